This design comes from an exercise in tuning for small area on the open sky130 flow, not from production work.
At most, simulation tests tie the RTL to the original design; equivalence was not proved.
Runs are listed by start time; runs that overlapped did not see each other's results, and the first one shown may already differ from the original design.
Some runs may be left out. An edit can pass the tests and still lose a function that they never use.
Only the layout flow was run in run 1; the RTL was not checked for function there.
The clock cells of runs 8 and 9 come from the design's own scripts or RTL, not from TritonCTS.
The flow treats the clock pin as an ideal source. Dropping or thinning the clock tree relies on that and would not hold on a real chip.
Power and IR drop assume default switching activity.

`flow/run.sh`:
```
#!/bin/bash
# synth_recipe.tcl (not shown) runs the flow's synth.tcl, then flattens the netlist and writes it again
# the make line also repeats each setting of config.mk as NAME=value (left out here)
make -C /OpenROAD-flow-scripts/flow DESIGN_CONFIG=/design/flow/config.mk WORK_HOME=/design/flow/orfs CLKGATE_MAP_FILE= SYNTH_SCRIPT=/design/flow/synth_recipe.tcl finish
```
`flow/config.mk`:
```
export PLATFORM = sky130hd
export DESIGN_NAME = irig_ctrl
export DESIGN_NICKNAME = irig_ctrl
export VERILOG_FILES = /design/flow/design.v
export SDC_FILE = /design/flow/constraint.sdc
export NUM_CORES = 4
export LEC_CHECK = 0
export CAP_MARGIN = 20
export CORE_MARGIN = 2
export CORE_UTILIZATION = 40
export SLEW_MARGIN = 20
```
`flow/constraint.sdc`:
```
create_clock -name core_clock -period 5.0 [get_ports {clk}]
set_input_delay 1.0000 -clock core_clock [delete_from_list [all_inputs] [get_ports {clk}]]
set_output_delay 1.0000 -clock core_clock [all_outputs]
set_load 0.01 [all_outputs]
```
`flow/design.v`:
```
`timescale 1 ns / 1 ps
module irig_read_2 ( clk ,ce ,state ,en ,irig_data ,cal ,hrd_rst ,ind ,write ,dir ,start ,rst_reg ,cont ,in_frame ,terminate ,issue, aux_out );
output [3:0] aux_out;
wire [3:0] aux_out;
output [4:0] state ;
wire [4:0] state ;
output write ;
wire write ;
output [3:0] dir ;
wire [3:0] dir ;
output start ;
wire start ;
output rst_reg ;
wire rst_reg ;
output cont ;
wire cont ;
output in_frame ;
wire in_frame ;
output terminate ;
wire terminate ;
output issue ;
wire issue ;
input clk ;
wire clk ;
input ce ;
wire ce ;
input en ;
wire en ;
input [2:0] irig_data ;
wire [2:0] irig_data ;
input cal ;
wire cal ;
input hrd_rst ;
wire hrd_rst ;
input [7:0] ind ;
wire [7:0] ind ;
reg[1:0] count;
reg[7:0] count_fin;
reg[3:0] aux;
reg[4:0] next_state;
parameter start_state = 5'b01111;
parameter a = 5'b01110;
parameter b = 5'b01100;
parameter c = 5'b01101;
parameter d = 5'b11101;
parameter e = 5'b11001;
parameter f = 5'b01001;
parameter g = 5'b10111;
parameter h = 5'b10101;
parameter i = 5'b10011;
parameter j = 5'b10010;
parameter k = 5'b00110;
parameter l = 5'b00010;
parameter m = 5'b10100;
parameter n = 5'b10110;
parameter o = 5'b11110;
parameter p = 5'b10000;
parameter q = 5'b00000;
parameter r = 5'b00100;
parameter s = 5'b00101;
parameter t = 5'b10001;
parameter u = 5'b00001;
parameter v = 5'b01000;
parameter x = 5'b11100;
parameter y = 5'b01011;
parameter z = 5'b11111;
parameter aa = 5'b11000;
parameter [7:0]val = 8'b00000011;
reg[3:0] dir_dic;
always@(*)begin
	case(ind)
		8'd1, 8'd2, 8'd3, 8'd4:			dir_dic = 4'b0000;
		8'd6, 8'd7, 8'd8:			dir_dic = 4'b0001;
		8'd9, 8'd19, 8'd29, 8'd39, 8'd49:	dir_dic = 4'b1100;
		8'd10, 8'd11, 8'd12, 8'd13:		dir_dic = 4'b0010;
		8'd15, 8'd16, 8'd17:			dir_dic = 4'b0011;
		8'd20, 8'd21, 8'd22, 8'd23:		dir_dic = 4'b0100;
		8'd24:					dir_dic = 4'b0111;
		8'd25, 8'd26:				dir_dic = 4'b0101;
		8'd30, 8'd31, 8'd32, 8'd33:		dir_dic = 4'b0110;
		8'd35, 8'd36, 8'd37, 8'd38:		dir_dic = 4'b0111;
		8'd40, 8'd41:				dir_dic = 4'b1000;
		default:				dir_dic = 4'b1111;
	endcase
end
reg terminate_, cont_, in_frame_, issue_, rst_reg_, start_, write_;
reg[3:0] dir_;
reg[4:0] actual_state;
always@(posedge clk, posedge hrd_rst)begin
	if(hrd_rst)
		actual_state <= start_state;
	else
		actual_state <= next_state;
end
always@(*)begin
	case(actual_state)
	   	start_state:
	   		next_state = a;
	   	a:
	   		next_state = b;
	   	b:
	   		if(~cal)		next_state = b;
		   	else			next_state = c;
	   	c:
	   		next_state = d;
	   	d:
	   		next_state = e;
	   	e:
	   		if(~en)			next_state = e;
	   		else			next_state = f;
	   	f:
	   		next_state = y;
	   	g:
			next_state = h;
		h:
			if(irig_data == 3'b111)	next_state = i;
			else 			next_state = z;
		i:
			next_state = j;
		j:
			if(count == 2)		next_state = k;
			else				next_state = x;
		k:
			next_state = l;
		l:
			if(~en)			next_state = l;
			else			next_state = m;
		m:
			if(ind==100)			next_state = n;
			else 				next_state = aa;
		n:
			if(count_fin==val)	next_state = o;
			else 				next_state = n;
		o:
			next_state = b;
		p:
			if(aux==4'b1100)	next_state = r;
			else if(aux==4'b1111)	next_state = q;
			else if(aux<9)		next_state = t;
			else			next_state = p;
		q:
			next_state = l;
		r:
			if(irig_data == 3'b111)		next_state = q;
			else						next_state = s;
		s:
			next_state = c;
		t:
			if(irig_data == 3'b011)			next_state = u;
			else if(irig_data == 3'b001)	next_state = v;
			else 							next_state = s;
		u:
			next_state = q;
		v:
			next_state = q;
		x:
			next_state = e;
		y:
			next_state = g;
                z:
                        next_state = d;
                aa:
                        next_state = p;
		default:
			next_state = c;
	endcase
end
always@(posedge clk, posedge hrd_rst) begin
	if(hrd_rst) begin
		rst_reg_ <= 0;
		cont_ <= 0;
		dir_ <= 4'b1111;
		start_ <= 0;
		write_ <= 0;
		in_frame_ <= 0;
		terminate_ <= 0;
		issue_ <= 0;
		aux <= 4'b1111;
	end
	else case(actual_state)
		start_state:
			begin
			 	start_ <= 0;
				terminate_ <= 0;
			 	cont_ <= 0;
				in_frame_ <= 0;
				issue_ <= 0;
				rst_reg_ <= 1;
				dir_ <= 4'b1111;
				write_ <= 0;
			end
		a:
		  	begin
				dir_ <= 4'b1111;
				rst_reg_ <= 0;
			end
		b:
			begin
				terminate_ <= 0;
				rst_reg_ <= 0;
			end
		c:
			begin
				start_ <= 0;
				rst_reg_ <= 1;
				issue_ <= 0;
			end
		d:
			begin
				rst_reg_ <= 0;
                                issue_ <= 0;
			end
		e:
                        begin
                            rst_reg_ <= 0;
			    cont_ <= 0;
                        end
                f:
                        begin
                            rst_reg_ <= 0;
                        end
		k:
			begin
				in_frame_ <= 1;
				start_ <= 1;
			end
		l:
			begin
				in_frame_ <= 0;
				terminate_ <= 0;
				issue_ <= 0;
				cont_ <= 0;
			end
		n:
			dir_ <= 4'b1111;
		o:
			terminate_ <= 1;
		aa:
			aux <= dir_dic;
		q:
			begin
				dir_ <= 4'b1111;
				in_frame_ <= 1;
			end
		s:
			begin
				dir_ <= 4'b1111;
				issue_ <= 1;
			end
		u:
			begin
				dir_ <= aux;
				write_ <= 1;
			end
		v:
			begin
				dir_ <= aux;
				write_ <= 0;
			end
		x:
			cont_ <= 1;
                z:
                        issue_ <= 1;
		default: ;
	endcase
end
always@(posedge clk) begin
	case(actual_state)
		d:
			count <= 0;
		i:
			count <= count + 1;
		l:
			count_fin <= 0;
		n:
			count_fin <= count_fin + 1;
		default: ;
	endcase
end
assign start = start_;
assign terminate = terminate_;
assign dir = dir_;
assign write = write_;
assign rst_reg = rst_reg_;
assign cont = cont_;
assign in_frame = in_frame_;
assign state = actual_state;
assign issue = issue_;
assign aux_out = aux;
endmodule
`timescale 1 ns / 1 ps
module parse_inputs ( clk ,ce ,hard_rst ,rst ,gpio ,cal ,in_frame ,terminate ,cont ,en_ind ,rst_ind ,data_ready ,en_cbh ,rst_cbh, state_out, reg_wait);
output en_ind ;
wire en_ind ;
output rst_ind ;
wire rst_ind ;
output data_ready ;
wire data_ready ;
output en_cbh ;
wire en_cbh ;
output rst_cbh ;
wire rst_cbh ;
output [3:0] state_out;
wire  [3:0] state_out;
input clk ;
wire clk ;
input ce ;
wire ce ;
input hard_rst ;
wire hard_rst ;
input rst ;
wire rst ;
input gpio ;
wire gpio ;
input cal ;
wire cal ;
input in_frame ;
wire in_frame ;
input terminate ;
wire terminate ;
input cont ;
wire cont ;
input[15:0] reg_wait;
wire[15:0] reg_wait;
reg[15:0] aux;
reg[15:0] counter;
reg[3:0] next_state;
parameter start = 4'b1011;
parameter a = 4'b1010;
parameter b = 4'b0010;
parameter c = 4'b0000;
parameter d = 4'b1101;
parameter e = 4'b1111;
parameter f = 4'b1110;
parameter g = 4'b1000;
parameter h = 4'b0101;
parameter i = 4'b1100;
parameter j = 4'b0001;
parameter k = 4'b1001;
parameter l = 4'b0100;
parameter m = 4'b0110;
reg[3:0] actual_state;
reg en_ind_r, rst_ind_r, en_cbh_r, rst_cbh_r, data_ready_r;
always@(posedge clk, posedge hard_rst)begin
	if(hard_rst)
		actual_state <= start;
	else
		actual_state <= next_state;
end
always@(*)begin
	case(actual_state)
		start:
			next_state = a;
		a:
			next_state = b;
		b:
			if(~cal)		next_state = b;
			else			next_state = c;
		c:
			next_state = h;
		d:
			if(~gpio)		next_state = d;
			else			next_state = e;
		e:
			if(gpio)		next_state = e;
			else			next_state = m;
		f:
			next_state = g;
		g:
			if(terminate)	next_state = a;
			else if(rst& ~terminate)	next_state = k;
			else if(in_frame & ~rst & ~terminate )	next_state = i;
			else if(cont & ~in_frame & ~rst & ~terminate)	next_state = c;
			else	next_state = g;
		h:
			next_state = d;
		i:
			next_state = j;
		j:
			next_state = c;
		k:
			next_state = l;
		l:
			next_state = c;
		m:
			begin
				if(aux < counter)	next_state = f;
				else              next_state = c;
			end
		default:
			next_state = start;
	endcase
end
always@(posedge clk, posedge hard_rst) begin
	if(hard_rst) begin
		en_ind_r <= 0;
		rst_ind_r <= 0;
		en_cbh_r <= 0;
		rst_cbh_r <= 0;
		data_ready_r <= 0;
	end
	else case(actual_state)
		start:
		begin
			data_ready_r <= 0;
			en_ind_r <= 0;
			rst_ind_r <= 1;
			en_cbh_r <= 0;
			rst_cbh_r <= 1;
		end
		a:
			rst_ind_r <= 1;
		b:
			rst_ind_r <= 0;
		c:
			rst_cbh_r <= 1;
		e:
			en_cbh_r <= 1;
		f:
		begin
			en_cbh_r <= 0;
			data_ready_r <= 1;
		end
		g:
			data_ready_r <= 0;
		h:
			rst_cbh_r <= 0;
		i:
			en_ind_r <= 1;
		j:
			en_ind_r <= 0;
		k:
			begin
			en_ind_r <= 0;
			rst_ind_r <= 1;
			end
		l:
			rst_ind_r <= 0;
		m:
			en_cbh_r <= 0;
		default: ;
	endcase
end
always@(posedge clk) begin
	case(actual_state)
		start:
			aux <= reg_wait;
		c:
			counter <= 0;
		e:
			counter <= counter +1;
		default: ;
	endcase
end
assign data_ready = data_ready_r;
assign en_ind = en_ind_r;
assign rst_ind = rst_ind_r;
assign en_cbh = en_cbh_r;
assign rst_cbh = rst_cbh_r;
assign state_out = actual_state;
endmodule
`timescale 1 ns / 1 ps
module fsm_frac_sec (clk ,ce ,hard_rst, gpio,new_count, waiting, threshold, state );
output new_count;
wire new_count;
output[2:0] state;
wire [2:0]	state;
input clk;
wire clk;
input ce;
wire ce;
input hard_rst;
wire hard_rst;
input gpio;
wire gpio;
input [15:0] threshold;
wire [15:0] threshold;
input [15:0] waiting;
wire [15:0]  waiting;
reg[15:0] aux;
reg[15:0] aux_wait;
reg[15:0] counter;
reg[2:0] actual_state;
reg[2:0] next_state;
reg new_count_r;
parameter start = 3'b000;
parameter a = 3'b100;
parameter b = 3'b101;
parameter c = 3'b001;
parameter d = 3'b011;
parameter e = 3'b111;
parameter f = 3'b110;
always@(posedge clk, posedge hard_rst)begin
	if(hard_rst)
		actual_state <= start;
	else
		actual_state <= next_state;
end
always@(*)begin
	case(actual_state)
		start:
			next_state = a;
		a:
			if(gpio)        next_state = b;
			else            next_state = a;
		b:
         		begin
				if(counter >aux)                 next_state = c;
				else if (~gpio)			 next_state = start;
				else                         	 next_state = b;
         		end
      		c:
			next_state = d;
		d:
			if(counter>aux_wait)			next_state = e;
			else					next_state = d;
		e:
			if(~gpio)				next_state = f;
			else					next_state = e;
		f:
			next_state = a;
		default:
			next_state = start;
	endcase
end
always@(posedge clk, posedge hard_rst) begin
	if(hard_rst) begin
		new_count_r <= 0;
		counter <= 0;
	end
	else case(actual_state)
		start:
				new_count_r <= 0;
		b:
			counter <= counter+1;
		c:
			begin
				new_count_r <= 1;
				counter <= 0;
			end
     		d:
			begin
				counter <= counter+1;
				new_count_r <= 0;
			end
		f:
			counter <= 0;
		default: ;
	endcase
end
always@(posedge clk) begin
	if(actual_state == start) begin
		aux <= threshold;
		aux_wait <= waiting;
	end
end
assign new_count = new_count_r;
assign state = actual_state;
endmodule
`timescale 1 ns / 1 ps
module irig_ctrl (
    input         clk,
    input         rst,
    input         ir_en,
    input         ir_cal,
    input  [2:0]  ir_irig_data,
    input  [7:0]  ir_ind,
    output        ir_write,
    output [3:0]  ir_dir,
    output        ir_start,
    output        ir_rst_reg,
    output        ir_cont,
    output        ir_in_frame,
    output        ir_terminate,
    output        ir_issue,
    output [3:0]  ir_aux_out,
    input         pi_rst,
    input         pi_gpio,
    input         pi_cal,
    input         pi_in_frame,
    input         pi_terminate,
    input         pi_cont,
    input  [15:0] pi_reg_wait,
    output        pi_en_ind,
    output        pi_rst_ind,
    output        pi_data_ready,
    output        pi_en_cbh,
    output        pi_rst_cbh,
    input         fs_gpio,
    input  [15:0] fs_threshold,
    input  [15:0] fs_waiting,
    output        fs_new_count
);
    wire [4:0] ir_state;
    wire [3:0] pi_state;
    wire [2:0] fs_state;
    irig_read_2 u_irig (
        .clk(clk), .ce(1'b1), .state(ir_state), .en(ir_en),
        .irig_data(ir_irig_data), .cal(ir_cal), .hrd_rst(rst), .ind(ir_ind),
        .write(ir_write), .dir(ir_dir), .start(ir_start), .rst_reg(ir_rst_reg),
        .cont(ir_cont), .in_frame(ir_in_frame), .terminate(ir_terminate),
        .issue(ir_issue), .aux_out(ir_aux_out)
    );
    parse_inputs u_parse (
        .clk(clk), .ce(1'b1), .hard_rst(rst), .rst(pi_rst), .gpio(pi_gpio),
        .cal(pi_cal), .in_frame(pi_in_frame), .terminate(pi_terminate),
        .cont(pi_cont), .en_ind(pi_en_ind), .rst_ind(pi_rst_ind),
        .data_ready(pi_data_ready), .en_cbh(pi_en_cbh), .rst_cbh(pi_rst_cbh),
        .state_out(pi_state), .reg_wait(pi_reg_wait)
    );
    fsm_frac_sec u_frac (
        .clk(clk), .ce(1'b1), .hard_rst(rst), .gpio(fs_gpio),
        .new_count(fs_new_count), .waiting(fs_waiting),
        .threshold(fs_threshold), .state(fs_state)
    );
endmodule
```
==> flow_metrics.py, run 1 <==
metrics = {
    "synth": {
        "synth-seq-area-share_pct": 48.5,
        "synth_area_leaders": "edfxtp_1 (31%), dfrtp_1 (12%), ha_1 (10%), dfstp_2 (5.5%), a21oi_1 (4.3%)",
        "yosysTopAreaCell": "edfxtp_1",
        "async_flop_share_pct": 39.8,
        "synth.top_cell.area_share_pct": 31.1,
        "synth_ff_type": "edfxtp_1",
        "synth_cells": 728,
        "postSynthAreaPerCell_um2": 9.82,
        "yosysMostFrequentCell": "nor2_1",
        "synth.distinct_cells": 64,
        "ys_ff_latch": 123,
        "synth_enable_flop_cells": 74,
        "synthTopCellsByCount": "nor2_1 (76), edfxtp_1 (74), inv_1 (65), a21oi_1 (61), nand2_1 (61)",
        "syn_area_um2": 7150,
        "synth_fp_nets": 855,
        "ys.warnings.count": 3,
    },
    "final_layout": {
        "area_growth_pct": 23.0,
        "layout.nets": 937,
        "drive_gt1_share_pct": 6.81,
        "diodes": 0,
        "instances_no_fill": 1047,
    },
    "placed_design": {
        "place_ws_ns": 1.59,
        "numPortBuffers": 90,
        "dp_cells": 1016,
        "dpl.hpwl_um": 11400,
        "place.gp.congestion": 0.915,
    },
    "clock_network": {
        "clockBufferDepth": 2,
        "cts_setup_buffers": 0,
        "root_buffer": "clkbuf_16",
        "holdBufCountCts": 0,
        "numCtsBuffers": 17,
        "clk_pin_slew_worst_paths_ns": 0.06,
        "htreeDepth": 4,
        "cts_tree": "yes",
        "clk_latency_ns": 0.42,
        "cts.sinks": 123,
        "cts_resized": 0,
    },
    "drt": {
        "ant_nets": 0,
        "routed_wl_um": 15600,
        "drt-initial-drc-count": 511,
        "viasPerCell": 5.35,
        "vias": 5605,
        "drc_errors": 0,
        "wire_per_inst_um": 14.9,
        "firstDrtPassIters": 5,
    },
    "die": {
        "die_y_um": 138,
        "start_util_pct": 41.2,
        "io_pins": 91,
        "die-area_um2": 18900,
        "fp-row-count": 48,
        "dieWidth_um": 138,
        "core-area_um2": 17400,
    },
    "timing": {
        "worst_slack_ns": 1.99,
        "period_needed_ns": 3.01,
        "hold_slack_ns": 0.496,
        "finalSetupTns_ns": 0,
        "tightest_slew_ns": 1.04,
        "hold_viol_final": 0,
        "setup_viol": 0,
        "timing.fmax_mhz": 332,
        "rsz0062_at_grt": "no",
        "finClkSkew_ns": 0.00682,
        "relSlewSlack_pct": 30.5,
        "finalCritPeriodShare_pct": 60.2,
        "slew_viol_final": 0,
    },
    "pwr": {
        "clkPwrFrac_pct": 27.1,
        "seq_power_share_pct": 41.2,
        "powerDensity_nw_per_um2": 500,
        "power.internal_mw": 2.82,
        "p_sw_mw": 1.58,
        "power_mw": 4.40,
        "ir_drop_mv": 0.232,
        "leakage_nw": 3.55,
        "p_comb_share_pct": 31.7,
        "netSwitchingFraction_pct": 35.8,
    },
    "setup_path": {
        "cp.arrival_ns": 3.33,
        "cp-end-kind": "flop",
        "slowest_delay_ns": 0.64,
        "crit_slowest_cell": "clkdlybuf4s50_1",
        "cp_cell_sequence": "clkdlybuf4s50_1, inv_1, ha_1, and4b_1, a21oi_4, o22ai_1, and3_1, or4_1",
        "path_class": "in -> reg",
        "cp.required_ns": 5.32,
        "cp_max_fo": 8,
        "startpoint_type": "input pin",
    },
    "run_status": {
        "status": "timing/DRC/antenna clean",
    },
    "global_routing": {
        "antenna_found_initial": 0,
        "grt_use_total_pct": 17.4,
        "grt_pass1_wl_um": 25900,
        "grt_pass1_vias": 5503,
        "grt_max_degree": 50,
        "grt_overflow": 0,
    },
    "worst_hold_path": {
        "hp-class": "reg -> reg",
    },
    "job": {
        "drv_cap": 0,
    },
}
==> layout make-up <==
class	count	area (µm²)
multi-input cells	511	3320
well taps	225	282
clock inverters	11	128
inverters	66	249
repair buffers	91	908
fillers	1587	8570
flip-flops and latches	123	3470
clock buffers	20	437
==> cell usage in the layout (no fill, tap or decap), types with 9 or more instances in the layout <==
cell type	Yosys	layout
a31oi_1	10	10
nand4_1	16	16
ha_1	57	57
o211ai_1	9	9
clkbuf_16	0	17
clkdlybuf4s50_1	0	90
dfstp_2	15	15
nor3_1	14	13
edfxtp_1	74	74
o21ai_0	41	41
xor2_1	12	12
inv_1	65	64
xnor2_1	19	19
a21oi_1	61	61
dfrtp_1	34	34
nand3_1	23	23
nand2_1	61	61
nor2_1	76	76
==> critical path: cells and delay by family <==
family | cells | cell delay, ns
AOI/OAI and AO/OA | 2 | 0.29
and+or+nand+nor | 3 | 0.98
adders and majority gates | 1 | 0.27
buffers and inverters | 2 | 0.79
==> state kept, by name (all words and copies together) (netlist names), 2 cells and up <==
register / cells
u_parse.aux: 16
u_parse.actual_state: 4
u_irig.count: 2
u_frac.aux_wait: 16
u_frac.counter: 16
u_frac.actual_state: 3
u_irig.aux: 4
u_frac.aux: 16
u_irig.actual_state: 5
u_parse.counter: 16
u_irig.count_fin: 8
u_irig.dir_: 4
==> power groups by stage <==
stage          combinational [mW]  sequential [mW]  clock, mW
6_report                     1.39             1.81       1.19
5_1_grt                      1.57             1.87       1.27
4_1_cts                      1.40             1.81       1.22
3_5_place_dp                 1.40             1.83          0
3_3_place_gp                 1.35             1.82          0
2_1_floorplan                1.12             1.61          0
==> kinds of logic (layout without fill, tap and decap cells) <==
logic type	Yosys count	count (layout)	share of synthesized area [%]
AOI/OAI and AO/OA	172	172	14.9
xor gates and xnor gates	32	32	4.18
adders and majority gates	58	58	10.1
buffers and inverters	94	188	5.22
DFF	123	123	48.5
muxes	5	5	0.718
and+or+nand+nor	244	244	16.3
==> layer usage <==
metal | share of wire [%] | track usage [%] | up-vias
met3 | 4.4 | 4.49 | 21
met1 | 46 | 22.6 | 2668
li1 | - | - | 2777
met4 | 1.3 | 5.78 | 0
met5 | 0 | 0 | -
met2 | 48 | 28.2 | 139
==> path summary, 6_finish.rpt <==
path | from | end | slack (ns) | cells past startpoint
max in group asynchronous | rst | u_frac.counter[7] | 3.39 | 2
worst min-delay path | u_frac.new_count_r | u_frac.new_count_r | 0.50 | 1
worst max-delay path | ir_ind[1] | u_irig.actual_state[2] | 1.99 | 8
worst min register to register | u_frac.new_count_r | u_frac.new_count_r | 0.50 | 1
worst max register to register | u_irig.actual_state[1] | u_irig.count_fin[7] | 2.53 | 2
min in group asynchronous | rst | u_irig.actual_state[4] | 1.08 | 2
==> through the flow <==
step                utilization (%)  area [µm²]
floorplan                         -        7150
global placement               47.4        8220
detailed placement             47.4        8220
CTS                            50.6        8790
global route                   50.6        8790
finish                         50.6        8790
==> inputs of run 2 (changes only) <==
==> flow/design.v (replaced) <==
`timescale 1 ns / 1 ps
module irig_read_2 (clk, ce, state, en, irig_data, cal, hrd_rst, ind, write, dir, start, rst_reg, cont, in_frame, terminate, issue, aux_out);
output [3:0] aux_out;
output [4:0] state;
output write;
output [3:0] dir;
output start;
output rst_reg;
output cont;
output in_frame;
output terminate;
output issue;
input clk;
input ce;
input en;
input [2:0] irig_data;
input cal;
input hrd_rst;
input [7:0] ind;
localparam S  = 5'd0,  A  = 5'd1,  B  = 5'd2,  AA = 5'd3,  C  = 5'd4,  CS = 5'd5,  DC = 5'd6,  DZ = 5'd7,
           E  = 5'd8,  EX = 5'd9,  F  = 5'd10, Y  = 5'd11, G  = 5'd12, H  = 5'd13, I  = 5'd14, J  = 5'd15,
           K  = 5'd16, L1 = 5'd17, L  = 5'd18, M  = 5'd19, N  = 5'd20, O  = 5'd21, P  = 5'd22, Q  = 5'd23,
           QU = 5'd24, R  = 5'd25, SS = 5'd26, T  = 5'd27, U  = 5'd28, V  = 5'd29, X  = 5'd30, Z  = 5'd31;
reg [3:0] dir_dic;
always @(*) begin
	case (ind)
		8'd1, 8'd2, 8'd3, 8'd4:			dir_dic = 4'b0000;
		8'd6, 8'd7, 8'd8:			dir_dic = 4'b0001;
		8'd9, 8'd19, 8'd29, 8'd39, 8'd49:	dir_dic = 4'b1100;
		8'd10, 8'd11, 8'd12, 8'd13:		dir_dic = 4'b0010;
		8'd15, 8'd16, 8'd17:			dir_dic = 4'b0011;
		8'd20, 8'd21, 8'd22, 8'd23:		dir_dic = 4'b0100;
		8'd24:					dir_dic = 4'b0111;
		8'd25, 8'd26:				dir_dic = 4'b0101;
		8'd30, 8'd31, 8'd32, 8'd33:		dir_dic = 4'b0110;
		8'd35, 8'd36, 8'd37, 8'd38:		dir_dic = 4'b0111;
		8'd40, 8'd41:				dir_dic = 4'b1000;
		default:				dir_dic = 4'b1111;
	endcase
end
reg [4:0] st, nx;
reg [1:0] cnt;       
reg [3:0] aux;
reg start_r, write_r, term_r;
always @(posedge clk, posedge hrd_rst)
	if (hrd_rst) st <= S;
	else st <= nx;
always @(*) begin
	case (st)
		S:      nx = A;
		A:      nx = B;
		B:      nx = cal ? C : B;
		C, CS:  nx = DC;
		DC, DZ: nx = E;
		E, EX:  nx = en ? F : E;
		F:      nx = Y;
		Y:      nx = G;
		G:      nx = H;
		H:      nx = (irig_data == 3'b111) ? I : Z;
		I:      nx = J;
		J:      nx = cnt[1] ? K : X;
		K:      nx = L1;
		L1, L:  nx = en ? M : L;
		M:      nx = (ind == 8'd100) ? N : AA;
		N:      nx = (cnt == 2'd3) ? O : N;
		O:      nx = B;
		AA:     nx = P;
		P:      nx = (aux == 4'b1100) ? R : (aux == 4'b1111) ? Q : T;
		Q, QU:  nx = L1;
		R:      nx = (irig_data == 3'b111) ? Q : SS;
		SS:     nx = CS;
		T:      nx = (irig_data == 3'b011) ? U : (irig_data == 3'b001) ? V : SS;
		U, V:   nx = QU;
		X:      nx = EX;
		default: nx = DZ;  
	endcase
end
always @(posedge clk, posedge hrd_rst)
	if (hrd_rst) begin
		start_r <= 1'b0;
		write_r <= 1'b0;
		term_r <= 1'b0;
		aux <= 4'b1111;
	end else begin
		case (st)
			K: start_r <= 1'b1;
			S, C, CS: start_r <= 1'b0;
			default: ;
		endcase
		case (st)
			U: write_r <= 1'b1;
			S, V: write_r <= 1'b0;
			default: ;
		endcase
		term_r <= (st == O);
		if (st == AA) aux <= dir_dic;
	end
always @(posedge clk)
	case (st)
		DC, DZ, L1, L: cnt <= 2'd0;
		I, N: cnt <= cnt + 2'd1;
		default: ;
	endcase
assign start = start_r;
assign write = write_r;
assign terminate = term_r;
assign rst_reg = (st == A) | (st == DC);
assign issue = (st == CS) | (st == DZ);
assign cont = (st == EX);
assign in_frame = (st == L1);
assign dir = (st == QU) ? aux : 4'b1111;
assign aux_out = aux;
assign state = st;
endmodule
`timescale 1 ns / 1 ps
module parse_inputs (clk, ce, hard_rst, rst, gpio, cal, in_frame, terminate, cont, en_ind, rst_ind, data_ready, en_cbh, rst_cbh, state_out, reg_wait);
output en_ind;
output rst_ind;
output data_ready;
output en_cbh;
output rst_cbh;
output [3:0] state_out;
input clk;
input ce;
input hard_rst;
input rst;
input gpio;
input cal;
input in_frame;
input terminate;
input cont;
input [15:0] reg_wait;
localparam START = 4'd0, A = 4'd1, B = 4'd2, C = 4'd3, D = 4'd4, E1 = 4'd5, E2 = 4'd6, F = 4'd7,
           G1 = 4'd8, G = 4'd9, H = 4'd10, I = 4'd11, J = 4'd12, K = 4'd13, L = 4'd14, M = 4'd15;
reg [3:0] st, nx;
reg [15:0] aux, counter;
reg rst_ind_r, rst_cbh_r;
reg gt;     
always @(posedge clk, posedge hard_rst)
	if (hard_rst) st <= START;
	else st <= nx;
always @(*) begin
	case (st)
		START: nx = A;
		A: nx = B;
		B: nx = cal ? C : B;
		C: nx = H;
		H: nx = D;
		D: nx = gpio ? E1 : D;
		E1, E2: nx = gpio ? E2 : M;
		M: nx = gt ? F : C;
		F: nx = G1;
		G1, G: nx = terminate ? A : rst ? K : in_frame ? I : cont ? C : G;
		I: nx = J;
		J: nx = C;
		K: nx = L;
		default: nx = C;  
	endcase
end
always @(posedge clk, posedge hard_rst)
	if (hard_rst) begin
		rst_ind_r <= 1'b0;
		rst_cbh_r <= 1'b0;
	end else begin
		case (st)
			START, A, K: rst_ind_r <= 1'b1;
			B, L: rst_ind_r <= 1'b0;
			default: ;
		endcase
		case (st)
			START, C: rst_cbh_r <= 1'b1;
			H: rst_cbh_r <= 1'b0;
			default: ;
		endcase
	end
always @(posedge clk) begin
	if (st == START) aux <= reg_wait;
	if (st == E1 || st == E2) begin
		counter <= counter + 16'd1;
		gt <= (counter != 16'hffff) && (gt || counter == aux);
	end else begin
		counter <= 16'd0;
		gt <= 1'b0;
	end
end
assign data_ready = (st == G1);
assign en_ind = (st == J);
assign en_cbh = (st == E2) | (st == M);
assign rst_ind = rst_ind_r;
assign rst_cbh = rst_cbh_r;
assign state_out = st;
endmodule
`timescale 1 ns / 1 ps
module fsm_frac_sec (clk, ce, hard_rst, gpio, new_count, waiting, threshold, state);
output new_count;
output [2:0] state;
input clk;
input ce;
input hard_rst;
input gpio;
input [15:0] threshold;
input [15:0] waiting;
localparam S0 = 3'd0, ST = 3'd1, A = 3'd2, B = 3'd3, C = 3'd4, D = 3'd5, E = 3'd6, F = 3'd7;
reg [2:0] st, nx;
reg [15:0] aux, aux_wait, counter;
reg nc;
reg d_exit;    
always @(posedge clk, posedge hard_rst)
	if (hard_rst) st <= S0;
	else st <= nx;
always @(*) begin
	case (st)
		S0, ST: nx = A;
		A: nx = gpio ? B : A;
		B: nx = (counter > aux) ? C : (~gpio ? ST : B);
		C: nx = D;
		D: nx = d_exit ? E : D;
		E: nx = ~gpio ? F : E;
		default: nx = A;  
	endcase
end
always @(posedge clk, posedge hard_rst)
	if (hard_rst) nc <= 1'b0;
	else nc <= (st == C);
always @(posedge clk) begin
	if (st == S0 || st == C || st == F) counter <= 16'd0;
	else counter <= counter + {15'd0, (st == B || st == D)};
	d_exit <= (st == D) && (counter == aux_wait) && (counter != 16'hffff);
end
always @(posedge clk)
	if (st == S0 || st == ST) begin
		aux <= threshold;
		aux_wait <= waiting;
	end
assign new_count = nc;
assign state = st;
endmodule
`timescale 1 ns / 1 ps
module irig_ctrl (
    input         clk,
    input         rst,
    input         ir_en,
    input         ir_cal,
    input  [2:0]  ir_irig_data,
    input  [7:0]  ir_ind,
    output        ir_write,
    output [3:0]  ir_dir,
    output        ir_start,
    output        ir_rst_reg,
    output        ir_cont,
    output        ir_in_frame,
    output        ir_terminate,
    output        ir_issue,
    output [3:0]  ir_aux_out,
    input         pi_rst,
    input         pi_gpio,
    input         pi_cal,
    input         pi_in_frame,
    input         pi_terminate,
    input         pi_cont,
    input  [15:0] pi_reg_wait,
    output        pi_en_ind,
    output        pi_rst_ind,
    output        pi_data_ready,
    output        pi_en_cbh,
    output        pi_rst_cbh,
    input         fs_gpio,
    input  [15:0] fs_threshold,
    input  [15:0] fs_waiting,
    output        fs_new_count
);
    wire [4:0] ir_state;
    wire [3:0] pi_state;
    wire [2:0] fs_state;
    irig_read_2 u_irig (
        .clk(clk), .ce(1'b1), .state(ir_state), .en(ir_en),
        .irig_data(ir_irig_data), .cal(ir_cal), .hrd_rst(rst), .ind(ir_ind),
        .write(ir_write), .dir(ir_dir), .start(ir_start), .rst_reg(ir_rst_reg),
        .cont(ir_cont), .in_frame(ir_in_frame), .terminate(ir_terminate),
        .issue(ir_issue), .aux_out(ir_aux_out)
    );
    parse_inputs u_parse (
        .clk(clk), .ce(1'b1), .hard_rst(rst), .rst(pi_rst), .gpio(pi_gpio),
        .cal(pi_cal), .in_frame(pi_in_frame), .terminate(pi_terminate),
        .cont(pi_cont), .en_ind(pi_en_ind), .rst_ind(pi_rst_ind),
        .data_ready(pi_data_ready), .en_cbh(pi_en_cbh), .rst_cbh(pi_rst_cbh),
        .state_out(pi_state), .reg_wait(pi_reg_wait)
    );
    fsm_frac_sec u_frac (
        .clk(clk), .ce(1'b1), .hard_rst(rst), .gpio(fs_gpio),
        .new_count(fs_new_count), .waiting(fs_waiting),
        .threshold(fs_threshold), .state(fs_state)
    );
endmodule
==> flow_metrics.py, run 2 <==
metrics = {
    "synth": {
        "synth_xor_area_share_pct": 8.81,
        "synthSimpleGateAreaFrac_pct": 20.6,
        "synth_top_family_by_area": "simple AND/OR/NAND/NOR gates",
        "syn_area_um2": 5770,
        "yosysMostFrequentCell": "nor2_1",
        "synth_compound_area_share_pct": 13.0,
        "postSynthAreaPerCell_um2": 9.71,
        "synth_ff_type": "edfxtp_1",
        "synth_fp_nets": 690,
        "synth-seq-area-share_pct": 47.5,
        "async_flop_share_pct": 20.8,
        "synth_cells": 594,
        "yosysTopAreaCell": "edfxtp_1",
        "synth_area_leaders": "edfxtp_1 (26%), dfxtp_1 (12%), dfrtp_1 (7.8%), xor2_1 (7.4%), ha_1 (5.6%)",
        "synth.distinct_cells": 66,
        "synth-adder-area-share_pct": 5.64,
        "synth.top_cell.area_share_pct": 26.0,
        "synth_enable_flop_cells": 50,
        "ys_ff_latch": 106,
        "ys.warnings.count": 3,
        "synth_mux_area_share_pct": 0.369,
        "synthTopCellsByCount": "nor2_1 (57), edfxtp_1 (50), xor2_1 (49), nand2_1 (37), dfxtp_1 (34)",
    },
    "final_layout": {
        "area_growth_pct": 23.0,
        "layout.nets": 764,
        "final_common_cell": "clkdlybuf4s50_1",
        "diodes": 0,
        "drive_gt1_share_pct": 4.61,
        "final_cell_mix": "clkdlybuf4s50_1 (90), nor2_1 (56), edfxtp_1 (50), xor2_1 (49), nand2_1 (37)",
        "instances_no_fill": 853,
        "finalCoreUtilization_pct": 50.7,
    },
    "die": {
        "core-area_um2": 14000,
        "io_pins": 91,
        "start_util_pct": 41.2,
        "fp-row-count": 43,
        "die-area_um2": 15400,
        "dieWidth_um": 124,
        "die_y_um": 124,
    },
    "timing": {
        "hold_viol_final": 0,
        "relSlewSlack_pct": 38.2,
        "hold_slack_ns": 0.509,
        "period_needed_ns": 3.41,
        "setup_viol": 0,
        "rsz0062_at_grt": "no",
        "worst_slack_ns": 1.59,
        "slew_viol_final": 0,
        "finalSetupTns_ns": 0,
        "finClkSkew_ns": 0.00679,
        "timing.fmax_mhz": 293,
        "finalCritPeriodShare_pct": 68.2,
        "tightest_slew_ns": 0.926,
    },
    "setup_path": {
        "startpoint_type": "flop",
        "cp_max_fo": 25,
        "cp-end-kind": "output pin",
        "path_class": "reg -> out",
        "cp.required_ns": 4.00,
        "cp.arrival_ns": 2.41,
    },
    "drt": {
        "wire_per_inst_um": 14.8,
        "routed_wl_um": 12600,
        "drc_errors": 0,
        "ant_nets": 0,
        "viasPerCell": 5.34,
        "firstDrtPassIters": 4,
        "drt-initial-drc-count": 323,
        "vias": 4558,
    },
    "run_status": {
        "status": "timing/DRC/antenna clean",
    },
    "global_routing": {
        "grt-busiest-layer": "met2",
        "antenna_found_initial": 0,
        "grt_overflow": 0,
        "met3_usage_pct": 4.81,
        "grt_use_met1_pct": 22.6,
        "grt_use_total_pct": 17.0,
        "grt_pass1_vias": 4380,
        "grt_max_degree": 30,
        "grt_pass1_wl_um": 20500,
        "met2_usage_pct": 27.5,
    },
    "placed_design": {
        "numPortBuffers": 90,
        "dpl.hpwl_um": 9320,
        "place.gp.congestion": 0.854,
        "place_ws_ns": 1.93,
        "dp_cells": 837,
    },
    "clock_network": {
        "cts_setup_buffers": 0,
        "cts_tree": "yes",
        "clk_latency_ns": 0.35,
        "numCtsBuffers": 9,
        "cts.sinks": 106,
        "holdBufCountCts": 0,
        "cts_resized": 0,
        "clk_pin_slew_worst_paths_ns": 0.07,
        "clockBufferDepth": 2,
        "htreeDepth": 3,
        "root_buffer": "clkbuf_16",
    },
    "pwr": {
        "leakage_nw": 2.81,
        "powerDensity_nw_per_um2": 420,
        "ir_drop_mv": 0.203,
    },
    "worst_hold_path": {
        "hp-class": "reg -> reg",
    },
    "job": {
        "drv_cap": 0,
    },
}
[run 2: cell count changes after synthesis, sizes merged, moves of 11 or more]
cell / delta
o21ai: -12
a21oi: -29
dfxtp: +34
nor2: -19
dfrtp: -16
edfxtp: -24
ha: -31
xor2: +36
inv: -38
dfstp: -11
nand2: -25
[run 2: where the power goes]
| part | total [mW] | leakage, nW | switching [mW] | internal, mW |
|---|---|---|---|---|
| Clock | 0.709 | 0.143 | 0.307 | 0.403 |
| Combinational | 0.895 | 1.66 | 0.459 | 0.435 |
| Sequential | 1.37 | 1.00 | 0.283 | 1.09 |
[run 2: stage by stage]
step / total power, mW / instance area [µm²]
global placement: 2.26 / 6790
global route: 3.18 / 7090
floorplan: 1.96 / 5770
finish: 2.98 / 7090
detailed placement: 2.28 / 6790
CTS: 3.01 / 7090
[run 2: logic make-up after synthesis]
family                     after synthesis
AOI/OAI and AO/OA                      116
adders and majority gates               26
buffers and inverters                   58
muxes                                    2
and+or+nand+nor                        228
xor gates and xnor gates                58
DFF                                    106
[run 2: worst paths after layout]
path	startpoint	to	slack [ns]	depth (start not counted)
setup / recovery	u_irig.st[4]	ir_dir[2]	1.59	4
hold / removal	u_parse.counter[0]	u_parse.counter[0]	0.51	1
setup reg to reg	u_irig.st[2]	u_irig.st[1]	2.57	5
hold reg to reg	u_parse.counter[0]	u_parse.counter[0]	0.51	1
max in group asynchronous	rst	u_frac.nc	3.27	2
min in group asynchronous	rst	u_irig.term_r	1.16	2
[run 2: per-layer routing]
layer | vias to the layer above | part of all wire, %
met2 | 107 | 48
met3 | 8 | 5.5
met5 | - | 0
li1 | 2279 | -
met4 | 0 | 0.85
met1 | 2164 | 46
[run 2: layout make-up]
type	instances	area, µm²
sequential	106	2740
timing repair buffer	93	923
tap	180	225
inverter	28	105
fill	1281	6900
multi-input combinational	430	2800
clock inverter	4	51.3
clock buffer	12	246
[run 2: worst max-delay path: stages (launching register included)]
cell and delay, ns:
dfrtp_1 0.84, nand2b_1 0.21, nor3_1 0.42, nand2b_1 0.10, clkdlybuf4s50_1 0.49
==> inputs of run 3 (changes only) <==
==> flow/flow/run.sh (new file) <==
#!/bin/bash
# Own layout flow: the standard ORFS flow with
#  - synthesis mapped by an area-oriented ABC script and without the
#    half/full-adder extraction (registers are mapped as in the standard
#    synthesis, so they keep their names and cells),
#  - the smallest buffer on each port,
#  - a clock tree of small clock buffers without dummy loads.
# Each step's full output goes to its own log file in the work folder.
set -euo pipefail
W=$(pwd)
F=$W/flow
export FLOW_ABC_SCRIPT=$F/area.abc
bash standard.sh SYNTH_SCRIPT=$F/synth.tcl ADDER_MAP_FILE= synth > $W/log_synth.txt 2>&1
bash standard.sh SYNTH_SCRIPT=$F/synth.tcl ADDER_MAP_FILE= \
  "BUFFER_PORTS_ARGS=-buffer_cell sky130_fd_sc_hd__buf_1" \
  "CTS_ARGS=-sink_clustering_enable -repair_clock_nets -dont_use_dummy_load -buf_list {sky130_fd_sc_hd__clkbuf_4 sky130_fd_sc_hd__clkbuf_8}" \
  finish > $W/log_layout.txt 2>&1
==> flow/flow/area.abc (new file) <==
strash
&get -n
&deepsyn -T 40
&put
dch -f
amap
topo
stime -c
buffer -c
==> flow/flow/synth.tcl (new file) <==
proc synth {args} { yosys synth -nofsm -noshare {*}$args }
proc abc {args} {
  set i [lsearch -exact $args -script]
  if { $i >= 0 } {
    set args [lreplace $args $i [expr { $i + 1 }] -script $::env(FLOW_ABC_SCRIPT)]
  }
  yosys abc {*}$args
}
source $::env(SCRIPTS_DIR)/synth.tcl
# left out here: clear keep_hierarchy, flatten, clean up, hide names made inside functions, write 1_2_yosys.v
==> flow/standard.sh (new file) <==
#!/bin/bash
# synth_recipe.tcl (not shown) runs the flow's synth.tcl, then flattens the netlist and writes it again
# the make line also repeats each setting of config.mk as NAME=value (left out here)
make -C /OpenROAD-flow-scripts/flow DESIGN_CONFIG=/design/flow/config.mk WORK_HOME=/design/flow/orfs CLKGATE_MAP_FILE= SYNTH_SCRIPT=/design/flow/synth_recipe.tcl "${@:-finish}"
removed: flow/run.sh
==> flow_metrics.py, run 3 <==
metrics = {
    "clock_network": {
        "htreeDepth": 3,
        "numCtsBuffers": 9,
        "clockBufferDepth": 2,
        "root_buffer": "clkbuf_8",
        "holdBufCountCts": 0,
        "clk_pin_slew_worst_paths_ns": 0.09,
        "clk_latency_ns": 0.36,
        "cts.sinks": 106,
        "cts_resized": 0,
        "cts_setup_buffers": 0,
        "cts_tree": "yes",
    },
    "setup_path": {
        "worstSetupEndpoint": "u_frac.d_exit",
        "r2r-end": "u_frac.d_exit",
        "cp.arrival_ns": 3.67,
        "cp_max_fo": 6,
        "startpoint": "u_frac.st[1]",
        "ff2ff_path_depth": 19,
        "startpoint_type": "flop",
        "path_class": "reg -> reg",
        "cp.required_ns": 5.26,
        "r2r_slack_ns": 1.60,
        "cp-end-kind": "flop",
        "worstReg2RegStart": "u_frac.st[1]",
    },
    "pwr": {
        "leakage_nw": 2.00,
        "ir_drop_mv": 0.193,
        "powerDensity_nw_per_um2": 468,
    },
    "synth": {
        "synth.top_cell.area_share_pct": 30.0,
        "yosysTopAreaCell": "edfxtp_1",
        "yosysMostFrequentCell": "nor2_1",
        "async_flop_share_pct": 20.8,
        "synth_area_leaders": "edfxtp_1 (30%), dfxtp_1 (14%), dfrtp_1 (9.0%), nor2_1 (8.7%), inv_1 (5.7%)",
        "synth_enable_flop_cells": 50,
        "synth_fp_nets": 615,
        "syn_area_um2": 5000,
        "synth_cells": 545,
        "synth_ff_type": "edfxtp_1",
        "synth.distinct_cells": 48,
        "synth-seq-area-share_pct": 54.7,
        "synthTopCellsByCount": "nor2_1 (116), inv_1 (76), edfxtp_1 (50), nand2_1 (45), o21ai_0 (35)",
        "postSynthAreaPerCell_um2": 9.18,
        "ys.warnings.count": 3,
        "ys_ff_latch": 106,
    },
    "placed_design": {
        "numPortBuffers": 90,
        "place_area_um2": 5470,
        "dpl.hpwl_um": 8380,
        "place.gp.congestion": 0.881,
        "dp_cells": 798,
        "place_ws_ns": 1.60,
    },
    "drt": {
        "ant_nets": 0,
        "routed_wl_um": 10900,
        "firstDrtPassIters": 5,
        "wire_per_inst_um": 13.5,
        "drt-initial-drc-count": 234,
        "drc_errors": 0,
        "viasPerCell": 5.10,
        "vias": 4119,
    },
    "global_routing": {
        "grt_max_degree": 33,
        "antenna_found_initial": 0,
        "grt_pass1_vias": 3907,
        "grt_pass1_wl_um": 18100,
        "grt_use_total_pct": 17.1,
        "grt_overflow": 0,
    },
    "timing": {
        "hold_viol_final": 0,
        "finalSetupTns_ns": 0,
        "finClkSkew_ns": 0.0218,
        "setup_viol": 0,
        "slew_viol_final": 0,
        "timing.fmax_mhz": 294,
        "tightest_slew_ns": 0.873,
        "finalCritPeriodShare_pct": 68.1,
        "rsz0062_at_grt": "no",
        "relSlewSlack_pct": 41.8,
        "worst_slack_ns": 1.60,
        "period_needed_ns": 3.40,
    },
    "final_layout": {
        "layout.nets": 711,
        "final_common_cell": "nor2_1",
        "stdcell_area_um2": 5600,
        "diodes": 0,
        "fillers": 1235,
        "area_growth_pct": 11.9,
        "finalCoreUtilization_pct": 46.2,
        "instances_no_fill": 807,
        "drive_gt1_share_pct": 6.57,
        "final_cell_mix": "nor2_1 (115), buf_1 (90), inv_1 (76), edfxtp_1 (50), nand2_1 (45)",
    },
    "run_status": {
        "status": "timing/DRC/antenna clean",
    },
    "die": {
        "start_util_pct": 41.3,
        "dieWidth_um": 116,
        "io_pins": 91,
        "core-area_um2": 12100,
        "die_y_um": 116,
        "fp-row-count": 40,
        "die-area_um2": 13400,
    },
    "worst_hold_path": {
        "hp-class": "reg -> reg",
    },
    "job": {
        "drv_cap": 0,
    },
}
## run 3: cell types whose count changed after synthesis, sizes merged, moves of 17 or more
| cell | before | now |
|---|---|---|
| nor2 | 57 | 116 |
| xor2 | 49 | 0 |
| buf | 17 | 0 |
| nand2b | 18 | 0 |
| ha | 26 | 0 |
| nand3 | 26 | 4 |
| inv | 28 | 76 |
## run 3: critical path, cell delays in order (launching register included)
cell and delay (ns):
dfrtp_1 0.45, nand2_1 0.13, o21ai_0 0.26, nand2_1 0.13, nor2_1 0.18, nand2_1 0.12
nor2_1 0.19, nand2_1 0.11, nor2_1 0.18, nand2_1 0.11, nor2_1 0.17, nand2_1 0.10
nor2_1 0.16, nand2_1 0.11, nor2_1 0.16, nand2_1 0.11, nor2_1 0.18, and2_2 0.20
nor2_1 0.05, o2111a_1 0.22
## run 3: area by class of cell
type | instances | area, µm² | share of cell area (%)
Timing Repair Buffer | 93 | 360 | 6.44
Clock buffer | 9 | 124 | 2.21
Multi-Input combinational cell | 354 | 1880 | 33.5
Inverter | 77 | 289 | 5.16
Tap cell | 168 | 210 | 3.76
Sequential cell | 106 | 2740 | 48.9
## run 3: report_power, final
group / internal (mW) / total, mW / switching [mW]
registers: 1.14 / 1.32 / 0.172
logic: 0.316 / 0.895 / 0.578
clock network: 0.162 / 0.409 / 0.247
total: 1.62 / 2.62 / 0.997
## run 3: how the worst min path moves through the flow
| stage | startpoint | endpoint | slack [ns] | cells after the start |
|---|---|---|---|---|
| after global placement | u_parse.counter[0] | u_parse.counter[0] | 0.40 | 1 |
| after CTS | u_parse.counter[0] | u_parse.counter[0] | 0.42 | 1 |
| final | u_parse.counter[0] | u_parse.counter[0] | 0.41 | 1 |
| after detailed placement | u_parse.counter[0] | u_parse.counter[0] | 0.41 | 1 |
| after global routing | u_parse.counter[0] | u_parse.counter[0] | 0.44 | 1 |
| after floorplan | u_parse.counter[0] | u_parse.counter[0] | 0.39 | 1 |
## run 3: routing by layer
metal  part of all wire, %  GRT usage, %  up-vias
li1                      -             -     2096
met1                    46          22.4     1888
met2                    48          28.3      129
met3                   5.3          4.13        6
met4                  0.45          4.76        0
met5                     0             0        -
## run 3: logic make-up (layout without fill, tap and decap cells)
| kind of cell | Yosys count | count (layout) | share of synthesized area, % |
|---|---|---|---|
| and+or+nand+nor | 209 | 209 | 18.1 |
| buffers and inverters | 85 | 179 | 7.93 |
| DFF | 106 | 106 | 54.7 |
| AOI/OAI and AO/OA | 145 | 145 | 19.3 |
## run 3: per-stage QoR
stage | power (mW) | hold slack [ns]
2_1_floorplan | 2.01 | 0.391
3_5_place_dp | 2.22 | 0.405
4_1_cts | 2.64 | 0.417
6_report | 2.62 | 0.413
3_3_place_gp | 2.21 | 0.402
5_1_grt | 2.83 | 0.441
==> inputs of run 4 (changes only) <==
--- a/flow/design.v
+++ b/flow/design.v
@@ -66,5 +66,5 @@
 		O:      nx = B;
 		AA:     nx = P;
-		P:      nx = (aux == 4'b1100) ? R : (aux == 4'b1111) ? Q : T;
+		P:      nx = (aux[3] & aux[2]) ? (aux[0] ? Q : R) : T;
 		Q, QU:  nx = L1;
 		R:      nx = (irig_data == 3'b111) ? Q : SS;
@@ -97,9 +97,6 @@
 	end
 always @(posedge clk)
-	case (st)
-		DC, DZ, L1, L: cnt <= 2'd0;
-		I, N: cnt <= cnt + 2'd1;
-		default: ;
-	endcase
+	if (st == DC || st == DZ || st == L1 || st == L) cnt <= 2'd0;
+	else cnt <= cnt + {1'b0, (st == I || st == N)};
 assign start = start_r;
 assign write = write_r;
--- a/flow/flow/run.sh
+++ b/flow/flow/run.sh
@@ -11,7 +11,8 @@
 F=$W/flow
 export FLOW_ABC_SCRIPT=$F/area.abc
+CTS='-sink_clustering_enable -repair_clock_nets -dont_use_dummy_load -buf_list {sky130_fd_sc_hd__clkbuf_4 sky130_fd_sc_hd__clkbuf_8}'
 bash standard.sh SYNTH_SCRIPT=$F/synth.tcl ADDER_MAP_FILE= synth > $W/log_synth.txt 2>&1
 bash standard.sh SYNTH_SCRIPT=$F/synth.tcl ADDER_MAP_FILE= \
   "BUFFER_PORTS_ARGS=-buffer_cell sky130_fd_sc_hd__buf_1" \
-  "CTS_ARGS=-sink_clustering_enable -repair_clock_nets -dont_use_dummy_load -buf_list {sky130_fd_sc_hd__clkbuf_4 sky130_fd_sc_hd__clkbuf_8}" \
+  "CTS_ARGS=$CTS" \
   finish > $W/log_layout.txt 2>&1
==> flow/flow/area.abc (replaced) <==
strash
&get -n
&deepsyn -T 40
&put
dch -f
amap
==> flow_metrics.py, run 4 <==
metrics = {
    "run_status": {
        "status": "timing/DRC/antenna clean",
    },
    "final_layout": {
        "stdcell_area_um2": 5500,
        "area_growth_pct": 13.7,
        "instances_no_fill": 777,
        "final_common_cell": "nor2_1",
        "final_cell_mix": "nor2_1 (105), buf_1 (90), clkinv_1 (74), edfxtp_1 (48), nand2_1 (44)",
        "multi_input_area_um2": 1850,
        "drive_gt1_share_pct": 2.54,
        "layout.nets": 702,
        "fillers": 1204,
        "finalCoreUtilization_pct": 46.2,
        "seqCellArea_um2": 2720,
        "diodes": 0,
    },
    "setup_path": {
        "worstReg2RegStart": "u_frac.st[1]",
        "r2r_slack_ns": 1.50,
        "worstSetupEndpoint": "u_frac.d_exit",
        "slowest_delay_ns": 0.41,
        "path_class": "reg -> reg",
        "cp_max_fo": 5,
        "crit_slowest_cell": "dfrtp_1",
        "cp-end-kind": "flop",
        "cp_cell_sequence": "clkinv_1, nor2_1, a211oi_1, nor2_1, clkinv_1, nor2_1, nand2_1, nor2_1, nand2_1, nor2_1, nand2_1, nor2_1, nand2_1, nor2_1, nand2_1, nor2_1, nand2_1, nor2_1, nand2_1, nor2_1, o21a_1, nor4b_1",
        "cp.arrival_ns": 3.76,
        "ff2ff_path_depth": 22,
        "cp.required_ns": 5.26,
        "startpoint_type": "flop",
        "r2r-end": "u_frac.d_exit",
        "cp_common_cell": "nor2_1",
        "startpoint": "u_frac.st[1]",
    },
    "placed_design": {
        "place_area_um2": 5380,
        "place_ws_ns": 1.55,
        "dpl.hpwl_um": 8230,
        "place.gp.congestion": 0.892,
        "numPortBuffers": 90,
        "dp_cells": 768,
    },
    "die": {
        "fp-row-count": 40,
        "start_util_pct": 40.6,
        "dieWidth_um": 114,
        "io_pins": 91,
        "die-area_um2": 13000,
        "core-area_um2": 11900,
        "die_y_um": 114,
    },
    "drt": {
        "viasPerCell": 5.32,
        "firstDrtPassIters": 4,
        "wire_per_inst_um": 14.0,
        "drc_errors": 0,
        "ant_nets": 0,
        "drt-initial-drc-count": 258,
        "routed_wl_um": 10900,
        "vias": 4130,
    },
    "worst_hold_path": {
        "hp-class": "reg -> reg",
    },
    "timing": {
        "period_needed_ns": 3.50,
        "rsz0062_at_grt": "no",
        "finClkSkew_ns": 0.0135,
        "timing.fmax_mhz": 286,
        "tightest_slew_ns": 0.930,
        "setup_viol": 0,
        "hold_viol_final": 0,
        "finalSetupTns_ns": 0,
        "finalCritPeriodShare_pct": 69.9,
        "worst_slack_ns": 1.50,
        "slew_viol_final": 0,
        "hold_slack_ns": 0.424,
        "relSlewSlack_pct": 37.7,
    },
    "global_routing": {
        "grt_use_total_pct": 17.6,
        "antenna_found_initial": 0,
        "grt_pass1_wl_um": 18100,
        "grt_pass1_vias": 3931,
        "grt_max_degree": 33,
        "grt_overflow": 0,
    },
    "synth": {
        "async_flop_share_pct": 20.8,
        "synth_area_leaders": "edfxtp_1 (30%), dfxtp_1 (15%), dfrtp_1 (9.3%), nor2_1 (8.2%), clkinv_1 (5.7%)",
        "ys_ff_latch": 106,
        "ys.warnings.count": 3,
        "synthTopCellsByCount": "nor2_1 (106), clkinv_1 (74), edfxtp_1 (48), nand2_1 (44), o21ai_0 (40)",
        "synth-seq-area-share_pct": 56.2,
        "synth.distinct_cells": 37,
        "synth.top_cell.area_share_pct": 29.8,
        "synth_enable_flop_cells": 48,
        "synth_cells": 529,
        "synth_ff_type": "edfxtp_1",
        "synth_fp_nets": 599,
        "yosysTopAreaCell": "edfxtp_1",
        "syn_area_um2": 4840,
        "postSynthAreaPerCell_um2": 9.15,
        "yosysMostFrequentCell": "nor2_1",
    },
    "pwr": {
        "power.internal_mw": 1.54,
        "leakage_nw": 1.80,
        "p_comb_share_pct": 33.2,
        "netSwitchingFraction_pct": 38.2,
        "ir_drop_mv": 0.255,
        "power_mw": 2.49,
        "p_sw_uw": 952,
        "clkPwrFrac_pct": 16.9,
        "powerDensity_nw_per_um2": 453,
        "seq_power_share_pct": 49.9,
    },
    "clock_network": {
        "holdBufCountCts": 0,
        "cts_setup_buffers": 0,
        "root_buffer": "clkbuf_8",
        "clk_pin_slew_worst_paths_ns": 0.10,
        "numCtsBuffers": 9,
        "cts_resized": 0,
        "clk_latency_ns": 0.37,
        "htreeDepth": 3,
        "cts_tree": "yes",
        "cts.sinks": 106,
        "clockBufferDepth": 2,
    },
    "job": {
        "drv_cap": 0,
    },
}
==> run 4: cell count changes after synthesis, sizes merged, moves of 5 or more <==
cell and delta:
nor3b -6, a21oi -9, nor2 -10, clkbuf -7, clkinv +73, o21ai +5, o211ai +6, inv -76
==> run 4: worst min path at each step <==
stage,from,end,slack (ns),depth (start not counted)
2_1_floorplan,u_parse.counter[0],u_parse.counter[0],0.40,1
3_3_place_gp,u_parse.counter[0],u_parse.counter[0],0.41,1
3_5_place_dp,u_parse.counter[0],u_parse.counter[0],0.41,1
4_1_cts,u_parse.counter[0],u_parse.counter[0],0.43,1
5_1_grt,u_parse.counter[0],u_parse.counter[0],0.45,1
6_report,u_parse.counter[0],u_parse.counter[0],0.42,1
==> run 4: area by class of cell <==
type | instances | share of cell area (%)
sequential | 106 | 49.4
multi-input combinational | 349 | 33.5
timing repair buffer | 92 | 6.41
inverter | 74 | 5.05
tap | 147 | 3.34
clock buffer | 9 | 2.25
==> run 4: layer usage <==
layer	share of wire [%]	track usage, %
met1	46	23.2
met5	0	0
met2	46	28.3
met4	2.7	8.13
met3	5.1	3.19
==> run 4: worst max-delay path, delay by kind of cell, from the launching register on <==
family,cells,cell delay (ns)
AND/OR/NAND/NOR,18,2.50
flip-flops,1,0.41
buffers and inverters,2,0.22
AO/OA/AOI/OAI,2,0.24
==> run 4: logic make-up (layout without fill, tap and decap cells) <==
kind of cell | Yosys count | count (layout) | synth area share (%)
AO/OA/AOI/OAI | 149 | 149 | 20.5
buffers and inverters | 74 | 175 | 5.74
flip-flops | 106 | 106 | 56.2
AND/OR/NAND/NOR | 200 | 200 | 17.6
==> run 4: power groups by stage <==
| stage | logic (mW) | clock network [mW] | registers [mW] |
|---|---|---|---|
| 2_1_floorplan | 0.582 | 0 | 1.24 |
| 3_3_place_gp | 0.813 | 0 | 1.26 |
| 3_5_place_dp | 0.820 | 0 | 1.26 |
| 4_1_cts | 0.823 | 0.437 | 1.24 |
| 5_1_grt | 0.952 | 0.466 | 1.27 |
| 6_report | 0.828 | 0.420 | 1.24 |
==> inputs of run 5 (changes only) <==
--- a/flow/design.v
+++ b/flow/design.v
@@ -133,5 +133,4 @@
 reg [15:0] aux, counter;
 reg rst_ind_r, rst_cbh_r;
-reg gt;     
 always @(posedge clk, posedge hard_rst)
 	if (hard_rst) st <= START;
@@ -146,5 +145,5 @@
 		D: nx = gpio ? E1 : D;
 		E1, E2: nx = gpio ? E2 : M;
-		M: nx = gt ? F : C;
+		M: nx = (aux < counter) ? F : C;
 		F: nx = G1;
 		G1, G: nx = terminate ? A : rst ? K : in_frame ? I : cont ? C : G;
@@ -173,11 +172,6 @@
 always @(posedge clk) begin
 	if (st == START) aux <= reg_wait;
-	if (st == E1 || st == E2) begin
-		counter <= counter + 16'd1;
-		gt <= (counter != 16'hffff) && (gt || counter == aux);
-	end else begin
-		counter <= 16'd0;
-		gt <= 1'b0;
-	end
+	if (st == E1 || st == E2) counter <= counter + 16'd1;
+	else counter <= 16'd0;
 end
 assign data_ready = (st == G1);
@@ -202,5 +196,4 @@
 reg [15:0] aux, aux_wait, counter;
 reg nc;
-reg d_exit;    
 always @(posedge clk, posedge hard_rst)
 	if (hard_rst) st <= S0;
@@ -210,7 +203,7 @@
 		S0, ST: nx = A;
 		A: nx = gpio ? B : A;
-		B: nx = (counter > aux) ? C : (~gpio ? ST : B);
+		B: nx = gt ? C : (~gpio ? ST : B);
 		C: nx = D;
-		D: nx = d_exit ? E : D;
+		D: nx = gt ? E : D;
 		E: nx = ~gpio ? F : E;
 		default: nx = A;  
@@ -220,9 +213,8 @@
 	if (hard_rst) nc <= 1'b0;
 	else nc <= (st == C);
-always @(posedge clk) begin
+wire gt = counter > ((st == D) ? aux_wait : aux);
+always @(posedge clk)
 	if (st == S0 || st == C || st == F) counter <= 16'd0;
 	else counter <= counter + {15'd0, (st == B || st == D)};
-	d_exit <= (st == D) && (counter == aux_wait) && (counter != 16'hffff);
-end
 always @(posedge clk)
 	if (st == S0 || st == ST) begin
==> flow_metrics.py, run 5 <==
metrics = {
    "timing": {
        "tightest_slew_ns": 0.855,
        "finClkSkew_ns": 0.0246,
        "relSlewSlack_pct": 42.7,
        "finalCritPeriodShare_pct": 73.6,
        "period_needed_ns": 3.68,
        "timing.fmax_mhz": 272,
        "setup_viol": 0,
        "rsz0062_at_grt": "no",
        "finalSetupTns_ns": 0,
        "hold_viol_final": 0,
        "slew_viol_final": 0,
        "worst_slack_ns": 1.32,
    },
    "drt": {
        "firstDrtPassIters": 5,
        "ant_nets": 0,
        "viasPerCell": 5.42,
        "routed_wl_um": 10500,
        "vias": 4101,
        "drt-initial-drc-count": 276,
        "drc_errors": 0,
        "wire_per_inst_um": 13.9,
    },
    "setup_path": {
        "cp.arrival_ns": 3.97,
        "path_class": "reg -> reg",
        "cp-end-kind": "flop",
        "r2r_slack_ns": 1.32,
        "startpoint_type": "flop",
        "cp_max_fo": 20,
        "cp.required_ns": 5.29,
    },
    "die": {
        "dieWidth_um": 112,
        "io_pins": 91,
        "fp-row-count": 39,
        "die_y_um": 112,
        "core-area_um2": 11500,
        "die-area_um2": 12700,
        "start_util_pct": 41.1,
    },
    "synth": {
        "synth_cells": 509,
        "yosysMostFrequentCell": "nor2_1",
        "synthTopCellsByCount": "nor2_1 (107), clkinv_1 (61), edfxtp_1 (48), nand2_1 (39), dfxtp_1 (34)",
        "synth_fp_nets": 579,
        "synth-seq-area-share_pct": 56.9,
        "postSynthAreaPerCell_um2": 9.25,
        "ys_ff_latch": 104,
        "yosysTopAreaCell": "edfxtp_1",
        "synth.top_cell.area_share_pct": 30.6,
        "synth.distinct_cells": 46,
        "async_flop_share_pct": 21.2,
        "synth_area_leaders": "edfxtp_1 (31%), dfxtp_1 (14%), dfrtp_1 (9.6%), nor2_1 (8.5%), clkinv_1 (4.9%)",
        "synth_enable_flop_cells": 48,
        "synth_ff_type": "edfxtp_1",
        "syn_area_um2": 4710,
        "ys.warnings.count": 3,
    },
    "clock_network": {
        "root_buffer": "clkbuf_8",
        "cts_setup_buffers": 0,
        "cts_tree": "yes",
        "clk_pin_slew_worst_paths_ns": 0.09,
        "cts.sinks": 104,
        "clockBufferDepth": 2,
        "clk_latency_ns": 0.38,
        "holdBufCountCts": 0,
        "htreeDepth": 3,
        "cts_resized": 0,
        "numCtsBuffers": 9,
    },
    "pwr": {
        "leakage_nw": 1.79,
        "ir_drop_mv": 0.190,
        "powerDensity_nw_per_um2": 452,
    },
    "global_routing": {
        "grt_overflow": 0,
        "grt_max_degree": 33,
        "antenna_found_initial": 1,
        "grt_pass1_wl_um": 17400,
        "grt_pass1_vias": 3812,
        "grt_use_total_pct": 16.7,
    },
    "final_layout": {
        "seqCellArea_um2": 2680,
        "fillers": 1111,
        "final_common_cell": "nor2_1",
        "area_growth_pct": 14.4,
        "multi_input_area_um2": 1800,
        "drive_gt1_share_pct": 2.94,
        "final_cell_mix": "nor2_1 (106), buf_1 (90), clkinv_1 (61), edfxtp_1 (48), nand2_1 (39)",
        "instances_no_fill": 756,
        "layout.nets": 684,
        "finalCoreUtilization_pct": 47.0,
    },
    "placed_design": {
        "place.gp.congestion": 0.884,
        "numPortBuffers": 90,
        "dp_cells": 746,
        "dpl.hpwl_um": 7780,
        "place_ws_ns": 1.34,
    },
    "run_status": {
        "status": "timing/DRC/antenna clean",
    },
    "job": {
        "drv_cap": 0,
    },
    "worst_hold_path": {
        "hp-class": "reg -> reg",
    },
}
## run 5: final timing paths
check | startpoint | end | cells past startpoint
max in group asynchronous | rst | u_irig.st[3] | 2
min in group asynchronous | rst | u_irig.write_r | 2
max | u_frac.st[1] | u_frac.st[1] | 25
min reg2reg | u_parse.counter[0] | u_parse.counter[0] | 1
min | u_parse.counter[0] | u_parse.counter[0] | 1
max reg2reg | u_frac.st[1] | u_frac.st[1] | 25
## run 5: cell type report
type	count	area share [%]
multi-input cells	344	33.5
repair buffers	94	6.83
flip-flops and latches	104	49.7
clock buffers	9	2.30
inverters	61	4.25
diodes	1	0.0465
well taps	143	3.32
## run 5: worst max-delay path, cell delays in order, from the launching register on
cell and delay, ns:
dfrtp_1 0.33, buf_4 0.24, clkinv_1 0.49, a221oi_1 0.42
a21oi_1 0.06, o21ai_0 0.18, o21a_1 0.14, o22ai_1 0.07
o21ai_0 0.08, a222oi_1 0.08, o21ai_0 0.18, o21ai_0 0.11
o21ai_0 0.08, o221a_1 0.18, a21oi_1 0.04, nor2_1 0.09
a21oi_1 0.05, nor2_1 0.09, a21oi_1 0.04, nor2_1 0.09
a21oi_1 0.04, nor2_1 0.09, a21oi_1 0.07, nor2_1 0.15
nor2_1 0.06, a31oi_1 0.16
## run 5: cell families after synthesis
family	Yosys count	synth area share, %
flops	104	56.9
compound gates	139	19.4
buf+inv	61	4.86
simple gates	205	18.9
## run 5: where the power goes
part	switching (mW)	total [mW]	leakage [nW]	internal [mW]
sequential	0.134	1.22	0.983	1.09
combinational	0.521	0.799	0.746	0.277
clock	0.250	0.412	0.0647	0.162
## run 5: layer usage
metal	global-route usage [%]	up-vias	part of all wire [%]
met3	4.32	25	6.4
met1	22.5	1869	45
met2	25.9	154	46
met4	6.99	0	2.2
met5	0	-	0
li1	-	2053	-
## run 5: metrics by stage
| step | cell area [µm²] | hold slack [ns] | total power [mW] |
|---|---|---|---|
| 5_1_grt | 5380 | 0.433 | 2.60 |
| 3_3_place_gp | 5260 | 0.411 | 2.02 |
| 6_report | 5380 | 0.422 | 2.43 |
| 4_1_cts | 5380 | 0.424 | 2.45 |
| 2_1_floorplan | 4710 | 0.401 | 1.77 |
| 3_5_place_dp | 5260 | 0.412 | 2.03 |
==> inputs of run 6 (changes only) <==
--- a/flow/design.v
+++ b/flow/design.v
@@ -97,5 +97,5 @@
 	end
 always @(posedge clk)
-	if (st == DC || st == DZ || st == L1 || st == L) cnt <= 2'd0;
+	if (st == DC || st == DZ || st == M) cnt <= 2'd0;
 	else cnt <= cnt + {1'b0, (st == I || st == N)};
 assign start = start_r;
==> flow_metrics.py, run 6 <==
metrics = {
    "run_status": {
        "status": "timing/DRC/antenna clean",
    },
    "synth": {
        "synth_ff_type": "edfxtp_1",
        "synth_cells": 519,
        "synthTopCellsByCount": "nor2_1 (118), clkinv_1 (67), edfxtp_1 (48), nand2_1 (43), dfxtp_1 (34)",
        "synth.top_cell.area_share_pct": 30.2,
        "syn_area_um2": 4770,
        "synth_fp_nets": 589,
        "postSynthAreaPerCell_um2": 9.19,
        "synth.distinct_cells": 43,
        "yosysTopAreaCell": "edfxtp_1",
        "synth_enable_flop_cells": 48,
        "ys.warnings.count": 3,
        "ys_ff_latch": 104,
        "yosysMostFrequentCell": "nor2_1",
        "async_flop_share_pct": 21.2,
        "synth_area_leaders": "edfxtp_1 (30%), dfxtp_1 (14%), dfrtp_1 (9.4%), nor2_1 (9.3%), clkinv_1 (5.3%)",
        "synth-seq-area-share_pct": 56.2,
    },
    "setup_path": {
        "critical_path.top_delay_family": "compound AO/OA/AOI/OAI gates",
        "cp.required_ns": 5.30,
        "cp.arrival_ns": 4.38,
        "cp_max_fo": 21,
        "cp-end-kind": "flop",
        "worstReg2RegStart": "u_frac.st[2]",
        "startpoint_type": "flop",
        "r2r-end": "u_frac.st[1]",
        "r2r_slack_ns": 0.92,
        "path_depth": 29,
        "crit_slowest_cell": "dfrtp_1",
        "cp_num_buf_inv": 2,
        "path_class": "reg -> reg",
        "ff2ff_path_depth": 29,
        "slowest_delay_ns": 0.75,
    },
    "drt": {
        "routed_wl_um": 9890,
        "drt-initial-drc-count": 491,
        "ant_nets": 0,
        "viasPerCell": 5.22,
        "firstDrtPassIters": 16,
        "vias": 3993,
        "drc_errors": 0,
        "wire_per_inst_um": 12.9,
    },
    "timing": {
        "tightest_slew_ns": 0.847,
        "rsz0062_at_grt": "no",
        "period_needed_ns": 4.08,
        "timing.fmax_mhz": 245,
        "finalCritPeriodShare_pct": 81.6,
        "finClkSkew_ns": 0.0363,
        "slew_viol_final": 0,
        "hold_viol_final": 0,
        "setup_viol": 0,
        "hold_slack_ns": 0.428,
        "relSlewSlack_pct": 43.2,
        "finalSetupTns_ns": 0,
        "worst_slack_ns": 0.918,
    },
    "clock_network": {
        "cts_tree": "yes",
        "root_buffer": "clkbuf_8",
        "clockBufferDepth": 2,
        "cts.sinks": 104,
        "cts_setup_buffers": 0,
        "clk_latency_ns": 0.37,
        "clk_pin_slew_worst_paths_ns": 0.09,
        "htreeDepth": 3,
        "numCtsBuffers": 9,
        "cts_resized": 0,
        "holdBufCountCts": 0,
    },
    "final_layout": {
        "diodes": 0,
        "area_growth_pct": 14.1,
        "drive_gt1_share_pct": 2.89,
        "stdcell_area_um2": 5440,
        "instances_no_fill": 765,
        "final_common_cell": "nor2_1",
        "finalCoreUtilization_pct": 47.2,
        "layout.nets": 694,
        "final_cell_mix": "nor2_1 (117), buf_1 (90), clkinv_1 (67), edfxtp_1 (48), nand2_1 (43)",
    },
    "global_routing": {
        "antenna_found_initial": 0,
        "grt_max_degree": 34,
        "grt_overflow": 0,
        "grt_pass1_wl_um": 17000,
        "grt_pass1_vias": 3747,
        "grt_use_total_pct": 16.4,
    },
    "die": {
        "core-area_um2": 11500,
        "die-area_um2": 12800,
        "start_util_pct": 41.4,
        "fp-row-count": 39,
        "die_y_um": 113,
        "dieWidth_um": 113,
        "io_pins": 91,
    },
    "pwr": {
        "p_sw_uw": 962,
        "seq_power_share_pct": 50.3,
        "power.internal_mw": 1.59,
        "leakage_nw": 1.77,
        "netSwitchingFraction_pct": 37.7,
        "powerDensity_nw_per_um2": 469,
        "clkPwrFrac_pct": 15.8,
        "ir_drop_mv": 0.241,
        "power_mw": 2.55,
        "p_comb_share_pct": 34.0,
    },
    "worst_hold_path": {
        "min_to": "u_parse.counter[0]",
        "hp-class": "reg -> reg",
        "whs_path_depth": 1,
        "holdCritStartpoint": "u_parse.counter[0]",
    },
    "placed_design": {
        "dpl.hpwl_um": 7580,
        "place_area_um2": 5320,
        "place_ws_ns": 0.970,
        "dp_cells": 756,
        "numPortBuffers": 90,
        "place.gp.congestion": 0.956,
    },
    "job": {
        "drv_cap": 0,
    },
}
==> run 6: changes by cell type after synthesis, sizes merged, moves of 6 or more <==
cell / before / now
nor2: 107 / 118
o22ai: 23 / 12
o21ai: 28 / 19
and3: 8 / 0
nor3b: 3 / 11
a22o: 3 / 10
clkinv: 61 / 67
==> run 6: cell type report <==
| class | instances | area, µm² |
|---|---|---|
| tap | 143 | 179 |
| clock buffer | 9 | 124 |
| timing repair buffer | 94 | 368 |
| fill | 1105 | 6080 |
| sequential | 104 | 2680 |
| inverter | 67 | 251 |
| multi-input combinational | 348 | 1840 |
==> run 6: worst max path at each step <==
stage | startpoint | end | slack, ns
finish | u_frac.st[2] | u_frac.st[1] | 0.92
global route | u_frac.st[2] | u_frac.st[1] | 0.32
CTS | u_frac.st[2] | u_frac.st[1] | 0.96
detailed placement | u_frac.st[2] | u_frac.st[1] | 0.97
global placement | u_frac.st[2] | u_frac.st[1] | 1.10
floorplan | u_frac.st[2] | u_frac.st[1] | 1.25
==> run 6: power groups by stage <==
stage / Clock (mW) / Combinational, mW / Sequential, mW
after floorplan: 0 / 0.624 / 1.27
after global placement: 0 / 0.863 / 1.30
after detailed placement: 0 / 0.864 / 1.30
after CTS: 0.434 / 0.866 / 1.28
after global routing: 0.463 / 0.987 / 1.31
final: 0.402 / 0.867 / 1.28
==> run 6: layer usage <==
layer	up-vias	track usage, %	wire (µm)
li1	2064	-	-
met1	1769	22.2	4510
met2	147	25.6	4590
met3	13	4.66	667
met4	0	5.53	124
met5	-	0	0
==> run 6: cell families (layout without fill, tap and decap cells) <==
family / after synthesis / in the layout / share of synthesized area (%)
AND/OR/NAND/NOR: 213 / 213 / 19.1
AO/OA/AOI/OAI: 135 / 135 / 19.5
flip-flops: 104 / 104 / 56.2
buffers and inverters: 67 / 170 / 5.28
==> inputs of run 7 (changes only) <==
==> flow/flow/area.abc (replaced) <==
strash
&get -n
&deepsyn -J 300
&put
dch -f
amap
==> flow_metrics.py, run 7 <==
metrics = {
    "run_status": {
        "status": "timing/DRC/antenna clean",
    },
    "global_routing": {
        "grt_pass1_vias": 3707,
        "grt_use_total_pct": 15.9,
        "grt_max_degree": 33,
        "grt_pass1_wl_um": 16600,
        "grt_overflow": 0,
        "antenna_found_initial": 0,
    },
    "synth": {
        "yosysTopAreaCell": "edfxtp_1",
        "async_flop_share_pct": 21.2,
        "ys.warnings.count": 3,
        "synthTopCellsByCount": "nor2_1 (97), clkinv_1 (58), edfxtp_1 (48), nand2_1 (37), dfxtp_1 (34)",
        "synth_enable_flop_cells": 48,
        "yosysMostFrequentCell": "nor2_1",
        "synth_area_leaders": "edfxtp_1 (31%), dfxtp_1 (15%), dfrtp_1 (9.6%), nor2_1 (7.8%), clkinv_1 (4.7%)",
        "postSynthAreaPerCell_um2": 9.37,
        "synth-seq-area-share_pct": 57.3,
        "synth_ff_type": "edfxtp_1",
        "synth.top_cell.area_share_pct": 30.8,
        "ys_ff_latch": 104,
        "synth.distinct_cells": 40,
        "synth_fp_nets": 569,
        "synth_cells": 499,
        "syn_area_um2": 4670,
    },
    "drt": {
        "firstDrtPassIters": 5,
        "drt-initial-drc-count": 250,
        "wire_per_inst_um": 13.1,
        "drc_errors": 0,
        "ant_nets": 0,
        "viasPerCell": 5.39,
        "vias": 4013,
        "routed_wl_um": 9760,
    },
    "final_layout": {
        "layout.nets": 673,
        "stdcell_area_um2": 5340,
        "fillers": 1103,
        "seqCellArea_um2": 2680,
        "drive_gt1_share_pct": 2.83,
        "area_growth_pct": 14.2,
        "diodes": 0,
        "finalCoreUtilization_pct": 46.8,
        "instances_no_fill": 744,
        "final_cell_mix": "nor2_1 (96), buf_1 (90), clkinv_1 (58), edfxtp_1 (48), nand2_1 (37)",
        "multi_input_area_um2": 1780,
        "final_common_cell": "nor2_1",
    },
    "pwr": {
        "power.internal_mw": 1.50,
        "seq_power_share_pct": 51.5,
        "leakage_nw": 1.78,
        "power_mw": 2.36,
        "p_comb_share_pct": 31.6,
        "ir_drop_mv": 0.215,
        "clkPwrFrac_pct": 16.9,
        "netSwitchingFraction_pct": 36.5,
        "powerDensity_nw_per_um2": 442,
        "p_sw_uw": 863,
    },
    "setup_path": {
        "startpoint_type": "flop",
        "path_class": "reg -> reg",
        "cp.arrival_ns": 3.99,
        "cp_max_fo": 23,
        "cp.required_ns": 5.21,
        "cp-end-kind": "flop",
    },
    "job": {
        "drv_cap": 0,
    },
    "timing": {
        "finClkSkew_ns": 0.0264,
        "tightest_slew_ns": 0.825,
        "worst_slack_ns": 1.22,
        "slew_viol_final": 0,
        "timing.fmax_mhz": 264,
        "finalCritPeriodShare_pct": 75.6,
        "hold_slack_ns": 0.425,
        "rsz0062_at_grt": "no",
        "period_needed_ns": 3.78,
        "setup_viol": 0,
        "hold_viol_final": 0,
        "relSlewSlack_pct": 44.6,
        "finalSetupTns_ns": 0,
    },
    "clock_network": {
        "cts.sinks": 104,
        "numCtsBuffers": 9,
        "clockBufferDepth": 2,
        "holdBufCountCts": 0,
        "cts_resized": 0,
        "clk_latency_ns": 0.36,
        "root_buffer": "clkbuf_8",
        "cts_setup_buffers": 0,
        "cts_tree": "yes",
        "htreeDepth": 3,
        "clk_pin_slew_worst_paths_ns": 0.09,
    },
    "placed_design": {
        "numPortBuffers": 90,
        "dp_cells": 735,
        "place_ws_ns": 1.20,
        "place.gp.congestion": 0.906,
        "place_area_um2": 5220,
        "dpl.hpwl_um": 7380,
    },
    "die": {
        "dieWidth_um": 112,
        "core-area_um2": 11400,
        "die-area_um2": 12600,
        "start_util_pct": 40.9,
        "fp-row-count": 39,
        "io_pins": 91,
        "die_y_um": 112,
    },
    "worst_hold_path": {
        "hp-class": "reg -> reg",
    },
}
run 7: final timing paths:
| kind | start | end | cells after the start | slack, ns |
|---|---|---|---|---|
| max in group asynchronous | rst | u_irig.st[2] | 2 | 3.91 |
| setup reg to reg | u_frac.st[2] | u_frac.st[1] | 19 | 1.22 |
| setup / recovery | u_frac.st[2] | u_frac.st[1] | 19 | 1.22 |
| hold reg to reg | u_parse.counter[0] | u_parse.counter[0] | 1 | 0.43 |
| min in group asynchronous | rst | u_frac.st[0] | 2 | 0.67 |
| hold / removal | u_parse.counter[0] | u_parse.counter[0] | 1 | 0.43 |
run 7: per-layer routing:
layer,part of all wire [%],track usage (%),vias to the layer above
li1,-,-,2017
met1,45,20.8,1848
met2,47,25.6,135
met3,7.0,4.91,13
met4,1.2,4.80,0
met5,0,0,-
run 7: power by group through the flow:
stage,Clock [mW],Sequential [mW],Combinational [mW]
2_1_floorplan,0,1.21,0.523
4_1_cts,0.424,1.22,0.743
3_3_place_gp,0,1.23,0.729
3_5_place_dp,0,1.23,0.740
6_report,0.399,1.22,0.745
5_1_grt,0.460,1.24,0.846
run 7: cell families (layout without fill, tap and decap cells):
family,Yosys count,count (layout),share of synthesized area [%]
simple gates,197,197,18.3
compound gates,140,140,19.8
buf+inv,58,160,4.66
flops,104,104,57.3
run 7: worst max-delay path: stages (launching register included):
cell,delay (ns)
dfrtp_1,0.81
clkinv_1,0.65
a221oi_1,0.40
a21oi_1,0.06
o21ai_0,0.16
o21a_1,0.14
o22ai_1,0.07
o21ai_0,0.08
a222oi_1,0.09
nor3_1,0.15
a221o_1,0.13
o221ai_1,0.10
nand2_1,0.07
o221ai_1,0.10
nand2_1,0.08
o221ai_1,0.10
nand2_1,0.07
o211ai_1,0.14
a21oi_1,0.18
a31oi_1,0.05
run 7: layout make-up:
class,count,area share [%]
clock buffers,9,2.32
inverters,58,4.08
multi-input cells,337,33.4
flip-flops and latches,104,50.1
well taps,143,3.35
repair buffers,93,6.75
==> inputs of run 8 (changes only) <==
==> flow/flow/run.sh (replaced) <==
#!/bin/bash
# Own layout flow: the standard ORFS flow with
#  - synthesis mapped by an area-oriented ABC script (flow/area.abc) and
#    without the half/full-adder extraction; registers are mapped as in the
#    standard synthesis, so they keep their names and cells,
#  - the smallest buffer on each port,
#  - a small balanced clock tree built by flow/cts_pre.tcl: the clock port
#    drives one root buffer, which drives four leaf buffers, each driving
#    the registers of one quarter of the core.
# Each step's full output goes to its own log file in the work folder.
set -euo pipefail
W=$(pwd)
F=$W/flow
export FLOW_ABC_SCRIPT=$F/area.abc
export FLOW_CLOCK_PORT=clk
export FLOW_CTS_LEAVES=4
export FLOW_CTS_LEAF_CELL=sky130_fd_sc_hd__clkbuf_16
export FLOW_CTS_ROOT_CELL=sky130_fd_sc_hd__clkbuf_4
bash standard.sh SYNTH_SCRIPT=$F/synth.tcl ADDER_MAP_FILE= synth > $W/log_synth.txt 2>&1
bash standard.sh SYNTH_SCRIPT=$F/synth.tcl ADDER_MAP_FILE= \
  "BUFFER_PORTS_ARGS=-buffer_cell sky130_fd_sc_hd__buf_1" \
  PRE_CTS_TCL=$F/cts_pre.tcl \
  finish > $W/log_layout.txt 2>&1
==> flow/flow/cts_pre.tcl (new file) <==
# Sourced before ORFS's CTS step (PRE_CTS_TCL): replaces clock_tree_synthesis
# with a small two-level tree: the clock port drives one root buffer, which
# drives FLOW_CTS_LEAVES leaf buffers, each driving one group of registers
# (groups split by position, buffers placed at their group's centre).
proc clock_tree_synthesis { args } {
  set leaves $::env(FLOW_CTS_LEAVES)
  set leaf_cell $::env(FLOW_CTS_LEAF_CELL)
  set root_cell $::env(FLOW_CTS_ROOT_CELL)
  set block [ord::get_db_block]
  set clk_net [$block findNet $::env(FLOW_CLOCK_PORT)]
  set sinks {}
  foreach it [$clk_net getITerms] {
    set inst [$it getInst]
    set box [$inst getBBox]
    set x [expr { ([$box xMin] + [$box xMax]) / 2 }]
    set y [expr { ([$box yMin] + [$box yMax]) / 2 }]
    lappend sinks [list $x $y "[$inst getName]/[[$it getMTerm] getName]"]
  }
  set n [llength $sinks]
  puts "flow cts: $n sinks, $leaves leaves of $leaf_cell, root $root_cell"
  # split into groups: sort by x into columns, then by y within a column
  set cols [expr { $leaves >= 4 ? 2 : 1 }]
  set rows [expr { $leaves / $cols }]
  set byx [lsort -integer -index 0 $sinks]
  set groups {}
  for { set c 0 } { $c < $cols } { incr c } {
    set a [expr { $c * $n / $cols }]
    set b [expr { ($c + 1) * $n / $cols - 1 }]
    set col [lsort -integer -index 1 [lrange $byx $a $b]]
    set m [llength $col]
    for { set r 0 } { $r < $rows } { incr r } {
      lappend groups [lrange $col [expr { $r * $m / $rows }] [expr { ($r + 1) * $m / $rows - 1 }]]
    }
  }
  set dbu [$block getDbUnitsPerMicron]
  set leaf_pins {}
  set sx 0; set sy 0
  set i 0
  foreach g $groups {
    set gx 0; set gy 0; set pins {}
    foreach s $g {
      set gx [expr { $gx + [lindex $s 0] }]
      set gy [expr { $gy + [lindex $s 1] }]
      lappend pins [get_pins [lindex $s 2]]
    }
    set gx [expr { double($gx) / [llength $g] / $dbu }]
    set gy [expr { double($gy) / [llength $g] / $dbu }]
    set sx [expr { $sx + $gx }]; set sy [expr { $sy + $gy }]
    set b [insert_buffer -buffer_cell $leaf_cell -net [get_nets $::env(FLOW_CLOCK_PORT)] -load_pins $pins \
      -location [list $gx $gy] -buffer_name clkbuf_leaf_$i -net_name clknet_leaf_$i]
    puts "leaf $i: [llength $g] sinks, buffer $b"
    foreach it [[$block findNet $::env(FLOW_CLOCK_PORT)] getITerms] {
      if { [[$it getInst] getMaster] == [[ord::get_db] findMaster $leaf_cell] } {
        lappend leaf_pins [get_pins "[[$it getInst] getName]/[[$it getMTerm] getName]"]
      }
    }
    incr i
  }
  set sx [expr { $sx / [llength $groups] }]
  set sy [expr { $sy / [llength $groups] }]
  set leaf_pins [lsort -unique $leaf_pins]
  puts "root drives [llength $leaf_pins] leaves"
  insert_buffer -buffer_cell $root_cell -net [get_nets $::env(FLOW_CLOCK_PORT)] -load_pins $leaf_pins \
    -location [list $sx $sy] -buffer_name clkbuf_root -net_name clknet_root
  foreach net [$block getNets] {
    if { [string match clknet_* [$net getName]] } { $net setSigType CLOCK }
  }
  set_propagated_clock [all_clocks]
}
==> flow_metrics.py, run 8 <==
metrics = {
    "final_layout": {
        "diodes": 0,
        "drive_gt1_share_pct": 2.18,
        "layout.nets": 669,
        "fillers": 1103,
        "final_common_cell": "nor2_1",
        "stdcell_area_um2": 5320,
        "area_growth_pct": 13.9,
        "final_cell_mix": "nor2_1 (96), buf_1 (90), clkinv_1 (58), edfxtp_1 (48), nand2_1 (37)",
    },
    "timing": {
        "rsz0062_at_grt": "no",
        "slew_viol_final": 0,
        "relSlewSlack_pct": 43.2,
        "period_needed_ns": 3.78,
        "hold_viol_final": 0,
        "tightest_slew_ns": 0.846,
        "finalCritPeriodShare_pct": 75.5,
        "finalSetupTns_ns": 0,
        "finClkSkew_ns": 0.00591,
        "timing.fmax_mhz": 265,
        "setup_viol": 0,
        "worst_slack_ns": 1.22,
    },
    "die": {
        "core-area_um2": 11400,
        "dieWidth_um": 112,
        "start_util_pct": 40.9,
        "io_pins": 91,
        "die_y_um": 112,
        "fp-row-count": 39,
        "die-area_um2": 12600,
    },
    "placed_design": {
        "place.gp.congestion": 0.906,
        "numPortBuffers": 90,
        "dpl.hpwl_um": 7380,
        "place_ws_ns": 1.20,
        "place_area_um2": 5220,
    },
    "setup_path": {
        "cp.arrival_ns": 4.06,
        "path_class": "reg -> reg",
        "startpoint_type": "flop",
        "startpoint": "u_frac.st[2]",
        "cp.required_ns": 5.28,
        "worstReg2RegStart": "u_frac.st[2]",
        "cp_max_fo": 23,
        "cp-end-kind": "flop",
    },
    "global_routing": {
        "grt_overflow": 0,
        "grt_use_total_pct": 14.9,
        "antenna_found_initial": 0,
        "grt_pass1_wl_um": 16400,
        "grt_max_degree": 33,
        "grt_pass1_vias": 3675,
    },
    "synth": {
        "synth-seq-area-share_pct": 57.3,
        "synth_ff_type": "edfxtp_1",
        "synth_enable_flop_cells": 48,
        "async_flop_share_pct": 21.2,
        "yosysTopAreaCell": "edfxtp_1",
        "postSynthAreaPerCell_um2": 9.37,
        "syn_area_um2": 4670,
        "ys_ff_latch": 104,
        "synth.top_cell.area_share_pct": 30.8,
        "yosysMostFrequentCell": "nor2_1",
        "ys.warnings.count": 3,
        "synth_area_leaders": "edfxtp_1 (31%), dfxtp_1 (15%), dfrtp_1 (9.6%), nor2_1 (7.8%), clkinv_1 (4.7%)",
        "synthTopCellsByCount": "nor2_1 (97), clkinv_1 (58), edfxtp_1 (48), nand2_1 (37), dfxtp_1 (34)",
        "synth_cells": 499,
        "synth.distinct_cells": 40,
        "synth_fp_nets": 569,
    },
    "drt": {
        "vias": 3964,
        "ant_nets": 0,
        "firstDrtPassIters": 5,
        "drc_errors": 0,
        "drt-initial-drc-count": 259,
        "viasPerCell": 5.36,
        "routed_wl_um": 9670,
        "wire_per_inst_um": 13.1,
    },
    "clock_network": {
        "cts_resized": 0,
        "holdBufCountCts": 0,
        "cts_setup_buffers": 0,
        "clk_latency_ns": 0.43,
        "clk_pin_slew_worst_paths_ns": 0.10,
    },
    "job": {
        "drv_cap": 0,
    },
    "pwr": {
        "powerDensity_nw_per_um2": 441,
        "ir_drop_mv": 0.230,
        "leakage_nw": 1.77,
    },
    "worst_hold_path": {
        "holdCritStartpoint": "u_parse.counter[0]",
        "hp-class": "reg -> reg",
    },
    "run_status": {
        "status": "timing/DRC/antenna clean",
    },
}
## run 8: cell counts after synthesis
No cell type changed its count.
## run 8: cells by family (layout without fill, tap and decap cells)
| kind of cell | after synthesis | after routing | synth area share [%] |
|---|---|---|---|
| and+or+nand+nor | 197 | 197 | 18.3 |
| AOI/OAI and AO/OA | 140 | 140 | 19.8 |
| DFF | 104 | 104 | 57.3 |
| buffers and inverters | 58 | 156 | 4.66 |
## run 8: per-stage QoR
stage	std cells	total power [mW]	hold slack [ns]	util (%)
5_1_grt	740	2.52	0.441	46.6
3_5_place_dp	735	1.97	0.416	45.7
3_3_place_gp	735	1.96	0.416	45.7
6_report	740	2.35	0.431	46.6
4_1_cts	740	2.37	0.431	46.6
2_1_floorplan	499	1.73	0.401	-
## run 8: critical path: stages (launching register included)
cell and delay (ns):
dfrtp_1 0.81, clkinv_1 0.65, a221oi_1 0.40, a21oi_1 0.06, o21ai_0 0.16, o21a_1 0.14, o22ai_1 0.07, o21ai_0 0.08
a222oi_1 0.08, nor3_1 0.15, a221o_1 0.13, o221ai_1 0.10, nand2_1 0.07, o221ai_1 0.10, nand2_1 0.08, o221ai_1 0.10
nand2_1 0.07, o211ai_1 0.14, a21oi_1 0.18, a31oi_1 0.05
## run 8: per-layer routing
metal,share of wire (%),up-vias,global-route usage [%]
met2,47,127,25.5
met3,5.4,17,1.67
met1,46,1804,20.7
li1,-,2016,-
met4,1.8,0,2.60
met5,0,-,0
## run 8: power by group
part / total [mW] / internal [mW] / switching [mW]
registers: 1.22 / 1.07 / 0.146
logic: 0.745 / 0.266 / 0.479
clock network: 0.385 / 0.153 / 0.232
## run 8: area by class of cell, without the clock buffers
cell class,instances,area (µm²),share of cell area [%]
multi-input combinational,337,1780,33.5
inverter,58,218,4.09
timing repair buffer,93,360,6.77
sequential,104,2680,50.3
tap,143,179,3.36
## run 8: final timing paths
path / slack [ns] / cells past startpoint / endpoint
min reg2reg: 0.43 / 1 / u_parse.counter[0]
max reg2reg: 1.22 / 19 / u_frac.st[1]
min: 0.43 / 1 / u_parse.counter[0]
max: 1.22 / 19 / u_frac.st[1]
min in group asynchronous: 0.61 / 2 / u_irig.term_r
max in group asynchronous: 3.99 / 2 / u_parse.st[2]
==> inputs of run 9 (changes only) <==
--- a/flow/design.v
+++ b/flow/design.v
@@ -196,4 +196,5 @@
 reg [15:0] aux, aux_wait, counter;
 reg nc;
+wire gt;    
 always @(posedge clk, posedge hard_rst)
 	if (hard_rst) st <= S0;
@@ -213,5 +214,5 @@
 	if (hard_rst) nc <= 1'b0;
 	else nc <= (st == C);
-wire gt = counter > ((st == D) ? aux_wait : aux);
+assign gt = counter > ((st == D) ? aux_wait : aux);
 always @(posedge clk)
 	if (st == S0 || st == C || st == F) counter <= 16'd0;
==> flow_metrics.py, run 9 <==
metrics = {
    "run_status": {
        "status": "timing/DRC/antenna clean",
    },
    "clock_network": {
        "holdBufCountCts": 0,
        "clk_pin_slew_worst_paths_ns": 0.10,
        "clk_latency_ns": 0.43,
        "cts_setup_buffers": 0,
        "cts_resized": 0,
    },
    "timing": {
        "finClkSkew_ns": 0.00591,
        "slew_viol_final": 0,
        "timing.fmax_mhz": 265,
        "period_needed_ns": 3.78,
        "finalCritPeriodShare_pct": 75.5,
        "tightest_slew_ns": 0.846,
        "finalSetupTns_ns": 0,
        "rsz0062_at_grt": "no",
        "worst_slack_ns": 1.22,
        "setup_viol": 0,
        "hold_viol_final": 0,
        "relSlewSlack_pct": 43.2,
    },
    "drt": {
        "firstDrtPassIters": 5,
        "viasPerCell": 5.36,
        "vias": 3964,
        "met2WireLength_um": 4540,
        "highest-signal-layer": "met4",
        "drt-initial-drc-count": 259,
        "wire_per_inst_um": 13.1,
        "ant_nets": 0,
        "drc_errors": 0,
        "routed_wl_um": 9670,
        "drt-met1-wl_um": 4440,
        "met3_length_um": 526,
    },
    "final_layout": {
        "layout.nets": 669,
        "area_growth_pct": 13.9,
        "fillers": 1103,
        "diodes": 0,
        "final_common_cell": "nor2_1",
        "drive_gt1_share_pct": 2.18,
        "final_cell_mix": "nor2_1 (96), buf_1 (90), clkinv_1 (58), edfxtp_1 (48), nand2_1 (37)",
    },
    "setup_path": {
        "cp.required_ns": 5.28,
        "cp-end-kind": "flop",
        "cp_max_fo": 23,
        "cp.arrival_ns": 4.06,
        "slowest_delay_ns": 0.81,
        "worstReg2RegStart": "u_frac.st[2]",
        "path_class": "reg -> reg",
        "r2r_slack_ns": 1.22,
        "crit_slowest_cell": "dfrtp_1",
        "r2r-end": "u_frac.st[1]",
        "ff2ff_path_depth": 19,
        "startpoint_type": "flop",
        "cp_cell_sequence": "clkinv_1, a221oi_1, a21oi_1, o21ai_0, o21a_1, o22ai_1, o21ai_0, a222oi_1, nor3_1, a221o_1, o221ai_1, nand2_1, o221ai_1, nand2_1, o221ai_1, nand2_1, o211ai_1, a21oi_1, a31oi_1",
    },
    "placed_design": {
        "place_ws_ns": 1.20,
        "numPortBuffers": 90,
        "dpl.hpwl_um": 7380,
        "place.gp.congestion": 0.906,
    },
    "synth": {
        "synth_fp_nets": 569,
        "synth_ff_type": "edfxtp_1",
        "yosysMostFrequentCell": "nor2_1",
        "async_flop_share_pct": 21.2,
        "synth_area_leaders": "edfxtp_1 (31%), dfxtp_1 (15%), dfrtp_1 (9.6%), nor2_1 (7.8%), clkinv_1 (4.7%)",
        "synth.top_cell.area_share_pct": 30.8,
        "yosysTopAreaCell": "edfxtp_1",
        "synth.distinct_cells": 40,
        "ys_ff_latch": 104,
        "synth_cells": 499,
        "synth-seq-area-share_pct": 57.3,
        "ys.warnings.count": 3,
        "postSynthAreaPerCell_um2": 9.37,
        "synth_enable_flop_cells": 48,
        "syn_area_um2": 4670,
        "synthTopCellsByCount": "nor2_1 (97), clkinv_1 (58), edfxtp_1 (48), nand2_1 (37), dfxtp_1 (34)",
    },
    "global_routing": {
        "grt_overflow": 0,
        "grt_max_degree": 33,
        "antenna_found_initial": 0,
        "grt_pass1_vias": 3675,
        "grt_pass1_wl_um": 16400,
        "grt_use_total_pct": 14.9,
    },
    "worst_hold_path": {
        "min_to": "u_parse.counter[0]",
        "holdCritStartpoint": "u_parse.counter[0]",
        "whs_path_depth": 1,
        "hp-class": "reg -> reg",
    },
    "die": {
        "die_y_um": 112,
        "dieWidth_um": 112,
        "io_pins": 91,
        "die-area_um2": 12600,
        "fp-row-count": 39,
        "core-area_um2": 11400,
        "start_util_pct": 40.9,
    },
    "pwr": {
        "leakage_nw": 1.77,
        "powerDensity_nw_per_um2": 441,
        "ir_drop_mv": 0.230,
    },
    "job": {
        "drv_cap": 0,
    },
}
run 9: worst max-delay path by stage:
stage	startpoint	to	slack, ns	cells past startpoint
6_report	u_frac.st[2]	u_frac.st[1]	1.22	19
5_1_grt	u_frac.st[2]	u_frac.st[1]	0.70	19
4_1_cts	u_frac.st[2]	u_frac.st[1]	1.19	19
3_5_place_dp	u_frac.st[2]	u_frac.st[1]	1.20	19
3_3_place_gp	u_frac.st[2]	u_frac.st[1]	1.42	19
2_1_floorplan	u_frac.st[1]	u_frac.counter[15]	1.68	12
run 9: worst max-delay path, delay by kind of cell, from the launching register on:
family | cells | cell delay (ns)
flip-flops | 1 | 0.81
buffers and inverters | 1 | 0.65
AND/OR/NAND/NOR | 4 | 0.37
AO/OA/AOI/OAI | 14 | 1.79
run 9: logic make-up after synthesis:
| group | share of synthesized area [%] |
|---|---|
| AND/OR/NAND/NOR | 18.3 |
| buffers and inverters | 4.66 |
| flip-flops | 57.3 |
| AO/OA/AOI/OAI | 19.8 |
run 9: power breakdown:
group	internal, mW	leakage (nW)	switching [mW]
sequential	1.07	0.983	0.146
combinational	0.266	0.730	0.479
clock	0.153	0.0539	0.232
run 9: routing by layer:
layer | track usage [%] | up-vias
met2 | 25.5 | 127
met1 | 20.7 | 1804
met3 | 1.67 | 17
met5 | 0 | -
li1 | - | 2016
met4 | 2.60 | 0
run 9: stage by stage:
stage	total power, mW	hold WS (ns)	cell area (µm²)	util (%)	instances
2_1_floorplan	1.73	0.401	4670	-	499
4_1_cts	2.37	0.431	5320	46.6	740
6_report	2.35	0.431	5320	46.6	740
5_1_grt	2.52	0.441	5320	46.6	740
3_3_place_gp	1.96	0.416	5220	45.7	735
3_5_place_dp	1.97	0.416	5220	45.7	735
run 9: cell type report, without the clock buffers:
class,instances,area (µm²),area share [%]
tap,143,179,3.36
timing repair buffer,93,360,6.77
sequential,104,2680,50.3
inverter,58,218,4.09
multi-input combinational,337,1780,33.5

-- port drivers added, routing unchanged --
The results above use ideal ports. As a check the final layouts listed here were re-extracted and re-timed, cells and wires unchanged. Step 1, drivers: a clkbuf_16 drives clk and a buf_2 each remaining input, both assumed. Step 2 times the ports against the registers' clock, not the clock port: input delays grow and output delays shrink by t, the midpoint of the rising clock arrivals with the driver on. Slacks: ideal ports / drivers / drivers and shift; pairs: ideal ports / drivers.
| run | shift t [ns] | slack for setup (ns) | clock arrival spread, ns |
|---|---|---|---|
| run 1 | 0.454 | 1.992 / 2.009 / 1.556 | 0.007 / 0.007 |
| run 2 | 0.384 | 1.588 / 1.546 / 1.930 | 0.009 / 0.008 |
| run 3 | 0.383 | 1.595 / 1.595 / 1.595 | 0.022 / 0.022 |
| run 4 | 0.398 | 1.504 / 1.504 / 1.504 | 0.020 / 0.020 |
| run 5 | 0.395 | 1.320 / 1.320 / 1.320 | 0.025 / 0.025 |
| run 6 | 0.385 | 0.918 / 0.918 / 0.918 | 0.036 / 0.036 |
| run 7 | 0.380 | 1.218 / 1.218 / 1.218 | 0.029 / 0.029 |
| run 8 | 0.455 | 1.223 / 1.223 / 1.223 | 0.008 / 0.009 |
| run 9 | 0.455 | 1.223 / 1.223 / 1.223 | 0.008 / 0.009 |
After both steps setup and hold are still met in every run listed. For run 1, which loses most, drivers alone change the setup slack by +0.017 ns; drivers and shift together by -0.436 ns.
